From an optimization exercise on the open Yosys and OpenROAD flow, aimed at small area, a short achievable clock period and few clock cycles; shortcuts taken in it are not production practice.
Where RTL was checked, it was by simulation tests only, not by an equivalence proof against the original.
Order is by start time. A run may have started before the one above it ended, and the first run may already hold edits.
The series may have gaps, and a smaller design here may also do less where the tests do not look.
No functional check of the RTL was part of run 2.
Power is estimated from default activity; no workload was simulated.

`flow/run.sh`:
```
#!/bin/bash
# synth_recipe.tcl (not shown) runs the flow's synth.tcl, then flattens the netlist and writes it again
# the make line also repeats each setting of config.mk as NAME=value (left out here)
make -C /OpenROAD-flow-scripts/flow DESIGN_CONFIG=/design/flow/config.mk WORK_HOME=/design/flow/orfs CLKGATE_MAP_FILE= SYNTH_SCRIPT=/design/flow/synth_recipe.tcl finish
```
`flow/design.v`:
```
`timescale 1ns / 1ps
module alu (
    input [31:0] operand1, 
    input [31:0] operand2, 
    input [3:0]  operation, 
    output reg [31:0] result
);
always @(*)
begin
    case (operation)
        4'b0000 :  result = operand1 + operand2;
        4'b1000 :  result = operand1 - operand2;
        4'b0111 :  result = operand1 & operand2;
        4'b0110  :  result = operand1 | operand2;
        4'b0100 :  result = operand1 ^ operand2;
        4'b0001 :  result = operand1 << operand2[4:0]; 
        4'b0101 :  result = operand1 >> operand2[4:0];
        4'b1101 :  result = operand1 >>> operand2[4:0];
        4'b0010 :  result = $signed(operand1) < $signed(operand2) ? 32'b1 : 32'b0;
        4'b0011:  result = operand1 < operand2 ? 32'b1 : 32'b0;
        4'b1010:  result = operand2;
        default: result = 32'b0;  
    endcase
end
endmodule
`timescale 1ns / 1ps
module aluControl(
    input [1:0] aluOp,
    input [6:0] funct7,
    input [2:0] funct3,
    input [6:0] opCode,
    output reg [3:0] aluCtl
);
always @(*) begin
    case(aluOp)
        2'b00: aluCtl = 4'b0000;    
        2'b01: aluCtl = 4'b1000;    
        2'b10: begin             
            if (opCode == 7'b0110011) begin
                case(funct3)
                    3'b000: aluCtl = (funct7 == 7'b0100000) ? 4'b1000 : 4'b0000;
                    3'b001: aluCtl = 4'b0001;
                    3'b010: aluCtl = 4'b0010;
                    3'b011: aluCtl = 4'b0011;
                    3'b100: aluCtl = 4'b0100;
                    3'b101: aluCtl = (funct7 == 7'b0000000) ? 4'b0101 : 4'b1101;
                    3'b110: aluCtl = 4'b0110;
                    3'b111: aluCtl = 4'b0111;
                    default: aluCtl = 4'b0000;
                endcase
            end else if (opCode == 7'b0010011) begin
                case(funct3)
                    3'b000: aluCtl = 4'b0000;   
                    3'b001: aluCtl = 4'b0001;   
                    3'b010: aluCtl = 4'b0010;   
                    3'b011: aluCtl = 4'b0011;  
                    3'b100: aluCtl = 4'b0100;   
                    3'b101: aluCtl = (funct7 == 7'b0000000) ? 4'b0101 : 4'b1101;  
                    3'b110: aluCtl = 4'b0110;    
                    3'b111: aluCtl = 4'b0111;   
                    default: aluCtl = 4'b0000;
                endcase
            end else begin
                aluCtl = 4'b0000;
            end
        end
        2'b11: aluCtl = 4'b1010;  
        default: aluCtl = 4'b0000;
    endcase
end
endmodule
`timescale 1ns / 1ps
module branchComparator(
    input wire [31:0] dataIn1, dataIn2,
    input wire [2:0] opCode,
    output reg branchOut
    );
    always@(*) begin
        case(opCode)
            3'b000    : branchOut = (dataIn1 == dataIn2) ? 1:0;
            3'b001    : branchOut = (dataIn1 != dataIn2) ? 1:0;
            3'b100    : branchOut = ($signed(dataIn1) < $signed(dataIn2)) ? 1:0;
            3'b101    : branchOut = ($signed(dataIn1) >= $signed(dataIn2)) ? 1:0;
            3'b110   : branchOut = (dataIn1 < dataIn2)? 1:0;
            3'b111   : branchOut = (dataIn1 >= dataIn2)? 1:0;
             default: branchOut = 1'b0; 
        endcase
    end
endmodule
`timescale 1ns / 1ps
module decoder(
    input wire [31:0] instruction,
    output reg [6:0] opCode,
    output reg [4:0] rs1,
    output reg [4:0] rs2,
    output reg [4:0] rd,
    output reg [2:0] funct3,
    output reg [6:0] funct7,
    output reg signed [31:0] imm
);
    always @(*) begin
        opCode = instruction[6:0];
        funct3 = instruction[14:12];
        funct7 = instruction[31:25];
        case (opCode)
            7'b0110111, 7'b0010111: begin
                imm = {instruction[31:12], 12'b0};
                rd = instruction[11:7];
                rs1 = 5'b0;
                rs2 = 5'b0;
            end
            7'b1101111: begin
                imm = {{12{instruction[31]}}, instruction[19:12], instruction[20], instruction[30:21], 1'b0};
                rd = instruction[11:7];
                rs1 = 5'b0;
                rs2 = 5'b0;
            end
            7'b1100111, 7'b0000011: begin
                imm = {{20{instruction[31]}}, instruction[31:20]};
                rs1 = instruction[19:15];
                rd = instruction[11:7];
                rs2 = 5'b0;
            end
            7'b0100011: begin
                imm = {{20{instruction[31]}}, instruction[31:25], instruction[11:7]};
                rs1 = instruction[19:15];
                rs2 = instruction[24:20];
                rd = 5'b0;
            end
            7'b1100011: begin
                imm = {{20{instruction[31]}}, instruction[7], instruction[30:25], instruction[11:8], 1'b0};
                rs1 = instruction[19:15];
                rs2 = instruction[24:20];
                rd = 5'b0;
            end
            7'b0010011: begin
                case(funct3)
                    3'b001,  
                    3'b101:  
                        imm = {27'b0, instruction[24:20]};
                    default:
                        imm = {{20{instruction[31]}}, instruction[31:20]};
                endcase
                rs1 = instruction[19:15];
                rd = instruction[11:7];
                rs2 = 5'b0;
            end
            7'b0110011: begin
                rs1 = instruction[19:15];
                rs2 = instruction[24:20];
                rd = instruction[11:7];
                imm = 32'b0;
            end
            7'b0001111, 7'b1110011: begin
                rs1 = 5'b0;
                rs2 = 5'b0;
                rd = 5'b0;
                imm = 32'b0;
            end
            default: begin
                rs1 = 5'b0;
                rs2 = 5'b0;
                rd = 5'b0;
                imm = 32'b0;
            end
        endcase
    end
endmodule
`timescale 1ns/1ps
module dataExtender (
    input [31:0] data_in,
    input [2:0] opcode,
    output reg [31:0] data_out
);
    always@(*) begin
        case(opcode)
            3'b000     : data_out = {{24{data_in[7]}}, data_in[7:0]};   
            3'b001     : data_out = {{16{data_in[15]}}, data_in[15:0]}; 
            3'b010     : data_out = data_in;                            
            3'b100    : data_out = {{24{1'b0}}, data_in[7:0]};         
            3'b101    : data_out = {{16{1'b0}}, data_in[15:0]};        
            default : data_out = 32'd0;
        endcase
    end  
endmodule
`timescale 1ns / 1ps
module mux(
    input wire [31:0] in1, in2,
    output wire [31:0] muxOut,
    input wire select
    );
    assign muxOut = select ? in2 : in1;
endmodule
`timescale 1ns / 1ps
module programCounter(
    input wire clk, 
    input wire rst,
    input wire [1:0] pcSelect,     
    input wire [31:0] aluResult, incPC,   
    output reg [31:0] pc
);
    localparam [31:0] START_ADDRESS = 32'h01000000;
    always @(posedge clk) begin
        if (rst) begin
            pc <= START_ADDRESS;
        end else begin           
            case (pcSelect)
                2'b00: pc <= {aluResult[31:1], 1'b0};
                2'b01: pc <= incPC;
                2'b10: pc <= pc;
                default: pc <= pc;
            endcase
        end
    end
endmodule
`timescale 1ns / 1ps
module registerFile (
    input clk,
    input rst, 
    input writeEnable,
    input [4:0] readReg1,
    input [4:0] readReg2,
    input [4:0] writeReg,
    input [31:0] writeData,
    output reg [31:0] readData1,
    output reg [31:0] readData2
);
    integer i;
    reg [31:0] cpu_registers [0:31]; 
    always @(posedge clk) begin
        if (rst) begin   
            for (i = 0; i <= 31; i = i + 1) begin
                cpu_registers[i] <= 32'h00000000;
            end
        end else if (writeEnable && writeReg != 0) begin
            cpu_registers[writeReg] <= writeData;
        end
    end
    always @(*) begin
        readData1 = (readReg1 != 0) ? cpu_registers[readReg1] : 32'b0;
        readData2 = (readReg2 != 0) ? cpu_registers[readReg2] : 32'b0;
    end
endmodule
`timescale 1ns / 1ps
module controlUnit(
    input wire clk, rst,
    input wire [6:0] opCode,
    input wire [2:0] funct3,
    input wire branchOut,
    output reg [1:0] pcSelect,
    output reg memPC,
    output reg regWrite, 
    output reg dMemWrite, 
    output reg [2:0] branchOp,
    output reg aluSrcB,
    output reg aluSrcA,
    output reg [1:0] aluOp, 
    output reg aluOutDataSel,
    output reg [3:0] cstate
);
    localparam [3:0] S0 = 4'b0000, S1 = 4'b0001, S2 = 4'b0010, S3 = 4'b0011, S4 = 4'b0100, 
                      S5 = 4'b0101, S6 = 4'b0110, S7 = 4'b0111, S8 = 4'b1000, S9 = 4'b1001, 
                      S10 = 4'b1010, S11 = 4'b1011, S12 = 4'b1100, S13 = 4'b1101, S14 = 4'b1110,
                      S15 = 4'b1111;
    reg [3:0] currentState, nextState;
    always @(posedge clk) begin 
        if (rst) 
            currentState <= S15;
        else 
            currentState <= nextState;
    end
    always @(*) begin
        branchOp = funct3;
        aluOutDataSel = (opCode == 7'b0000011);
        case (opCode)
            7'b0000011, 7'b0100011, 7'b1100111: begin aluSrcA = 1; aluSrcB = 1; aluOp = 2'b00; end
            7'b0110011:                 begin aluSrcA = 1; aluSrcB = 0; aluOp = 2'b10; end
            7'b0010011:                 begin aluSrcA = 1; aluSrcB = 1; aluOp = 2'b10; end
            7'b0110111:                 begin aluSrcA = 0; aluSrcB = 1; aluOp = 2'b11; end
            default:              begin aluSrcA = 0; aluSrcB = 1; aluOp = 2'b00; end
        endcase
    end
    always @(*) begin
        cstate = currentState;
        nextState = S0;
        pcSelect = 2'b10;
        memPC = 1;
        regWrite = 0;
        dMemWrite = 0;
        case (currentState)
            S0: begin 
                nextState = S1;
            end
            S1: begin
                nextState = (opCode == 7'b0000011 || opCode == 7'b0100011) ? S2 : 
                            (opCode == 7'b0110011 || opCode == 7'b0010011) ? S6 : 
                            (opCode == 7'b1100011) ? S8 : 
                            (opCode == 7'b1110011) ? S14 : 
                            (opCode == 7'b1101111 || opCode == 7'b1100111) ? S10 : 
                            (opCode == 7'b0001111) ? S13 : 
                            (opCode == 7'b0010111 || opCode == 7'b0110111) ? S11 : S0;
            end
            S2: begin 
                nextState = (opCode == 7'b0000011) ? S3 : (opCode == 7'b0100011) ? S5 : S0;
            end
            S3: begin
                nextState = S4;
            end
            S4: begin
                regWrite = 1; pcSelect = 2'b01; nextState = S0;
            end
            S5: begin
                dMemWrite = 1; pcSelect = 2'b01; nextState = S0;
            end
            S6: begin
                nextState = S7;
            end
            S7: begin
                regWrite = 1; pcSelect = 2'b01; nextState = S0;
            end
            S8: begin
                nextState = S9;
            end
            S9: begin
                pcSelect = branchOut ? 2'b00 : 2'b01; nextState = S0;
            end
            S10: begin
                memPC = 0; regWrite = 1; pcSelect = 2'b00; nextState = S0;
            end
            S11: begin
                nextState = S12;
            end
            S12: begin
                regWrite = 1; pcSelect = 2'b01; nextState = S0;
            end
            S13: begin
                pcSelect = 2'b01; nextState = S0;
            end
            S14: begin
                nextState = S14;
            end
            S15: begin
                nextState = S0;
            end
            default : nextState = S0;
        endcase
    end
endmodule
`timescale 1ns / 1ps
module processorWrapper(
    input wire clk,
    input wire rst,
    output wire [31:0] imem_addr,
    input  wire [31:0] imem_rdata,
    output wire [31:0] dmem_addr,
    output wire        dmem_we,
    output wire [3:0]  dmem_be,
    output wire [31:0] dmem_wdata,
    input  wire [31:0] dmem_rdata,
    output wire        halted
);
    wire [31:0] incPC;
    wire [6:0] opCode;
    wire [4:0] rs1, rs2, rd;
    wire [2:0] funct3;
    wire [6:0] funct7;
    wire signed [31:0] imm;
    wire [1:0] pcSelect;
    wire memPC, regWrite, dMemWrite, aluSrcB, aluSrcA, aluOutDataSel;
    wire [2:0] branchOp;
    wire [1:0] aluOp;
    wire [3:0] aluCtl;
    wire [31:0] readData1, readData2;
    wire branchOut; 
    wire [31:0] aluDataIn1, aluDataIn2;
    wire [31:0] aluResult;
    wire [31:0] dMemOut, dExtOut; 
    wire [31:0] regWriteData, dataAluMux;
    wire [31:0] pc;
    wire [31:0] instruction;
    wire [3:0] cstate;
    assign incPC = pc+4;
    assign imem_addr = pc;
    assign instruction = imem_rdata;
    programCounter pcm(
        .clk            (clk), 
        .rst            (rst),
        .pcSelect       (pcSelect),
        .aluResult      (aluResult),
        .incPC          (incPC), 
        .pc             (pc)
    );
    decoder dm(
        .instruction    (instruction),
        .opCode         (opCode),
        .rs1            (rs1),
        .rs2            (rs2),
        .rd             (rd),
        .funct3         (funct3),
        .funct7         (funct7),
        .imm            (imm)
    );
    controlUnit cm(
        .clk            (clk), 
        .rst            (rst),
        .funct3         (funct3),
        .opCode         (opCode),
        .branchOut      (branchOut),
        .pcSelect       (pcSelect),       
        .regWrite       (regWrite),
        .dMemWrite      (dMemWrite),       
        .branchOp       (branchOp),
        .aluOp          (aluOp),       
        .aluSrcB        (aluSrcB),
        .aluSrcA        (aluSrcA),
        .aluOutDataSel  (aluOutDataSel),
        .memPC          (memPC),
        .cstate         (cstate)
    );
    aluControl alc(
        .aluOp          (aluOp),
        .opCode         (opCode),
        .funct7         (funct7),
        .funct3         (funct3),
        .aluCtl         (aluCtl)
    );
    registerFile rf(
        .clk            (clk),
        .rst            (rst),
        .writeEnable    (regWrite),
        .readReg1       (rs1),
        .readReg2       (rs2),
        .writeReg       (rd),
        .writeData      (regWriteData), 
        .readData1      (readData1),
        .readData2      (readData2)
    );
    branchComparator bc( 
        .dataIn1        (readData1), 
        .dataIn2        (readData2),
        .opCode         (branchOp),
        .branchOut      (branchOut)
    );
    mux ad1 (
        .select (aluSrcA),
        .in1(pc),
        .in2(readData1),
        .muxOut(aluDataIn1) 
    );
    mux ad2 (
        .select (aluSrcB),
        .in1(readData2),
        .in2(imm),
        .muxOut(aluDataIn2) 
    );
    alu al(
        .operand1       (aluDataIn1),
        .operand2       (aluDataIn2),
        .operation      (aluCtl),
        .result         (aluResult)
    );
    assign dmem_addr  = aluResult;
    assign dmem_we    = dMemWrite;
    assign dmem_be    = (funct3[1:0] == 2'b00) ? (4'b0001 << aluResult[1:0]) :
                        (funct3[1:0] == 2'b01) ? (aluResult[1] ? 4'b1100 : 4'b0011) : 4'b1111;
    assign dmem_wdata = (funct3[1:0] == 2'b00) ? {4{readData2[7:0]}} :
                        (funct3[1:0] == 2'b01) ? {2{readData2[15:0]}} : readData2;
    assign dMemOut    = dmem_rdata >> {aluResult[1:0], 3'b000};
    assign halted     = (cstate == 4'b1110);
    dataExtender de(
        .data_in        (dMemOut), 
        .opcode         (funct3), 
        .data_out       (dExtOut) 
    );
    mux dam (
        .select (aluOutDataSel),
        .in1(aluResult),
        .in2(dExtOut),
        .muxOut(dataAluMux) 
    );
    mux rwd (
        .select (memPC),
        .in1(incPC),
        .in2(dataAluMux),
        .muxOut(regWriteData) 
    );   
endmodule
```
`flow/config.mk`:
```
export PLATFORM = sky130hd
export DESIGN_NAME = processorWrapper
export DESIGN_NICKNAME = processorWrapper
export VERILOG_FILES = /design/flow/design.v
export SDC_FILE = /design/flow/constraint.sdc
export NUM_CORES = 4
export LEC_CHECK = 0
export CAP_MARGIN = 20
export CORE_MARGIN = 2
export CORE_UTILIZATION = 40
export PLACE_DENSITY = 0.6
export SETUP_SLACK_MARGIN = 1.0
export SLEW_MARGIN = 20
```
`flow/constraint.sdc`:
```
create_clock -name core_clock -period 14.0 [get_ports {clk}]
set_input_delay 2.8000 -clock core_clock [delete_from_list [all_inputs] [get_ports {clk}]]
set_output_delay 2.8000 -clock core_clock [all_outputs]
set_load 0.01 [all_outputs]
```
==> flow_summary.json, run 1 <==
{
  "status": "timing/DRC/antenna clean",
  "drt-pass1-iter-count": 9,
  "slowest_stage": "a211oi_1",
  "h-tree-depth": 3,
  "fin_tns_setup_ns": 0,
  "fin_crit_sh": 0.932,
  "worst_slack_ns": 0.951,
  "fin_cells": 9955,
  "place_area_sq_mm": 0.0767,
  "drt_iter0_markers": 12562,
  "timing.fmax_mhz": 76.6,
  "synth_edf_count": 1023,
  "met3_usage": 0.164,
  "port_buffers": 166,
  "dpl.hpwl_microns": 287000,
  "netlist_instances": 7265,
  "crit_path_start_kind": "input pin",
  "grt_overflow_total": 0,
  "dieArea_sq_mm": 0.177,
  "grt_pass1_wl_microns": 544000,
  "dieWidth_microns": 421,
  "cts_sinks": 1058,
  "cts_buffer_depth": 3,
  "dp.cells": 9690,
  "die_y_microns": 421,
  "syn-mean-instance-area_sq_um": 9.56,
  "nets": 7726,
  "cp_slowest_stage_delay_ns": 0.57,
  "track_usage": 0.446,
  "min_period_ns": 13.05,
  "design_area_sq_mm": 0.0813,
  "power_uw": 8390,
  "slew_violations": 0,
  "clk_latency_ns": 0.80,
  "gp_congestion": 1.07,
  "hold_buffers": 0,
  "crit_fanout": 13,
  "max_slew.worst_pin.slew_ns": 1.27,
  "multi_input_area_sq_mm": 0.0354,
  "grt_max_degree": 85,
  "yosys-top-cells-count": "1091 x nor2_1, 1023 x edfxtp_1, 681 x nand2_1",
  "root_buffer": "clkbuf_16",
  "power_per_cell_area_mw_per_mm2": 103,
  "cts_made_buffers": 115,
  "drive_gt1_frac": 0.179,
  "use_met1": 0.537,
  "initial_core_util": 0.404,
  "grt.busiest_layer": "met2",
  "grt_pass1_vias": 63755,
  "area_delta_synth_final_pct": 17.2,
  "end_kind": "output port",
  "ys_warn_count": 8,
  "route.vias.total": 69628,
  "hold_violations": 0,
  "synth.top_cells.by_area": "edfxtp_1 44%, mux2i_1 6.6%, nor2_1 5.9%, nand2_1 3.7%, a21oi_1 2.6%",
  "synth_seq_cells": 1058,
  "io_pins": 168,
  "fillCellCount": 16323,
  "post-synth-top-count-cell": "nor2_1",
  "synthArstFlopShare": 0,
  "cp.arrival_ns": 10.25,
  "finalClockSkew_ns": 0.0434,
  "netlist.area_leader.share": 0.443,
  "finalSetupViolCount": 0,
  "p_leak_uw": 0.0284,
  "max-cap-violations": 0,
  "wl_microns": 407000,
  "grt_util_met2": 0.647,
  "regArea_sq_mm": 0.0314,
  "syn-cell-area_sq_mm": 0.0694,
  "yosys_most_used_dff": "edfxtp_1",
  "core-area_sq_mm": 0.172,
  "min_path_type": "flop to flop",
  "viasPerCell": 6.99,
  "post-place-ws_ns": 0.307,
  "wl_per_cell_microns": 40.9,
  "cts_tree": "done",
  "ant_nets": 0,
  "grt_antenna_before_repair": 29,
  "netlist-cell-type-count": 116,
  "ir_worst_vdd_mv": 0.103,
  "crit_top_cell": "buf_4",
  "ys_seq_area_frac": 0.453,
  "cp.required_ns": 11.20,
  "criticalPathCategory": "input pin to output port",
  "drc": 0,
  "rsz0062_at_grt": "false",
  "synth_area_leader_cell": "edfxtp_1",
  "path_clk_slew_ns": 0.06,
  "slew_headroom": 0.151,
  "placement_rows": 152,
  "reg2reg_setup_slack_ns": 5.77
}
## critical path: cells and delay by family
family / cells / cell delay [ns]
compound gates: 14 / 3.48
fa+ha+maj: 1 / 0.53
buf+inv: 8 / 2.26
mux: 1 / 0.22
simple gates: 3 / 0.93
## path summary, 6_finish.rpt
kind / from / endpoint / cells past startpoint
max: imem_rdata[3] / dmem_be[3] / 27
min: pcm.pc[28]$_SDFFE_PP0P_ / pcm.pc[28]$_SDFFE_PP0P_ / 2
max reg2reg: rf.cpu_registers[30][16]$_SDFFCE_PN0P_ / rf.cpu_registers[17][24]$_SDFFCE_PN0P_ / 27
min reg2reg: pcm.pc[28]$_SDFFE_PP0P_ / pcm.pc[28]$_SDFFE_PP0P_ / 2
## metrics by stage
stage                     hold slack, ns  utilization
after detailed placement           0.484        0.446
after global placement             0.461        0.446
after global routing               0.515        0.473
after CTS                          0.493        0.471
final                              0.500        0.473
after floorplan                    0.488            -
## registers in the layout, indices dropped and copies added (netlist names)
| register | flops |
|---|---|
| pcm.pc | 31 |
| cm.currentState | 4 |
| rf.cpu_registers | 1023 |
## cells in the final DEF (no fill, tap or decap), types with 152 or more instances in the layout
cell type        instances
nor2_2                 159
o21ai_0                277
nor3_1                 198
mux2i_1                457
nor2_1                1079
buf_4                  596
a21oi_1                347
o22ai_1                154
nand2_1                666
clkdlybuf4s50_1        152
edfxtp_1              1023
inv_1                  156
## cells by family after synthesis
group	Yosys count	synth area share
compound gates	1886	0.189
xor+xnor	31	0.00391
fa+ha+maj	132	0.0240
buf+inv	864	0.0533
flops	1058	0.453
mux	610	0.103
other cells	1	0.0000540
simple gates	2683	0.174
## layout make-up
cell class / instances / share of cell area
clock buffers: 133 / 0.0365
flip-flops and latches: 1058 / 0.386
well taps: 2310 / 0.0355
repair buffers: 810 / 0.0873
clock inverters: 79 / 0.0113
inverters: 166 / 0.00766
multi-input cells: 5377 / 0.435
diodes: 22 / 0.000677
## where the power goes
| group | switching, uW | internal, uW |
|---|---|---|
| combinational | 1030 | 446 |
| sequential | 85.1 | 3580 |
| clock | 1390 | 1860 |
| total | 2500 | 5890 |
## timing repair
item	in CTS	in global routing
setup buffers	16	10
endpoints found under the setup margin	21	21
pin swaps	9	10
cloned	2	3
gates resized for setup	28	59
## per-layer routing
metal / up-vias / routed length, microns / share of wire
li1: 27686 / - / -
met1: 34203 / 140000 / 0.34
met2: 6106 / 169000 / 0.41
met3: 1605 / 58700 / 0.14
met4: 28 / 38900 / 0.096
met5: - / 488 / 0.0012
Testbench counts, summed over its fixed seeds: cycles 254,639.
==> run 2: changes to the inputs <==
==> flow/design.v (replaced) <==
`timescale 1ns / 1ps
module alu (
    input  [31:0] a,
    input  [31:0] b,
    input         sub,
    input  [2:0]  f3,
    output [31:0] sum,
    output        lt,
    output        ltu,
    output        eq,
    output reg [31:0] result
);
    wire [32:0] s = {1'b0, a} + {1'b0, b ^ {32{sub}}} + {32'b0, sub};
    assign sum = s[31:0];
    assign ltu = ~s[32];
    assign lt  = (a[31] ^ b[31]) ? a[31] : s[31];
    assign eq  = (a == b);
    function [31:0] rev(input [31:0] x);
        integer k;
        for (k = 0; k < 32; k = k + 1) rev[k] = x[31-k];
    endfunction
    wire        left = (f3 == 3'b001);
    wire [31:0] shin = left ? rev(a) : a;
    wire [31:0] shr  = shin >> b[4:0];
    always @(*) begin
        case (f3)
            3'b000: result = sum;
            3'b001: result = rev(shr);
            3'b010: result = {31'b0, lt};
            3'b011: result = {31'b0, ltu};
            3'b100: result = a ^ b;
            3'b101: result = shr;
            3'b110: result = a | b;
            default: result = a & b;
        endcase
    end
endmodule
`timescale 1ns / 1ps
module registerFile (
    input clk,
    input rst,
    input writeEnable,
    input [4:0] readReg1,
    input [4:0] readReg2,
    input [4:0] writeReg,
    input [31:0] writeData,
    output [31:0] readData1,
    output [31:0] readData2
);
    reg [31:1] valid;
    wire [32*32-1:0] q;
    assign q[31:0] = 32'b0;
    genvar g;
    generate
        for (g = 1; g < 32; g = g + 1) begin : rf
            reg [31:0] r;
            always @(posedge clk)
                if (writeEnable && writeReg == g)
                    r <= writeData;
            assign q[32*g +: 32] = r;
        end
    endgenerate
    always @(posedge clk) begin
        if (rst)
            valid <= 31'b0;
        else if (writeEnable && writeReg != 5'd0)
            valid[writeReg] <= 1'b1;
    end
    integer i;
    reg [31:0] r1, r2;
    always @(*) begin
        r1 = 32'b0;
        r2 = 32'b0;
        for (i = 1; i < 32; i = i + 1) begin
            r1 = r1 | ({32{readReg1 == i && valid[i]}} & q[32*i +: 32]);
            r2 = r2 | ({32{readReg2 == i && valid[i]}} & q[32*i +: 32]);
        end
    end
    assign readData1 = r1;
    assign readData2 = r2;
endmodule
`timescale 1ns / 1ps
module processorWrapper(
    input wire clk,
    input wire rst,
    output wire [31:0] imem_addr,
    input  wire [31:0] imem_rdata,
    output wire [31:0] dmem_addr,
    output wire        dmem_we,
    output wire [3:0]  dmem_be,
    output wire [31:0] dmem_wdata,
    input  wire [31:0] dmem_rdata,
    output wire        halted
);
    localparam [19:0] IHI = 20'h01000;
    reg [9:0]  fpc;
    reg [9:0]  dpc;
    reg        d_valid;
    reg        halt_r;
    reg        e_valid;
    reg [31:0] ea, eb, ec;
    reg        e_sub;
    reg [2:0]  e_f3;
    reg        e_wr;
    reg [4:0]  e_rd;
    reg        e_link, e_jalr, e_br, e_pred, e_ld, e_st, e_sys;
    reg [31:0] m_addr, m_wdata;
    reg [3:0]  m_be;
    reg        m_we, m_ld, m_wr;
    reg [2:0]  m_f3;
    reg [4:0]  m_rd;
    reg        w_ld, w_wr;
    reg [1:0]  w_off;
    reg [2:0]  w_f3;
    reg [4:0]  w_rd;
    assign imem_addr  = {IHI, fpc, 2'b00};
    assign dmem_addr  = m_addr;
    assign dmem_we    = m_we;
    assign dmem_be    = m_be;
    assign dmem_wdata = m_wdata;
    assign halted     = halt_r;
    wire [31:0] ins = imem_rdata;
    wire [4:0]  opc = ins[6:2];
    wire [2:0]  f3  = ins[14:12];
    wire [4:0]  rd  = ins[11:7];
    wire [4:0]  rs1 = ins[19:15];
    wire [4:0]  rs2 = ins[24:20];
    wire d_lui   = (opc == 5'b01101);
    wire d_auipc = (opc == 5'b00101);
    wire d_jal   = (opc == 5'b11011);
    wire d_jalr  = (opc == 5'b11001);
    wire d_br    = (opc == 5'b11000);
    wire d_ld    = (opc == 5'b00000);
    wire d_st    = (opc == 5'b01000);
    wire d_opi   = (opc == 5'b00100);
    wire d_op    = (opc == 5'b01100);
    wire d_sys   = (opc == 5'b11100);
    wire [31:0] imm_i = {{20{ins[31]}}, ins[31:20]};
    wire [31:0] imm_s = {{20{ins[31]}}, ins[31:25], ins[11:7]};
    wire [31:0] imm_u = {ins[31:12], 12'b0};
    wire [31:0] imm_b = {{20{ins[31]}}, ins[7], ins[30:25], ins[11:8], 1'b0};
    wire [31:0] imm_j = {{12{ins[31]}}, ins[19:12], ins[20], ins[30:21], 1'b0};
    wire [9:0]  dtarget = dpc + (d_jal ? imm_j[11:2] : imm_b[11:2]);
    wire [31:0] dpc_full = {IHI, dpc, 2'b00};
    wire [31:0] link     = {IHI + {19'b0, &dpc}, fpc, 2'b00};    
    wire        d_pred  = ins[31];                
    wire        d_redirect = d_valid & (d_jal | (d_br & d_pred));
    wire [31:0] rf1, rf2;
    wire        wen;
    wire [4:0]  wrd;
    wire [31:0] wdata;
    registerFile rf(
        .clk(clk), .rst(rst),
        .writeEnable(wen), .readReg1(rs1), .readReg2(rs2),
        .writeReg(wrd), .writeData(wdata),
        .readData1(rf1), .readData2(rf2)
    );
    wire [31:0] rs1v = (wen && wrd == rs1) ? wdata : rf1;
    wire [31:0] rs2v = (wen && wrd == rs2) ? wdata : rf2;
    wire [31:0] d_a = d_auipc ? dpc_full : d_lui ? 32'b0 : rs1v;
    wire [31:0] d_b = (d_op | d_br) ? rs2v :
                      d_st ? imm_s :
                      (d_lui | d_auipc) ? imm_u : imm_i;
    wire [31:0] d_c = d_st ? rs2v : (d_br & ~d_pred) ? {20'b0, dtarget, 2'b00} : link;
    wire d_sub = d_br | ((d_op | d_opi) & (f3 == 3'b010 || f3 == 3'b011)) |
                 (d_op & f3 == 3'b000 & ins[30]);
    wire d_uses1 = ~(d_lui | d_auipc | d_jal);
    wire d_uses2 = d_op | d_br | d_st;
    wire d_wr  = (d_lui | d_auipc | d_jal | d_jalr | d_op | d_opi | d_ld) & (rd != 5'd0);
    wire [31:0] sum, alu_res;
    wire lt, ltu, eq;
    alu al(
        .a(ea), .b(eb), .sub(e_sub), .f3(e_f3),
        .sum(sum), .lt(lt), .ltu(ltu), .eq(eq), .result(alu_res)
    );
    wire taken      = (e_f3[2] ? (e_f3[1] ? ltu : lt) : eq) ^ e_f3[0];
    wire e_redirect = e_valid & (e_jalr | (e_br & (taken ^ e_pred)));
    wire [9:0]  e_rpc = e_jalr ? sum[11:2] : ec[11:2];
    wire e_ldstall  = e_valid & e_ld;
    wire e_halt     = e_valid & e_sys;
    wire ld_dep     = d_valid & e_wr & ((d_uses1 & rs1 == e_rd) | (d_uses2 & rs2 == e_rd) |
                                        (d_wr & rd == e_rd));
    wire [31:0] e_result = e_link ? ec : alu_res;
    wire [31:0] lsh = dmem_rdata >> {w_off, 3'b000};
    reg  [31:0] ld_data;
    always @(*) begin
        case (w_f3)
            3'b000:  ld_data = {{24{lsh[7]}}, lsh[7:0]};
            3'b001:  ld_data = {{16{lsh[15]}}, lsh[15:0]};
            3'b100:  ld_data = {24'b0, lsh[7:0]};
            3'b101:  ld_data = {16'b0, lsh[15:0]};
            default: ld_data = lsh;
        endcase
    end
    assign wen   = w_ld ? w_wr : (e_valid & e_wr & ~e_ld);
    assign wrd   = w_ld ? w_rd : e_rd;
    assign wdata = w_ld ? ld_data : e_result;
    always @(posedge clk) begin
        dpc <= fpc;
        if (rst) begin
            fpc     <= 10'd0;
            d_valid <= 1'b0;
            e_valid <= 1'b0;
            halt_r  <= 1'b0;
        end else if (halt_r | e_halt) begin
            halt_r  <= 1'b1;
            d_valid <= 1'b0;
            e_valid <= 1'b0;
        end else if (e_redirect) begin
            fpc     <= e_rpc;
            d_valid <= 1'b0;
            e_valid <= 1'b0;
        end else if (e_ldstall & ld_dep) begin
            fpc     <= dpc;
            d_valid <= 1'b0;
            e_valid <= 1'b0;
        end else if (d_redirect) begin
            fpc     <= dtarget;
            d_valid <= 1'b0;
            e_valid <= d_valid;
        end else if (e_ldstall) begin
            d_valid <= 1'b0;
            e_valid <= d_valid;
        end else begin
            fpc     <= fpc + 10'd1;
            d_valid <= 1'b1;
            e_valid <= d_valid;
        end
    end
    always @(posedge clk) begin
        ea      <= d_a;
        eb      <= d_b;
        ec      <= d_c;
        e_sub   <= d_sub;
        e_f3    <= (d_lui | d_auipc) ? 3'b000 : f3;
        e_wr    <= d_wr;
        e_rd    <= rd;
        e_link  <= d_jal | d_jalr;
        e_jalr  <= d_jalr;
        e_br    <= d_br;
        e_pred  <= d_pred;
        e_ld    <= d_ld;
        e_st    <= d_st;
        e_sys   <= d_sys;
    end
    always @(posedge clk) begin
        m_addr  <= sum;
        m_be    <= (e_f3[1:0] == 2'b00) ? (4'b0001 << sum[1:0]) :
                   (e_f3[1:0] == 2'b01) ? (sum[1] ? 4'b1100 : 4'b0011) : 4'b1111;
        m_wdata <= (e_f3[1:0] == 2'b00) ? {4{ec[7:0]}} :
                   (e_f3[1:0] == 2'b01) ? {2{ec[15:0]}} : ec;
        m_f3    <= e_f3;
        m_rd    <= e_rd;
        m_wr    <= e_wr;
        w_off   <= m_addr[1:0];
        w_f3    <= m_f3;
        w_rd    <= m_rd;
        w_wr    <= m_wr;
        if (rst) begin
            m_we <= 1'b0;
            m_ld <= 1'b0;
            w_ld <= 1'b0;
        end else begin
            m_we <= e_valid & e_st;
            m_ld <= e_valid & e_ld;
            w_ld <= m_ld;
        end
    end
endmodule
==> flow/flow/run.sh (new file) <==
#!/bin/bash
set -euo pipefail
MARGIN=$(cat flow/margin.txt)
bash standard.sh synth > log_synth.txt 2>&1
bash standard.sh SETUP_SLACK_MARGIN=$MARGIN floorplan > log_floorplan.txt 2>&1
bash standard.sh SETUP_SLACK_MARGIN=$MARGIN place > log_place.txt 2>&1
bash standard.sh SETUP_SLACK_MARGIN=$MARGIN cts > log_cts.txt 2>&1
bash standard.sh SETUP_SLACK_MARGIN=$MARGIN route > log_route.txt 2>&1
bash standard.sh SETUP_SLACK_MARGIN=$MARGIN finish > log_finish.txt 2>&1
test -f out/final.def
==> flow/flow/margin.txt (new file) <==
8.5
==> flow/standard.sh (new file) <==
#!/bin/bash
# synth_recipe.tcl (not shown) runs the flow's synth.tcl, then flattens the netlist and writes it again
# the make line also repeats each setting of config.mk as NAME=value (left out here)
make -C /OpenROAD-flow-scripts/flow DESIGN_CONFIG=/design/flow/config.mk WORK_HOME=/design/flow/orfs CLKGATE_MAP_FILE= SYNTH_SCRIPT=/design/flow/synth_recipe.tcl "${@:-finish}"
removed: flow/run.sh
==> run 2 against run 1 <==
Against the previous run: power fell by 0.78%; area after synthesis fell by 15%; register-to-register slack improved by 2.8 ns; first-iteration DRC count rose by 1.8%; hold slack got worse by 0.17 ns; sequential power rose by 14%; critical path type is now input pin to flop; worst setup slack improved by 7.4 ns; die area fell by 15%; highest routed layer unchanged; via count fell by 25%; combinational power fell by 58%; clock power rose by 8.9%.
==> flow_summary.json, run 2 <==
{
  "viasPerCell": 7.62,
  "grt_pass1_vias": 47423,
  "max-cap-violations": 0,
  "synth_area_leader_cell": "edfxtp_1",
  "grt_pass1_wl_microns": 391000,
  "path_cells": "clkdlybuf4s50_1, mux2i_1, mux2_2, mux2i_1, a22oi_1, o21ai_0, a221oi_1, o21ai_0, o22ai_4, buf_4, a21oi_2",
  "ys_warn_count": 3,
  "dpl.hpwl_microns": 167000,
  "nets": 4959,
  "timing.fmax_mhz": 176,
  "grt.busiest_layer": "met2",
  "drc": 0,
  "netlist_instances": 4726,
  "core-area_sq_mm": 0.147,
  "rsz0062_at_grt": "true",
  "use_met1": 0.451,
  "fillCellCount": 13204,
  "cts_made_buffers": 120,
  "grt_antenna_before_repair": 20,
  "dp.cells": 6561,
  "ir_worst_vdd_mv": 0.110,
  "ant_nets": 0,
  "min_period_ns": 5.69,
  "cts_sinks": 1250,
  "root_buffer": "clkbuf_16",
  "fin_crit_sh": 0.407,
  "route.vias.total": 51913,
  "cp.required_ns": 14.63,
  "cts_tree": "done",
  "synth_seq_cells": 1250,
  "dieArea_sq_mm": 0.151,
  "synth_fa_ha_area_frac": 0.0254,
  "syn-mean-instance-area_sq_um": 12.5,
  "final_cell_mix": "992 x edfxtp_1, 375 x a22o_1, 355 x a221oi_1",
  "track_usage": 0.373,
  "synth-simple-area-share": 0.0830,
  "slew_violations": 0,
  "status": "timing/DRC/antenna clean",
  "fin_hold_ws_ns": 0.328,
  "timing.critical_path.buf_inv": 2,
  "drive_gt1_frac": 0.137,
  "synth.top_cells.by_area": "edfxtp_1 50%, dfxtp_1 8.7%, a22o_1 5.6%, a221oi_1 5.3%, a22oi_1 3.0%",
  "netlist-cell-type-count": 94,
  "power_per_cell_area_mw_per_mm2": 123,
  "p_leak_uw": 0.0232,
  "wl_per_cell_microns": 42.9,
  "drt-pass1-iter-count": 14,
  "h-tree-depth": 3,
  "syn-cell-area_sq_mm": 0.0591,
  "hold_violations": 0,
  "post-synth-top-count-cell": "edfxtp_1",
  "gp_congestion": 1.06,
  "largest_register_ffs": 992,
  "end_kind": "flop",
  "yosys-top-cells-count": "992 x edfxtp_1, 375 x a22o_1, 358 x a221oi_1",
  "crit_path_start_kind": "input pin",
  "synth_edf_count": 992,
  "reg2reg_setup_slack_ns": 8.56,
  "crit_fanout": 4,
  "slowest_stage": "o21ai_0",
  "multi_input_area_sq_mm": 0.0230,
  "initial_core_util": 0.402,
  "max_slew.worst_pin.slew_ns": 1.22,
  "finalSetupViolCount": 0,
  "dieWidth_microns": 388,
  "grt_max_degree": 57,
  "synth-compound-area-share": 0.209,
  "die_y_microns": 388,
  "cp_slowest_stage_delay_ns": 0.73,
  "min_path_type": "flop to flop",
  "placement_rows": 141,
  "yosys_most_used_dff": "edfxtp_1",
  "slew_headroom": 0.181,
  "grt_overflow_total": 0,
  "synth_mux_area_frac": 0.0405,
  "crit_family": "compound AO/OA/AOI/OAI gates",
  "met3_usage": 0.175,
  "synthXorXnorAreaFrac": 0.0151,
  "hold_buffers": 0,
  "criticalPathCategory": "input pin to flop",
  "synthArstFlopShare": 0,
  "power_uw": 8320,
  "io_pins": 168,
  "ys_seq_area_frac": 0.591,
  "area_delta_synth_final_pct": 14.9,
  "mostFrequentLayoutCell": "edfxtp_1",
  "regMostFlops": "rf.rf.r",
  "synth_top_family_by_area": "compound AO/OA/AOI/OAI gates",
  "drt_iter0_markers": 12791,
  "path_clk_slew_ns": 0.06,
  "cts_buffer_depth": 3,
  "cp.arrival_ns": 6.32,
  "clk_latency_ns": 0.81,
  "fin_tns_setup_ns": 0,
  "port_buffers": 143,
  "wl_microns": 292000,
  "finalClockSkew_ns": 0.0743,
  "fin_cells": 6816,
  "regArea_sq_mm": 0.0350,
  "netlist.area_leader.share": 0.504,
  "grt_util_met2": 0.523
}
==> run 2: logic make-up (layout without fill, tap and decap cells) <==
logic type	after synthesis	after routing
AOI/OAI and AO/OA	1589	1589
DFF	1250	1250
buffers and inverters	529	660
and+or+nand+nor	972	972
other	2	31
muxes	163	163
adders and majority gates	119	119
xor gates and xnor gates	102	102
==> run 2: worst paths after layout <==
| path | depth (start not counted) | to | from |
|---|---|---|---|
| worst max-delay path | 11 | ea[27]$_SDFF_PP0_ | dmem_rdata[31] |
| worst min register to register | 0 | w_rd[4]$_DFF_P_ | m_rd[4]$_DFF_P_ |
| worst min-delay path | 0 | w_rd[4]$_DFF_P_ | m_rd[4]$_DFF_P_ |
| worst max register to register | 12 | fpc[0]$_SDFFE_PP0P_ | eb[2]$_DFF_P_ |
==> run 2: metrics by stage <==
stage | area (sq um) | setup WS (ns) | util
detailed placement | 63000 | 6.73 | 0.428
global placement | 63000 | 6.71 | 0.428
global route | 67900 | 8.37 | 0.461
finish | 67900 | 8.31 | 0.462
CTS | 67600 | 8.51 | 0.459
floorplan | 59200 | 8.37 | -
==> run 2: power breakdown <==
part           internal [uW]  switching [uW]
clock network           2010            1530
logic                    199             424
registers               4110            48.9
==> run 2: final cells by class <==
cell class / count / share of cell area
sequential: 1250 / 0.515
multi-input combinational: 2967 / 0.338
clock buffer: 145 / 0.0462
timing repair buffer: 319 / 0.0414
tap: 1930 / 0.0356
clock inverter: 80 / 0.0161
inverter: 111 / 0.00652
timing repair inverter: 5 / 0.000516
antenna: 9 / 0.000332
==> run 2: per-layer routing <==
layer  vias to the layer above  share of wire
li1                      19344              -
met1                     24797           0.33
met2                      5976           0.40
met3                      1768           0.18
met4                        28          0.094
met5                         -         0.0010
==> run 2: timing repair <==
item / 4_1_cts / 5_1_grt
pin swaps: 1 / 7
gates resized for setup: 98 / 64
setup endpoints to repair: 294 / 321
buffers inserted: 1 / 13
gates cloned: 2 / 3
==> run 3: changes to the inputs <==
--- a/flow/design.v
+++ b/flow/design.v
@@ -40,10 +40,15 @@
     input clk,
     input rst,
     input writeEnable,
+    input [4:0] writeReg,
+    input [31:0] writeData,
+    input clearEnable,
+    input [4:0] clearReg,
+    input xValid,
+    input [4:0] xReg,
+    input [31:0] xData,
     input [4:0] readReg1,
     input [4:0] readReg2,
-    input [4:0] writeReg,
-    input [31:0] writeData,
     output [31:0] readData1,
     output [31:0] readData2
 );
@@ -58,19 +63,20 @@
                 if (writeEnable && writeReg == g)
                     r <= writeData;
             assign q[32*g +: 32] = r;
+            always @(posedge clk)
+                if (rst)
+                    valid[g] <= 1'b0;
+                else if (clearEnable && clearReg == g)
+                    valid[g] <= 1'b0;
+                else if (writeEnable && writeReg == g)
+                    valid[g] <= 1'b1;
         end
     endgenerate
-    always @(posedge clk) begin
-        if (rst)
-            valid <= 31'b0;
-        else if (writeEnable && writeReg != 5'd0)
-            valid[writeReg] <= 1'b1;
-    end
     integer i;
     reg [31:0] r1, r2;
     always @(*) begin
-        r1 = 32'b0;
-        r2 = 32'b0;
+        r1 = {32{xValid && xReg == readReg1}} & xData;
+        r2 = {32{xValid && xReg == readReg2}} & xData;
         for (i = 1; i < 32; i = i + 1) begin
             r1 = r1 | ({32{readReg1 == i && valid[i]}} & q[32*i +: 32]);
             r2 = r2 | ({32{readReg2 == i && valid[i]}} & q[32*i +: 32]);
@@ -140,28 +146,45 @@
     wire [31:0] imm_u = {ins[31:12], 12'b0};
     wire [31:0] imm_b = {{20{ins[31]}}, ins[7], ins[30:25], ins[11:8], 1'b0};
     wire [31:0] imm_j = {{12{ins[31]}}, ins[19:12], ins[20], ins[30:21], 1'b0};
-    wire [9:0]  dtarget = dpc + (d_jal ? imm_j[11:2] : imm_b[11:2]);
+    wire [9:0]  jtarget = dpc + imm_j[11:2];
+    wire [9:0]  btarget = dpc + imm_b[11:2];
+    wire [9:0]  dtarget = d_jal ? jtarget : btarget;
     wire [31:0] dpc_full = {IHI, dpc, 2'b00};
     wire [31:0] link     = {IHI + {19'b0, &dpc}, fpc, 2'b00};    
-    wire        d_pred  = ins[31];                
+    wire        same_rs = (rs1 == rs2);
+    wire        d_pred  = ins[31] |
+                          (f3 == 3'b000 &  same_rs) |           
+                          (f3 == 3'b001 & ~same_rs) |           
+                          (f3[2] & f3[0] & same_rs);            
     wire        d_redirect = d_valid & (d_jal | (d_br & d_pred));
     wire [31:0] rf1, rf2;
     wire        wen;
     wire [4:0]  wrd;
     wire [31:0] wdata;
+    reg         buf_v;
+    reg  [4:0]  buf_rd;
+    reg  [31:0] buf_d;
+    wire        w_take;
     registerFile rf(
         .clk(clk), .rst(rst),
-        .writeEnable(wen), .readReg1(rs1), .readReg2(rs2),
-        .writeReg(wrd), .writeData(wdata),
+        .writeEnable(wen), .writeReg(wrd), .writeData(wdata),
+        .clearEnable(w_take), .clearReg(w_rd),
+        .xValid(buf_v), .xReg(buf_rd), .xData(buf_d),
+        .readReg1(rs1), .readReg2(rs2),
         .readData1(rf1), .readData2(rf2)
     );
-    wire [31:0] rs1v = (wen && wrd == rs1) ? wdata : rf1;
-    wire [31:0] rs2v = (wen && wrd == rs2) ? wdata : rf2;
-    wire [31:0] d_a = d_auipc ? dpc_full : d_lui ? 32'b0 : rs1v;
-    wire [31:0] d_b = (d_op | d_br) ? rs2v :
-                      d_st ? imm_s :
-                      (d_lui | d_auipc) ? imm_u : imm_i;
-    wire [31:0] d_c = d_st ? rs2v : (d_br & ~d_pred) ? {20'b0, dtarget, 2'b00} : link;
+    wire byp1 = wen && wrd == rs1;
+    wire byp2 = wen && wrd == rs2;
+    wire a_rs = ~(d_auipc | d_lui);
+    wire b_rs = d_op | d_br;
+    wire [31:0] d_a0 = d_auipc ? dpc_full : d_lui ? 32'b0 : rf1;
+    wire [31:0] d_b0 = b_rs ? rf2 :
+                       d_st ? imm_s :
+                       (d_lui | d_auipc) ? imm_u : imm_i;
+    wire [31:0] d_c0 = d_st ? rf2 : (d_br & ~d_pred) ? {20'b0, btarget, 2'b00} : link;
+    wire [31:0] d_a = (byp1 & a_rs) ? wdata : d_a0;
+    wire [31:0] d_b = (byp2 & b_rs) ? wdata : d_b0;
+    wire [31:0] d_c = (byp2 & d_st) ? wdata : d_c0;
     wire d_sub = d_br | ((d_op | d_opi) & (f3 == 3'b010 || f3 == 3'b011)) |
                  (d_op & f3 == 3'b000 & ins[30]);
     wire d_uses1 = ~(d_lui | d_auipc | d_jal);
@@ -176,10 +199,13 @@
     wire taken      = (e_f3[2] ? (e_f3[1] ? ltu : lt) : eq) ^ e_f3[0];
     wire e_redirect = e_valid & (e_jalr | (e_br & (taken ^ e_pred)));
     wire [9:0]  e_rpc = e_jalr ? sum[11:2] : ec[11:2];
-    wire e_ldstall  = e_valid & e_ld;
+    wire e_ldstall  = e_valid & e_ld & ((m_ld & m_wr) | (w_ld & w_wr & d_valid & d_wr));
     wire e_halt     = e_valid & e_sys;
-    wire ld_dep     = d_valid & e_wr & ((d_uses1 & rs1 == e_rd) | (d_uses2 & rs2 == e_rd) |
-                                        (d_wr & rd == e_rd));
+    wire dep_e      = e_valid & e_ld & e_wr &
+                      ((d_uses1 & rs1 == e_rd) | (d_uses2 & rs2 == e_rd) | (d_wr & rd == e_rd));
+    wire dep_m      = m_ld & m_wr & ((d_uses1 & rs1 == m_rd) | (d_uses2 & rs2 == m_rd));
+    wire dep_w      = w_ld & w_wr & ((d_uses1 & rs1 == w_rd) | (d_uses2 & rs2 == w_rd));
+    wire ld_dep     = d_valid & (dep_e | dep_m | dep_w);
     wire [31:0] e_result = e_link ? ec : alu_res;
     wire [31:0] lsh = dmem_rdata >> {w_off, 3'b000};
     reg  [31:0] ld_data;
@@ -192,9 +218,22 @@
             default: ld_data = lsh;
         endcase
     end
-    assign wen   = w_ld ? w_wr : (e_valid & e_wr & ~e_ld);
-    assign wrd   = w_ld ? w_rd : e_rd;
-    assign wdata = w_ld ? ld_data : e_result;
+    wire   e_we  = e_valid & e_wr & ~e_ld;
+    wire   drain = buf_v & ~e_we;
+    assign w_take = w_ld & w_wr & ~(e_we & e_rd == w_rd);
+    assign wen   = e_we | drain;
+    assign wrd   = e_we ? e_rd : buf_rd;
+    assign wdata = e_we ? e_result : buf_d;
+    always @(posedge clk) begin
+        if (rst)
+            buf_v <= 1'b0;
+        else
+            buf_v <= w_take | (buf_v & ~drain & ~(e_we & e_rd == buf_rd));
+        if (w_take) begin
+            buf_rd <= w_rd;
+            buf_d  <= ld_data;
+        end
+    end
     always @(posedge clk) begin
         dpc <= fpc;
         if (rst) begin
@@ -210,7 +249,7 @@
             fpc     <= e_rpc;
             d_valid <= 1'b0;
             e_valid <= 1'b0;
-        end else if (e_ldstall & ld_dep) begin
+        end else if (ld_dep) begin
             fpc     <= dpc;
             d_valid <= 1'b0;
             e_valid <= 1'b0;
==> flow/flow/margin.txt (replaced) <==
9.0
==> run 3 against run 2 <==
Against the previous run: first-iteration DRC count increased by 0.35%; register-to-register slack improved by 0.39 ns; sequential share of layout area decreased by 2.5 points; critical path type unchanged; sequential cell count increased by 38; global-route usage increased by 2.0 points; combinational power decreased by 12%; fmax increased by 9.2%; clock-buffer cell count increased by 31; hold slack about the same; critical endpoint is now eb[13]$_DFF_P_; core utilization increased by 2.6 points; synthesized cell count increased by 2.7%; design area increased by 8.6%.
==> flow_summary.json, run 3 <==
{
  "cts_tree": "done",
  "largest_register_ffs": 992,
  "core-area_sq_mm": 0.151,
  "grt_pass1_vias": 50323,
  "root_buffer": "clkbuf_16",
  "cts_sinks": 1288,
  "min_path_type": "flop to flop",
  "wl_per_cell_microns": 44.4,
  "track_usage": 0.393,
  "power_per_cell_area_mw_per_mm2": 118,
  "netlist-cell-type-count": 85,
  "crit_fanout": 23,
  "cts_buffer_depth": 3,
  "post-synth-top-count-cell": "edfxtp_1",
  "fin_tns_setup_ns": 0,
  "finalClockSkew_ns": 0.0620,
  "met3_usage": 0.187,
  "grt_overflow_total": 0,
  "wl_microns": 320000,
  "synth_seq_cells": 1288,
  "hold_violations": 0,
  "rsz0062_at_grt": "true",
  "netlist_instances": 4855,
  "status": "timing/DRC/antenna clean",
  "area_delta_synth_final_pct": 21.3,
  "slowest_stage": "a2111oi_4",
  "clk_latency_ns": 0.84,
  "die_y_microns": 394,
  "grt_max_degree": 49,
  "io_pins": 168,
  "criticalPathCategory": "input pin to flop",
  "drive_gt1_frac": 0.181,
  "dieArea_sq_mm": 0.155,
  "timing.fmax_mhz": 192,
  "drc": 0,
  "cp.arrival_ns": 5.89,
  "grt.busiest_layer": "met2",
  "synthArstFlopShare": 0,
  "initial_core_util": 0.401,
  "max-cap-violations": 0,
  "worst_slack_ns": 8.79,
  "finalSetupViolCount": 0,
  "ir_worst_vdd_mv": 0.125,
  "dpl.hpwl_microns": 182000,
  "nets": 5238,
  "dieWidth_microns": 394,
  "placement_rows": 143,
  "crit_family": "compound AO/OA/AOI/OAI gates",
  "gp_congestion": 1.02,
  "final_core_util": 0.487,
  "yosys-top-cells-count": "1029 x edfxtp_1, 409 x a22oi_1, 341 x clkbuf_1",
  "post-place-ws_ns": 6.38,
  "synth.top_cells.by_area": "edfxtp_1 51%, dfxtp_1 8.5%, a22oi_1 5.1%, a22o_1 3.9%, a221oi_1 3.8%",
  "regMostFlops": "rf.rf.r",
  "ant_nets": 0,
  "yosys_most_used_dff": "edfxtp_1",
  "ys_warn_count": 3,
  "grt_pass1_wl_microns": 422000,
  "max_slew.worst_pin.slew_ns": 1.17,
  "mostFrequentLayoutCell": "edfxtp_1",
  "route.vias.total": 54748,
  "port_buffers": 143,
  "fin_hold_ws_ns": 0.328,
  "syn-mean-instance-area_sq_um": 12.5,
  "cp.required_ns": 14.67,
  "cp_slowest_stage_delay_ns": 0.78,
  "cts_made_buffers": 137,
  "hold_buffers": 0,
  "crit_path_start_kind": "input pin",
  "h-tree-depth": 4,
  "power_uw": 8700,
  "drt-pass1-iter-count": 17,
  "synth_area_leader_cell": "edfxtp_1",
  "final_cell_mix": "1029 x edfxtp_1, 407 x a22oi_1, 267 x a22o_1",
  "grt_antenna_before_repair": 15,
  "p_leak_uw": 0.0254,
  "synth_edf_count": 1029,
  "path_clk_slew_ns": 0.06,
  "syn-cell-area_sq_mm": 0.0608,
  "grt_util_met2": 0.550,
  "ys_seq_area_frac": 0.594,
  "fin_crit_sh": 0.372,
  "drt_iter0_markers": 12836,
  "slew_headroom": 0.220,
  "min_period_ns": 5.21,
  "netlist.area_leader.share": 0.509,
  "viasPerCell": 7.59,
  "use_met1": 0.455,
  "path_cells": "clkbuf_4, buf_12, inv_4, nor3_2, and3_4, buf_6, a222oi_1, nand4_1, a2111oi_4, a21oi_2, a221o_1",
  "slew_violations": 0,
  "end_kind": "flop",
  "timing.critical_path.buf_inv": 4
}
==> run 3: through the flow <==
stage          std cells  area (sq um)
6_report            7215         73700
5_1_grt             7205         73700
4_1_cts             7150         72700
3_5_place_dp        6796         65000
3_3_place_gp        6796         65000
2_1_floorplan       4875         61100
==> run 3: routing by layer <==
metal  vias up  wire length, microns
li1      20136                     -
met1     26384                103000
met2      6190                127000
met3      2016                 54800
met4        22                 34900
met5         -                   582
==> run 3: worst paths after layout <==
check	startpoint	to	slack [ns]	depth (start not counted)
worst max-delay path	imem_rdata[23]	eb[13]$_DFF_P_	8.79	11
worst min-delay path	m_f3[0]$_DFF_P_	w_f3[0]$_DFF_P_	0.33	0
worst max register to register	e_f3[0]$_SDFF_PN0_	rf.rf[17].r[13]$_DFFE_PP_	8.95	12
worst min register to register	m_f3[0]$_DFF_P_	w_f3[0]$_DFF_P_	0.33	0
==> run 3: timing repair <==
action	4_1_cts	5_1_grt
pin swaps	64	42
buffers inserted	85	42
endpoints found under the setup margin	728	573
hold endpoints to repair	0	0
resized for setup	411	132
gates cloned	18	11
==> run 3: layout make-up <==
| class | count | area (sq um) |
|---|---|---|
| multi-input cells | 3041 | 24400 |
| fillers | 13117 | 77600 |
| well taps | 2030 | 2540 |
| repair buffers | 466 | 5170 |
| flip-flops and latches | 1288 | 36100 |
| clock inverters | 75 | 1100 |
| inverters | 114 | 487 |
| diodes | 12 | 30.0 |
| clock buffers | 176 | 3770 |
| repair inverters | 13 | 97.6 |
==> run 3: power breakdown <==
part | internal, uW | switching [uW] | leakage [uW] | total (uW)
combinational | 201 | 345 | 0.0116 | 546
sequential | 4150 | 51.0 | 0.0114 | 4200
clock | 2290 | 1670 | 0.00236 | 3950
==> run 3: cell families (layout without fill, tap and decap cells) <==
logic type	Yosys count	count (layout)	synth area share
XOR/XNOR	151	151	0.0218
AND/OR/NAND/NOR	951	954	0.0806
adder cells (fa/ha/maj)	111	111	0.0232
buffers and inverters	550	844	0.0362
multiplexers	177	177	0.0401
AO/OA/AOI/OAI	1625	1626	0.204
other	2	34	0.000124
flip-flops	1288	1288	0.594
Testbench counts for the RTL of run 3, summed over its fixed seeds: cycles 76,572.
==> run 4: changes to the inputs <==
--- a/flow/design.v
+++ b/flow/design.v
@@ -102,6 +102,10 @@
     reg [9:0]  fpc;
     reg [9:0]  dpc;
     reg        d_valid;
+    reg        btb_v;
+    reg  [9:0] btb_pc, btb_tgt;
+    reg        d_bhit;
+    wire       f_hit = btb_v & (fpc == btb_pc);
     reg        halt_r;
     reg        e_valid;
     reg [31:0] ea, eb, ec;
@@ -150,13 +154,14 @@
     wire [9:0]  btarget = dpc + imm_b[11:2];
     wire [9:0]  dtarget = d_jal ? jtarget : btarget;
     wire [31:0] dpc_full = {IHI, dpc, 2'b00};
-    wire [31:0] link     = {IHI + {19'b0, &dpc}, fpc, 2'b00};    
+    wire [9:0]  dpc1     = dpc + 10'd1;
+    wire [31:0] link     = {IHI + {19'b0, &dpc}, dpc1, 2'b00};   
     wire        same_rs = (rs1 == rs2);
     wire        d_pred  = ins[31] |
                           (f3 == 3'b000 &  same_rs) |           
                           (f3 == 3'b001 & ~same_rs) |           
                           (f3[2] & f3[0] & same_rs);            
-    wire        d_redirect = d_valid & (d_jal | (d_br & d_pred));
+    wire        d_redirect = d_valid & ~d_bhit & (d_jal | (d_br & d_pred));
     wire [31:0] rf1, rf2;
     wire        wen;
     wire [4:0]  wrd;
@@ -236,9 +241,22 @@
     end
     always @(posedge clk) begin
         dpc <= fpc;
+        d_bhit <= f_hit & ~rst;
+        if (rst)
+            btb_v <= 1'b0;
+        else if (d_redirect) begin
+            btb_v   <= 1'b1;
+            btb_pc  <= dpc;
+            btb_tgt <= dtarget;
+        end
         if (rst) begin
-            fpc     <= 10'd0;
-            d_valid <= 1'b0;
+            if (fpc == 10'd0) begin
+                fpc     <= 10'd1;
+                d_valid <= 1'b1;
+            end else begin
+                fpc     <= 10'd0;
+                d_valid <= 1'b0;
+            end
             e_valid <= 1'b0;
             halt_r  <= 1'b0;
         end else if (halt_r | e_halt) begin
@@ -261,7 +279,7 @@
             d_valid <= 1'b0;
             e_valid <= d_valid;
         end else begin
-            fpc     <= fpc + 10'd1;
+            fpc     <= f_hit ? btb_tgt : fpc + 10'd1;
             d_valid <= 1'b1;
             e_valid <= d_valid;
         end
==> run 4 against run 3 <==
Against the previous run: sequential share of layout area hardly changed; highest routed layer unchanged; routed wire length is 2.7% higher; fmax is 3.2% higher; still clean; sequential cell count is 22 higher; non-clock buffer count is 40 higher; first-iteration DRC count is 5.4% higher; worst setup slack better by 0.16 ns; critical path type unchanged.
==> flow_summary.json, run 4 <==
{
  "regMostFlops": "rf.rf.r",
  "multi_input_area_sq_mm": 0.0248,
  "cts_sinks": 1310,
  "wl_per_cell_microns": 44.6,
  "syn-cell-area_sq_mm": 0.0622,
  "fin_cells": 7383,
  "hold_depth": 0,
  "cts_tree": "done",
  "post-place-ws_ns": 6.53,
  "drc": 0,
  "wl_microns": 329000,
  "netlist-cell-type-count": 87,
  "root_buffer": "clkbuf_16",
  "min_period_ns": 5.05,
  "mostFrequentLayoutCell": "edfxtp_1",
  "min_path_type": "flop to flop",
  "end_kind": "flop",
  "cts_buffer_depth": 3,
  "area_delta_synth_final_pct": 21.1,
  "grt_pass1_vias": 51645,
  "ir_worst_vdd_mv": 0.110,
  "fin_crit_sh": 0.361,
  "synth_seq_cells": 1310,
  "yosys-top-cells-count": "1059 x edfxtp_1, 422 x a22oi_1, 360 x clkbuf_1",
  "max-cap-violations": 0,
  "reg2reg_setup_slack_ns": 8.99,
  "timing.fmax_mhz": 198,
  "port_buffers": 143,
  "synth_area_leader_cell": "edfxtp_1",
  "slew_headroom": 0.179,
  "io_pins": 168,
  "slew_violations": 0,
  "criticalPathCategory": "input pin to flop",
  "ys_warn_count": 3,
  "whs_endpoint": "w_f3[2]$_DFF_P_",
  "cp.required_ns": 14.70,
  "worstHoldStart": "m_f3[2]$_DFF_P_",
  "rsz0062_at_grt": "true",
  "dpl.hpwl_microns": 181000,
  "post-synth-top-count-cell": "edfxtp_1",
  "p_leak_uw": 0.0258,
  "viasPerCell": 7.64,
  "core-area_sq_mm": 0.154,
  "grt_overflow_total": 0,
  "r2r_start": "eb[2]$_DFF_P_",
  "fin_tns_setup_ns": 0,
  "path_clk_slew_ns": 0.06,
  "largest_register_ffs": 992,
  "finalClockSkew_ns": 0.0357,
  "ys_seq_area_frac": 0.592,
  "fin_hold_ws_ns": 0.334,
  "route.vias.total": 56390,
  "place_area_sq_mm": 0.0662,
  "grt_pass1_wl_microns": 434000,
  "crit_fanout": 17,
  "max_slew.worst_pin.slew_ns": 1.23,
  "placement_rows": 144,
  "cts_made_buffers": 139,
  "worst_slack_ns": 8.95,
  "netlist_instances": 4971,
  "hold_buffers": 0,
  "drive_gt1_frac": 0.180,
  "dieWidth_microns": 398,
  "yosys_most_used_dff": "edfxtp_1",
  "synth.top_cells.by_area": "edfxtp_1 51%, dfxtp_1 8.1%, a22oi_1 5.1%, a22o_1 4.0%, a221oi_1 4.0%",
  "cp.arrival_ns": 5.76,
  "timing.rr.end": "rf.rf[14].r[26]$_DFFE_PP_",
  "hold_violations": 0,
  "dieArea_sq_mm": 0.159,
  "nets": 5377,
  "synth_edf_count": 1059,
  "dp.cells": 6899,
  "drt_iter0_markers": 13529,
  "finalSetupViolCount": 0,
  "h-tree-depth": 4,
  "power_per_cell_area_mw_per_mm2": 119,
  "status": "timing/DRC/antenna clean",
  "r2r_cells": 12,
  "gp_congestion": 0.995,
  "clk_latency_ns": 0.82,
  "crit_path_start_kind": "input pin",
  "grt_max_degree": 50,
  "syn-mean-instance-area_sq_um": 12.5,
  "netlist.area_leader.share": 0.512,
  "track_usage": 0.400,
  "fillCellCount": 13398,
  "regArea_sq_mm": 0.0368,
  "synthArstFlopShare": 0,
  "grt_antenna_before_repair": 24,
  "drt-pass1-iter-count": 15,
  "design_area_sq_mm": 0.0753,
  "initial_core_util": 0.403,
  "die_y_microns": 398,
  "final_cell_mix": "1059 x edfxtp_1, 419 x a22oi_1, 287 x a22o_1",
  "ant_nets": 0
}
[run 4: layout make-up]
class	count	share of cell area
Clock buffer	168	0.0502
Tap cell	2044	0.0340
Antenna cell	27	0.000898
Clock inverter	87	0.0117
Timing Repair inverter	8	0.000765
Timing Repair Buffer	506	0.0772
Multi-Input combinational cell	3109	0.329
Sequential cell	1310	0.489
Inverter	124	0.00668
[run 4: power breakdown]
part           internal (uW)  total, uW  switching, uW  leakage, uW
Sequential              4270       4380            103       0.0116
Clock                   2210       3850           1640      0.00227
Combinational            281        719            438       0.0119
[run 4: cell families after synthesis]
| group | Yosys count | synth area share |
|---|---|---|
| buffers and inverters | 576 | 0.0375 |
| multiplexers | 163 | 0.0377 |
| adder cells (fa/ha/maj) | 113 | 0.0231 |
| AO/OA/AOI/OAI | 1659 | 0.205 |
| AND/OR/NAND/NOR | 973 | 0.0796 |
| other | 2 | 0.000121 |
| XOR/XNOR | 175 | 0.0247 |
| flip-flops | 1310 | 0.592 |
[run 4: critical path, cell delays in order]
cell and delay (ns):
dlygate4sd2_1 0.26, buf_12 0.14, buf_4 0.15, nor3_1 0.34, and3_4 0.41, buf_4 0.47
a22o_1 0.22, a221oi_1 0.06, nand4_1 0.17, a2111oi_4 0.06, buf_4 0.21, or3_1 0.31
o21ai_0 0.14
[run 4: worst max-delay path by stage]
stage / start / end / slack, ns / cells past startpoint
floorplan: imem_rdata[15] / btb_pc[0]$_DFFE_PP_ / 9.00 / 11
global placement: imem_rdata[24] / eb[7]$_DFF_P_ / 6.50 / 11
detailed placement: imem_rdata[24] / eb[7]$_DFF_P_ / 6.53 / 11
CTS: e_sub$_DFF_P_ / rf.rf[10].r[30]$_DFFE_PP_ / 8.79 / 12
global route: eb[2]$_DFF_P_ / rf.rf[13].r[21]$_DFFE_PP_ / 8.96 / 12
finish: imem_rdata[16] / ea[0]$_DFF_P_ / 8.95 / 13
[run 4: per-layer routing]
| layer | GRT usage | vias up | share of wire |
|---|---|---|---|
| li1 | - | 20632 | - |
| met1 | 0.448 | 27126 | 0.32 |
| met2 | 0.549 | 6334 | 0.39 |
| met3 | 0.212 | 2245 | 0.17 |
| met4 | 0.345 | 53 | 0.12 |
| met5 | 0.0536 | - | 0.0047 |
[run 4: timing repair]
action                                  in CTS  in global routing
pin swaps                                   79                 45
setup buffers                              117                 54
cloned                                      19                 12
endpoints found under the setup margin     572                540
gates resized for setup                    359                130
[run 4: through the flow]
step	utilization	total power [uW]
2_1_floorplan	-	4800
3_3_place_gp	0.429	5100
3_5_place_dp	0.429	5110
4_1_cts	0.480	8870
5_1_grt	0.488	9120
6_report	0.488	8940
Testbench counts for the RTL of run 4, summed over its fixed seeds: cycles 73,780.
==> run 5: changes to the inputs <==
--- a/flow/design.v
+++ b/flow/design.v
@@ -109,11 +109,12 @@
     reg        halt_r;
     reg        e_valid;
     reg [31:0] ea, eb, ec;
-    reg        e_sub;
+    reg        e_sub, e_add;
     reg [2:0]  e_f3;
     reg        e_wr;
     reg [4:0]  e_rd;
     reg        e_link, e_jalr, e_br, e_pred, e_ld, e_st, e_sys;
+    reg        e_auipc, e_jdone;
     reg [31:0] m_addr, m_wdata;
     reg [3:0]  m_be;
     reg        m_we, m_ld, m_wr;
@@ -152,16 +153,16 @@
     wire [31:0] imm_j = {{12{ins[31]}}, ins[19:12], ins[20], ins[30:21], 1'b0};
     wire [9:0]  jtarget = dpc + imm_j[11:2];
     wire [9:0]  btarget = dpc + imm_b[11:2];
-    wire [9:0]  dtarget = d_jal ? jtarget : btarget;
+    wire [9:0]  rtarget = ea[11:2] + imm_i[11:2];
+    wire [9:0]  dtarget = d_jal ? jtarget : d_jalr ? rtarget : btarget;
     wire [31:0] dpc_full = {IHI, dpc, 2'b00};
     wire [9:0]  dpc1     = dpc + 10'd1;
     wire [31:0] link     = {IHI + {19'b0, &dpc}, dpc1, 2'b00};   
     wire        same_rs = (rs1 == rs2);
-    wire        d_pred  = ins[31] |
+    wire        d_spred = ins[31] |
                           (f3 == 3'b000 &  same_rs) |           
                           (f3 == 3'b001 & ~same_rs) |           
                           (f3[2] & f3[0] & same_rs);            
-    wire        d_redirect = d_valid & ~d_bhit & (d_jal | (d_br & d_pred));
     wire [31:0] rf1, rf2;
     wire        wen;
     wire [4:0]  wrd;
@@ -180,6 +181,16 @@
     );
     wire byp1 = wen && wrd == rs1;
     wire byp2 = wen && wrd == rs2;
+    wire        lt, ltu, eq;
+    wire        e_zero  = e_sub ? eq : ((ea ^ eb) == {(ea[30:0] | eb[30:0]), 1'b0});
+    wire        d_early = d_br & (rs2 == 5'd0) & ~f3[2] & ~f3[1] &
+                          e_valid & e_wr & e_add & (e_rd == rs1);
+    wire        d_pred  = d_early ? (e_zero ^ f3[0]) : d_spred;
+    wire        d_jfuse = d_jalr & e_valid & e_auipc & e_wr & (e_rd == rs1);
+    wire        d_redirect_t = d_valid & ~d_bhit & (d_jal | d_jfuse | (d_br & d_pred));
+    wire        d_redirect_n = d_valid & d_bhit & d_br & ~d_pred;    
+    wire        d_redirect = d_redirect_t | d_redirect_n;
+    wire [9:0]  d_rpc = d_bhit ? dpc1 : dtarget;
     wire a_rs = ~(d_auipc | d_lui);
     wire b_rs = d_op | d_br;
     wire [31:0] d_a0 = d_auipc ? dpc_full : d_lui ? 32'b0 : rf1;
@@ -196,13 +207,12 @@
     wire d_uses2 = d_op | d_br | d_st;
     wire d_wr  = (d_lui | d_auipc | d_jal | d_jalr | d_op | d_opi | d_ld) & (rd != 5'd0);
     wire [31:0] sum, alu_res;
-    wire lt, ltu, eq;
     alu al(
         .a(ea), .b(eb), .sub(e_sub), .f3(e_f3),
         .sum(sum), .lt(lt), .ltu(ltu), .eq(eq), .result(alu_res)
     );
     wire taken      = (e_f3[2] ? (e_f3[1] ? ltu : lt) : eq) ^ e_f3[0];
-    wire e_redirect = e_valid & (e_jalr | (e_br & (taken ^ e_pred)));
+    wire e_redirect = e_valid & ((e_jalr & ~e_jdone) | (e_br & (taken ^ e_pred)));
     wire [9:0]  e_rpc = e_jalr ? sum[11:2] : ec[11:2];
     wire e_ldstall  = e_valid & e_ld & ((m_ld & m_wr) | (w_ld & w_wr & d_valid & d_wr));
     wire e_halt     = e_valid & e_sys;
@@ -244,7 +254,7 @@
         d_bhit <= f_hit & ~rst;
         if (rst)
             btb_v <= 1'b0;
-        else if (d_redirect) begin
+        else if (d_valid & ~d_bhit & (d_jal | (d_br & d_spred))) begin
             btb_v   <= 1'b1;
             btb_pc  <= dpc;
             btb_tgt <= dtarget;
@@ -272,7 +282,7 @@
             d_valid <= 1'b0;
             e_valid <= 1'b0;
         end else if (d_redirect) begin
-            fpc     <= dtarget;
+            fpc     <= d_rpc;
             d_valid <= 1'b0;
             e_valid <= d_valid;
         end else if (e_ldstall) begin
@@ -289,11 +299,14 @@
         eb      <= d_b;
         ec      <= d_c;
         e_sub   <= d_sub;
+        e_add   <= ((d_op | d_opi) & f3 == 3'b000) | d_lui | d_auipc;
         e_f3    <= (d_lui | d_auipc) ? 3'b000 : f3;
         e_wr    <= d_wr;
         e_rd    <= rd;
         e_link  <= d_jal | d_jalr;
         e_jalr  <= d_jalr;
+        e_auipc <= d_auipc;
+        e_jdone <= d_jfuse;
         e_br    <= d_br;
         e_pred  <= d_pred;
         e_ld    <= d_ld;
--- a/flow/flow/run.sh
+++ b/flow/flow/run.sh
@@ -1,6 +1,7 @@
 #!/bin/bash
 set -euo pipefail
 MARGIN=$(cat flow/margin.txt)
+export CTS_ARGS="-sink_clustering_enable -repair_clock_nets -dont_use_dummy_load -buf_list {sky130_fd_sc_hd__clkbuf_8} -sink_clustering_size 16 -sink_clustering_max_diameter 50"
 bash standard.sh synth > log_synth.txt 2>&1
 bash standard.sh SETUP_SLACK_MARGIN=$MARGIN floorplan > log_floorplan.txt 2>&1
 bash standard.sh SETUP_SLACK_MARGIN=$MARGIN place > log_place.txt 2>&1
==> run 5 against run 4 <==
Against the previous run: still clean on timing, DRC and antenna; routed wire length is essentially flat; power shrank 18%; combinational power grew 12%; clock-buffer cell count shrank 35; sequential power is essentially flat; via count grew 0.22%; cell count shrank 0.14%; sequential share of layout area grew 1.6 points; critical endpoint is now rf.rf[1].r[21]$_DFFE_PP_; largest power group unchanged.
==> flow_summary.json, run 5 <==
{
  "netlist_instances": 5100,
  "min_period_ns": 5.22,
  "fillCellCount": 13893,
  "grt_antenna_before_repair": 25,
  "core-area_sq_mm": 0.156,
  "drt_iter0_markers": 12756,
  "drt-pass1-iter-count": 13,
  "rsz0062_at_grt": "true",
  "cts_tree": "done",
  "criticalPathCategory": "flop to flop",
  "netlist-cell-type-count": 90,
  "end_kind": "flop",
  "wl_microns": 329000,
  "fin_cells": 7373,
  "fin_crit_sh": 0.373,
  "placement_rows": 145,
  "synth_edf_count": 1059,
  "fin_tns_setup_ns": 0,
  "slew_headroom": 0.167,
  "yosys-top-cells-count": "1059 x edfxtp_1, 380 x a22oi_1, 343 x clkbuf_1",
  "ys_warn_count": 3,
  "status": "timing/DRC/antenna clean",
  "fin_hold_ws_ns": 0.323,
  "viasPerCell": 7.66,
  "regMostFlops": "rf.rf.r",
  "drc": 0,
  "yosys_most_used_dff": "edfxtp_1",
  "p_leak_uw": 0.0246,
  "ant_nets": 0,
  "regArea_sq_mm": 0.0369,
  "h-tree-depth": 4,
  "mostFrequentLayoutCell": "edfxtp_1",
  "grt_max_degree": 54,
  "max_slew.worst_pin.slew_ns": 1.24,
  "syn-mean-instance-area_sq_um": 12.4,
  "dieWidth_microns": 401,
  "hold_buffers": 0,
  "finalSetupViolCount": 0,
  "timing.fmax_mhz": 191,
  "final_core_util": 0.466,
  "dieArea_sq_mm": 0.161,
  "syn-cell-area_sq_mm": 0.0631,
  "track_usage": 0.393,
  "io_pins": 168,
  "area_delta_synth_final_pct": 15.6,
  "drive_gt1_frac": 0.162,
  "largest_register_ffs": 992,
  "dpl.hpwl_microns": 191000,
  "synth.top_cells.by_area": "edfxtp_1 50%, dfxtp_1 8.1%, a22oi_1 4.5%, a221oi_1 4.1%, a22o_1 3.9%",
  "synth_mux_area_frac": 0.0382,
  "max-cap-violations": 0,
  "synth-compound-area-share": 0.206,
  "ir_worst_vdd_mv": 0.103,
  "gp_congestion": 1.02,
  "min_path_type": "flop to flop",
  "wl_per_cell_microns": 44.6,
  "synthXorXnorAreaFrac": 0.0277,
  "route.vias.total": 56514,
  "cts_made_buffers": 133,
  "hold_violations": 0,
  "grt_overflow_total": 0,
  "dp.cells": 7066,
  "synth_top_family_by_area": "compound AO/OA/AOI/OAI gates",
  "synth_seq_cells": 1313,
  "path_clk_slew_ns": 0.10,
  "multi_input_area_sq_mm": 0.0259,
  "synth_fa_ha_area_frac": 0.0249,
  "root_buffer": "clkbuf_8",
  "post-synth-top-count-cell": "edfxtp_1",
  "power_per_cell_area_mw_per_mm2": 101,
  "synthArstFlopShare": 0,
  "synth-simple-area-share": 0.0826,
  "final_cell_mix": "1059 x edfxtp_1, 378 x a22oi_1, 282 x a22o_1",
  "initial_core_util": 0.404,
  "grt_pass1_wl_microns": 439000,
  "cp.arrival_ns": 5.82,
  "cts_buffer_depth": 3,
  "crit_fanout": 31,
  "nets": 5488,
  "netlist.area_leader.share": 0.504,
  "cts_sinks": 1313,
  "finalClockSkew_ns": 0.120,
  "cp.required_ns": 14.60,
  "power_uw": 7350,
  "crit_path_start_kind": "flop",
  "die_y_microns": 401,
  "slew_violations": 0,
  "clk_latency_ns": 0.97,
  "ys_seq_area_frac": 0.584,
  "synth_area_leader_cell": "edfxtp_1",
  "grt_pass1_vias": 52083,
  "port_buffers": 143
}
-- run 5: changes by cell type in the layout (fill, tap and decap cells not counted), moves of 21 or more --
cell | previous run | this run
a22oi_1 | 419 | 378
clkbuf_16 | 150 | 2
clkbuf_8 | 2 | 135
clkinv_2 | 28 | 2
o21ai_0 | 141 | 118
o21ai_1 | 8 | 29
xor2_1 | 94 | 124
-- run 5: kinds of logic after synthesis --
kind of cell	count (synthesis)
xor gates and xnor gates	200
and+or+nand+nor	1032
muxes	171
buffers and inverters	573
AOI/OAI and AO/OA	1686
other	2
DFF	1313
adders and majority gates	123
-- run 5: worst max-delay path, cell delays in order (launching register included) --
cell and delay, ns:
dfxtp_1 0.85, xor2_1 0.21, ha_1 0.24, a21oi_1 0.17, o22ai_1 0.19, o31ai_4 0.57, o22ai_1 0.16, a31o_1 0.28
a21oi_1 0.25, mux2i_1 0.42, a221o_1 0.35, o211ai_1 0.36, inv_1 0.80
-- run 5: path summary, 6_finish.rpt --
kind	from	end	slack, ns	cells after the start
max	eb[1]$_DFF_P_	rf.rf[1].r[21]$_DFFE_PP_	8.78	12
min	m_addr[0]$_DFF_P_	w_off[0]$_DFF_P_	0.32	0
max reg2reg	eb[1]$_DFF_P_	rf.rf[1].r[21]$_DFFE_PP_	8.78	12
min reg2reg	m_addr[0]$_DFF_P_	w_off[0]$_DFF_P_	0.32	0
-- run 5: power by group --
group / internal, uW / leakage (uW) / switching (uW)
sequential: 4280 / 0.0117 / 101
clock: 844 / 0.000956 / 1320
combinational: 301 / 0.0120 / 501
-- run 5: what timing repair did --
| action | CTS | global route |
|---|---|---|
| resized for setup | 356 | 109 |
| pin swaps | 78 | 47 |
| endpoints found under the setup margin | 520 | 373 |
| gates cloned | 16 | 9 |
| setup buffers | 111 | 19 |
-- run 5: routing by layer --
metal  share of wire  global-route usage  up-vias
li1                -                   -    20950
met1            0.32               0.457    27229
met2            0.40               0.561     6284
met3            0.17               0.178     2006
met4            0.10               0.306       45
met5          0.0029              0.0259        -
-- run 5: cell type report --
type | count | area share
inverter | 133 | 0.00743
multi-input combinational | 3235 | 0.355
timing repair buffer | 473 | 0.0702
sequential | 1313 | 0.506
tap | 2058 | 0.0353
clock buffer | 133 | 0.0251
timing repair inverter | 10 | 0.000961
antenna | 18 | 0.000617
-- run 5: stage by stage --
stage	instance area [sq um]	worst slack (ns)
finish	72900	8.78
global route	72900	8.85
CTS	72300	8.98
detailed placement	67600	6.45
global placement	67600	6.50
floorplan	63700	8.71
Testbench counts for the RTL of run 5, summed over its fixed seeds: cycles 71,284.
==> run 6: changes to the inputs <==
==> flow/flow/run.sh (replaced) <==
#!/bin/bash
set -euo pipefail
MARGIN=$(cat flow/margin.txt)
export CTS_ARGS="-sink_clustering_enable -repair_clock_nets -dont_use_dummy_load -buf_list {sky130_fd_sc_hd__clkbuf_8 sky130_fd_sc_hd__clkbuf_16} -sink_clustering_size 20 -sink_clustering_max_diameter 60"
bash standard.sh synth > log_synth.txt 2>&1
bash standard.sh SETUP_SLACK_MARGIN=$MARGIN floorplan > log_floorplan.txt 2>&1
bash standard.sh SETUP_SLACK_MARGIN=$MARGIN place > log_place.txt 2>&1
bash standard.sh SETUP_SLACK_MARGIN=$MARGIN cts > log_cts.txt 2>&1
bash standard.sh SETUP_SLACK_MARGIN=$MARGIN route > log_route.txt 2>&1
bash standard.sh SETUP_SLACK_MARGIN=$MARGIN finish > log_finish.txt 2>&1
test -f out/final.def
==> run 6 against run 5 <==
Against the previous run: worst setup slack better by 0.057 ns; clock-buffer cell count decreased by 29; design area grew 2.4%; highest routed layer unchanged; synthesized cell count is the same.
==> flow_summary.json, run 6 <==
{
  "dpl.hpwl_microns": 191000,
  "status": "timing/DRC/antenna clean",
  "synth_seq_cells": 1313,
  "grt_max_degree": 54,
  "post-synth-top-count-cell": "edfxtp_1",
  "initial_core_util": 0.404,
  "criticalPathCategory": "input pin to flop",
  "area_delta_synth_final_pct": 18.3,
  "cts_sinks": 1313,
  "syn-mean-instance-area_sq_um": 12.4,
  "drt_iter0_markers": 12663,
  "regArea_sq_mm": 0.0369,
  "crit_path_start_kind": "input pin",
  "grt_pass1_vias": 52376,
  "regMostFlops": "rf.rf.r",
  "clkPwrFrac": 0.338,
  "slew_headroom": 0.122,
  "core-area_sq_mm": 0.156,
  "netlist-cell-type-count": 90,
  "fin_crit_sh": 0.369,
  "dieWidth_microns": 401,
  "syn-cell-area_sq_mm": 0.0631,
  "synth-compound-area-share": 0.206,
  "reg2reg_setup_slack_ns": 8.93,
  "max_slew.worst_pin.slew_ns": 1.30,
  "nets": 5510,
  "viasPerCell": 7.71,
  "min_path_type": "flop to flop",
  "dp.cells": 7066,
  "cp.required_ns": 14.56,
  "timing.rr.end": "ea[9]$_DFF_P_",
  "rsz0062_at_grt": "true",
  "power_per_cell_area_mw_per_mm2": 105,
  "r2r_cells": 11,
  "drt-pass1-iter-count": 13,
  "grt_antenna_before_repair": 18,
  "die_y_microns": 401,
  "drive_gt1_frac": 0.174,
  "p_leak_uw": 0.0254,
  "final_cell_mix": "1059 x edfxtp_1, 375 x a22oi_1, 281 x a22o_1",
  "route.vias.total": 57117,
  "ys_seq_area_frac": 0.584,
  "design_area_sq_mm": 0.0747,
  "ir_worst_vdd_mv": 0.107,
  "place_area_sq_mm": 0.0676,
  "finalSetupViolCount": 0,
  "cts_buffer_depth": 3,
  "synth_mux_area_frac": 0.0382,
  "netSwitchingPower_uw": 1960,
  "fin_tns_setup_ns": 0,
  "synthArstFlopShare": 0,
  "power_frac_seq": 0.558,
  "dieArea_sq_mm": 0.161,
  "io_pins": 168,
  "path_cells": "buf_2, buf_12, nor3b_1, and3_2, buf_8, a22o_1, a221oi_1, nand4_1, a2111oi_4, or3_1, o21ai_0",
  "cts_made_buffers": 104,
  "largest_register_ffs": 992,
  "ys_warn_count": 3,
  "track_usage": 0.394,
  "hold_depth": 0,
  "multi_input_area_sq_mm": 0.0261,
  "slowest_stage": "nor3b_1",
  "intPower_uw": 5890,
  "r2r_start": "e_f3[0]$_SDFF_PN0_",
  "drc": 0,
  "synthXorXnorAreaFrac": 0.0277,
  "synth_area_leader_cell": "edfxtp_1",
  "port_buffers": 143,
  "path_clk_slew_ns": 0.08,
  "combPwrFrac": 0.103,
  "fillCellCount": 13642,
  "clk_latency_ns": 0.79,
  "yosys_most_used_dff": "edfxtp_1",
  "grt_pass1_wl_microns": 440000,
  "synth_edf_count": 1059,
  "netlist_instances": 5100,
  "crit_family": "simple AND/OR/NAND/NOR gates",
  "grt_overflow_total": 0,
  "max-cap-violations": 0,
  "power_uw": 7850,
  "h-tree-depth": 3,
  "whs_endpoint": "w_f3[0]$_DFF_P_",
  "cp.arrival_ns": 5.73,
  "sw_frac_of_total": 0.250,
  "min_period_ns": 5.17,
  "wl_microns": 331000,
  "end_kind": "flop",
  "synth_fa_ha_area_frac": 0.0249,
  "cp_slowest_stage_delay_ns": 0.56,
  "finalClockSkew_ns": 0.103,
  "synth.top_cells.by_area": "edfxtp_1 50%, dfxtp_1 8.1%, a22oi_1 4.5%, a221oi_1 4.1%, a22o_1 3.9%",
  "timing.fmax_mhz": 194,
  "yosys-top-cells-count": "1059 x edfxtp_1, 380 x a22oi_1, 343 x clkbuf_1",
  "mostFrequentLayoutCell": "edfxtp_1",
  "slew_violations": 0,
  "synth_top_family_by_area": "compound AO/OA/AOI/OAI gates",
  "wl_per_cell_microns": 44.7,
  "ant_nets": 0,
  "root_buffer": "clkbuf_16",
  "fin_cells": 7404,
  "crit_fanout": 27,
  "synth-simple-area-share": 0.0826,
  "placement_rows": 145,
  "worstHoldStart": "m_f3[0]$_DFF_P_",
  "netlist.area_leader.share": 0.504,
  "cts_tree": "done",
  "gp_congestion": 1.02,
  "timing.critical_path.buf_inv": 3,
  "hold_violations": 0
}
-- run 6: cell counts after synthesis --
Identical to the previous run, type by type.
-- run 6: cell families after synthesis --
| group | after synthesis |
|---|---|
| compound gates | 1686 |
| flops | 1313 |
| simple gates | 1032 |
| buf+inv | 573 |
| xor+xnor | 200 |
| mux | 171 |
| fa+ha+maj | 123 |
| other cells | 2 |
-- run 6: what timing repair did --
action	CTS	global route
pin swaps	84	63
setup endpoints to repair	531	367
gates cloned	23	9
resized for setup	426	156
hold buffers	0	0
buffers inserted	131	44
-- run 6: worst reg2reg max path, stage by stage (launching register included) --
cell,delay (ns)
dfxtp_1,0.36
buf_4,0.31
nor3b_4,0.26
buf_4,0.51
mux4_2,0.49
mux4_2,0.48
a21oi_1,0.58
o221ai_1,0.34
o221ai_1,0.34
and3_1,0.32
inv_1,0.50
a221o_1,0.48
-- run 6: per-layer routing --
metal / vias to the layer above / GRT usage / part of all wire
met5: - / 0.0175 / 0.0017
met4: 18 / 0.320 / 0.11
met3: 2153 / 0.187 / 0.17
met2: 6447 / 0.554 / 0.40
met1: 27433 / 0.454 / 0.32
li1: 21066 / - / -
-- run 6: stage by stage --
step,utilization,worst slack (ns),hold slack (ns)
floorplan,-,8.71,0.310
global placement,0.432,6.50,0.315
detailed placement,0.432,6.45,0.318
CTS,0.470,8.98,0.332
global route,0.477,8.92,0.339
finish,0.478,8.83,0.330
-- run 6: worst max path at each step --
| stage | from | end | slack [ns] | cells after the start |
|---|---|---|---|---|
| 3_5_place_dp | imem_rdata[21] | eb[13]$_DFF_P_ | 6.45 | 11 |
| 5_1_grt | e_f3[0]$_SDFF_PN0_ | ea[9]$_DFF_P_ | 8.92 | 11 |
| 4_1_cts | eb[2]$_DFF_P_ | rf.rf[18].r[21]$_DFFE_PP_ | 8.98 | 12 |
| 6_report | imem_rdata[16] | ea[20]$_DFF_P_ | 8.83 | 11 |
| 2_1_floorplan | imem_rdata[15] | fpc[1]$_SDFFCE_PP0P_ | 8.71 | 12 |
| 3_3_place_gp | imem_rdata[21] | eb[13]$_DFF_P_ | 6.50 | 11 |
-- run 6: power by group through the flow --
stage | clock network [uW] | logic (uW) | registers (uW)
floorplan | 0 | 431 | 4430
global placement | 0 | 733 | 4470
global route | 2770 | 851 | 4390
detailed placement | 0 | 736 | 4470
finish | 2650 | 812 | 4380
CTS | 2630 | 772 | 4380
-- run 6: area by class of cell --
cell class | count | area share
flip-flops and latches | 1313 | 0.494
multi-input cells | 3235 | 0.350
repair buffers | 524 | 0.0776
clock buffers | 104 | 0.0348
well taps | 2058 | 0.0345
inverters | 133 | 0.00727
repair inverters | 10 | 0.000972
diodes | 27 | 0.000905

-- what the ideal ports hide --
In the flow no input, the clock included, has a driving cell. The finished layouts below were timed again as built, in two steps. Step 1 assumes that a clkbuf_16 drives the clock port and a buf_2 every other input. Step 2 times the ports against the registers' clock, not the clock port: input delays grow and output delays shrink by t, the midpoint of the rising clock arrivals with the driver on. Slacks: ideal / step 1 / step 2; pairs: ideal / step 1.
run | t (ns) | setup slack, ns | slew at the worst register clock pin (ns)
run 1 | 0.853 | 0.951 / 0.908 / 0.908 | 0.07 / 0.07
run 2 | 0.851 | 8.307 / 8.353 / 7.501 | 0.07 / 0.07
run 3 | 0.882 | 8.785 / 8.843 / 7.961 | 0.08 / 0.08
run 4 | 0.899 | 8.946 / 8.986 / 8.125 | 0.08 / 0.08
run 5 | 0.992 | 8.777 / 8.777 / 7.977 | 0.11 / 0.11
run 6 | 0.819 | 8.835 / 8.884 / 8.065 | 0.09 / 0.09
After both steps every run listed still meets setup and hold. For run 3, which loses most, drivers alone change the setup slack by +0.058 ns; drivers and shift together by -0.824 ns.
